This is an optimization exercise on Yosys and OpenROAD, whose aim is small area, not a production implementation.
In this exercise RTL edits were held to simulation tests only and were not proved equivalent to the original.
Runs are listed by start time; runs that overlapped did not see each other's results, and the first one shown may already differ from the original design.
Not every run is shown, and edits may drop behaviour that the tests do not exercise.
Power figures rest on the tool's default switching activity, not on a simulated workload.

### design/flow/constraint.sdc
create_clock -name core_clock -period 8.0 [get_ports {clk}]
set_input_delay 1.6000 -clock core_clock [delete_from_list [all_inputs] [get_ports {clk}]]
set_output_delay 1.6000 -clock core_clock [all_outputs]
set_load 0.01 [all_outputs]
### design/flow/config.mk
export PLATFORM = sky130hd
export DESIGN_NAME = puf
export DESIGN_NICKNAME = puf
export VERILOG_FILES = /design/flow/design.v
export SDC_FILE = /design/flow/constraint.sdc
export NUM_CORES = 4
export LEC_CHECK = 0
export CAP_MARGIN = 20
export CORE_MARGIN = 2
export CORE_UTILIZATION = 40
export SLEW_MARGIN = 20
### design/flow/run.sh
#!/bin/bash
# synth_recipe.tcl (not shown) runs the flow's synth.tcl, then flattens the netlist and writes it again
# the make line also repeats each setting of config.mk as NAME=value (left out here)
make -C /OpenROAD-flow-scripts/flow DESIGN_CONFIG=/design/flow/config.mk WORK_HOME=/design/flow/orfs CLKGATE_MAP_FILE= SYNTH_SCRIPT=/design/flow/synth_recipe.tcl finish
### design/flow/design.v
`default_nettype none
module clock_rand (
    input  wire        clk,
    input  wire        rst_n,
    input  wire        i_en,
    input  wire [7:0]  i_seed,
    input  wire        i_load,
    input  wire        i_ser_in_valid,
    input  wire        i_ser_in,
    output wire        o_ser_out_valid,
    output wire        o_ser_out,
    output wire        o_r0,
    output wire        o_r1,
    output wire        o_r2,
    output wire        o_clk,
    output wire        o_clk_en);
    integer idx;
    reg [7:0]  state;
    reg clk_rand;
    wire fb = (
        state[6] ^
        state[5] ^
        state[1] ^
        state[0]
    ) ^ (~(|state));
    always @(posedge clk or negedge rst_n)
        if (!rst_n) begin
            state <= 0;
            clk_rand <= 0;
        end
        else begin
            if (i_load)
                state <= i_seed;
            else if (i_ser_in_valid)
                state <= {i_ser_in, state[7:1]};
            else
                state <= {fb, state[7:1]};
            if (state[0] | (~i_en))
                clk_rand <= ~clk_rand;
        end
    assign o_clk = clk_rand;
    assign o_clk_en = (~clk_rand) & (state[0] | (~i_en));
    assign o_ser_out_valid = i_ser_in_valid;
    assign o_ser_out = state[0];
    assign o_r0 = state[4];
    assign o_r1 = state[6];
    assign o_r2 = state[2];
endmodule
`default_nettype none
module casr (
    input  wire        clk,
    input  wire        rst_n,
    input  wire [10:0] i_seed,
    input  wire        i_load,
    input  wire        i_ser_in_valid,
    input  wire        i_ser_in,
    output wire        o_ser_out_valid,
    output wire        o_ser_out,
    output wire        o_r0,
    output wire        o_r1,
    output wire        o_r2);
    integer idx;
    reg [10:0] state;
    wire [10:0] nxt_state;
    always @(posedge clk or negedge rst_n)
        if (!rst_n)
            state <= 0;
        else
            if (i_load)
                state <= i_seed;
            else if (i_ser_in_valid)
                state <= {i_ser_in, state[10:1]};
            else
                for (idx = 0; idx < 11; idx = idx+1)
                    state[idx] <= (~(|state)) ? 1 : nxt_state[idx];
    genvar  i;
    generate
        for (i = 1; i <= 11; i = i+1) begin : casr_blk
            wire left  = (i > 1)  ? state[11-i+1] : 0;
            wire right = (i < 11) ? state[11-i-1] : 0;
            assign nxt_state[11-i] = (i == 1) ? left ^ right ^ state[11-1] : left ^ right;
        end
    endgenerate
    assign o_ser_out_valid = i_ser_in_valid;
    assign o_ser_out = state[0];
    assign o_r0 = state[9];
    assign o_r1 = state[3];
    assign o_r2 = state[1];
endmodule
`default_nettype none
module smp_lfsr (
    input  wire        clk,
    input  wire        rst_n,
    input  wire [55:0] i_wdata1,
    input  wire        i_load,
    input  wire        i_halt,
    output wire [55:0] o_rdata1);
    reg [55:0]  state;
    wire fb = (
        state[22] ^
        state[21] ^
        state[1] ^
        state[0]
    );
    always @(posedge clk or negedge rst_n)
        if (!rst_n) begin
            state <= 56'b0;
        end
        else begin
            if (i_load)
                state <= i_wdata1;
            else if (!i_halt)
                state <= {fb, state[55:1]};
        end
    assign o_rdata1 = state;
endmodule
`default_nettype none
module ncm_nlfsr (
    input  wire        clk,
    input  wire        i_clk_en,
    input  wire        rst_n,
    input  wire [55:0] i_wdata1,
    input  wire        i_load,
    input  wire        i_halt,
    output wire [55:0] o_rdata1);
    reg [28:0]  sh1_s29;
    reg [26:0]  sh1_s27;
    wire sh1_p27 = sh1_s27[0];
    wire sh1_p29 = sh1_s29[0];
    wire sh1_fb29 = (
        (sh1_s29[28] & sh1_s29[20]) ^
        sh1_s29[27] ^
        sh1_s29[23] ^
        sh1_s29[22] ^
        sh1_s29[19] ^
        sh1_s29[16] ^
        sh1_s29[12] ^
        sh1_s29[11] ^
        sh1_s29[6] ^
        sh1_s29[5] ^
        sh1_s29[3] ^
        sh1_s29[0]
    ) ^ sh1_p27;
    wire sh1_fb27 = (
        (sh1_s27[10] & sh1_s27[6]) ^
        sh1_s27[21] ^
        sh1_s27[19] ^
        sh1_s27[17] ^
        sh1_s27[14] ^
        sh1_s27[11] ^
        sh1_s27[10] ^
        sh1_s27[8] ^
        sh1_s27[4] ^
        sh1_s27[2] ^
        sh1_s27[1] ^
        sh1_s27[0]
    ) ^ sh1_p29;
    always @(posedge clk or negedge rst_n)
        if (!rst_n) begin
            sh1_s29 <= 0;
            sh1_s27 <= 0;
        end
        else if (i_clk_en) begin
            if (i_load)
                { sh1_s29, sh1_s27 } <= i_wdata1;
            else if (!i_halt) begin
                sh1_s29 <= {sh1_fb29, sh1_s29[28:1]};
                sh1_s27 <= {sh1_fb27, sh1_s27[26:1]};
            end
        end
    wire [55:0] sh1 = {sh1_s29, sh1_s27};
    assign o_rdata1    = sh1;
endmodule
`default_nettype none
module msk_nlfsr (
    input  wire        clk,
    input  wire        i_clk_en,
    input  wire        rst_n,
    input  wire [55:0] i_wdata1,
    input  wire [55:0] i_wdata2,
    input  wire        i_load,
    input  wire        i_halt,
    input  wire        i_ser_in_valid,
    input  wire        i_ser_in,
    input  wire        i_r1,
    input  wire        i_r2,
    input  wire        i_rxor,
    output wire [55:0] o_rdata1,
    output wire [55:0] o_rdata2,
    output wire [55:0] o_rdata_xor);
    reg [28:0]  sh1_s29;
    reg [26:0]  sh1_s27;
    reg [28:0]  sh2_s29;
    reg [26:0]  sh2_s27;
    wire sh1_p27 = sh1_s27[0];
    wire sh1_p29 = sh1_s29[0];
    wire sh2_p27 = sh2_s27[0];
    wire sh2_p29 = sh2_s29[0];
    wire sh1_fb29 = (
        (
            (sh1_s29[28] & sh1_s29[20]) ^
            (sh1_s29[28] | (~sh2_s29[20]))
        ) ^
        sh1_s29[27] ^
        sh1_s29[23] ^
        sh1_s29[22] ^
        sh1_s29[19] ^
        sh1_s29[16] ^
        sh1_s29[12] ^
        sh1_s29[11] ^
        sh1_s29[6] ^
        sh1_s29[5] ^
        sh1_s29[3] ^
        sh1_s29[0]
    ) ^ sh1_p27 ^ i_r1;
    wire sh1_fb27 = (
        (
            (sh1_s27[10] & sh1_s27[6]) ^
            (sh1_s27[10] | (~sh2_s27[6]))
        ) ^
        sh1_s27[21] ^
        sh1_s27[19] ^
        sh1_s27[17] ^
        sh1_s27[14] ^
        sh1_s27[11] ^
        sh1_s27[10] ^
        sh1_s27[8] ^
        sh1_s27[4] ^
        sh1_s27[2] ^
        sh1_s27[1] ^
        sh1_s27[0]
    ) ^ sh1_p29 ^ i_r2;
    wire sh2_fb29 = (
        (
            (sh2_s29[28] | (~sh2_s29[20])) ^
            (sh2_s29[28] & sh1_s29[20])
        ) ^
        sh2_s29[27] ^
        sh2_s29[23] ^
        sh2_s29[22] ^
        sh2_s29[19] ^
        sh2_s29[16] ^
        sh2_s29[12] ^
        sh2_s29[11] ^
        sh2_s29[6] ^
        sh2_s29[5] ^
        sh2_s29[3] ^
        sh2_s29[0]
    ) ^ sh2_p27 ^ i_r1;
    wire sh2_fb27 = (
        (
            (sh2_s27[10] | (~sh2_s27[6])) ^
            (sh2_s27[10] & sh1_s27[6])
        ) ^
        sh2_s27[21] ^
        sh2_s27[19] ^
        sh2_s27[17] ^
        sh2_s27[14] ^
        sh2_s27[11] ^
        sh2_s27[10] ^
        sh2_s27[8] ^
        sh2_s27[4] ^
        sh2_s27[2] ^
        sh2_s27[1] ^
        sh2_s27[0]
    ) ^ sh2_p29 ^ i_r2;
    always @(posedge clk or negedge rst_n)
        if (!rst_n) begin
            sh1_s29 <= 0;
            sh1_s27 <= 0;
            sh2_s29 <= 0;
            sh2_s27 <= 0;
        end
        else if (i_clk_en) begin
            if (i_load) begin
                { sh1_s29, sh1_s27 } <= i_wdata1;
                { sh2_s29, sh2_s27 } <= i_wdata2;
            end
            else if (i_ser_in_valid) begin
                { sh1_s29, sh1_s27 } <= {i_ser_in, sh1_s29, sh1_s27[26:1]};
                { sh2_s29, sh2_s27 } <= {i_ser_in, sh2_s29, sh2_s27[26:1]};
            end
            else if (!i_halt) begin
                sh1_s29 <= {sh1_fb29, sh1_s29[28:1]};
                sh1_s27 <= {sh1_fb27, sh1_s27[26:1]};
                sh2_s29 <= {sh2_fb29, sh2_s29[28:1]};
                sh2_s27 <= {sh2_fb27, sh2_s27[26:1]};
            end
        end
    wire [55:0] sh1 = {sh1_s29, sh1_s27};
    wire [55:0] sh2 = {sh2_s29, sh2_s27};
    assign o_rdata1    = sh1;
    assign o_rdata2    = sh2;
    assign o_rdata_xor = sh1 ^ (i_rxor ? sh2 : 56'b0);
endmodule
`default_nettype none
module smp_core (
    input  wire        clk,
    input  wire        rst_n,
    input  wire        i_go,
    input  wire [55:0] i_chl_seed,
    input  wire [55:0] i_key1,
    input  wire [ 7:0] i_chx,
    input  wire [ 3:0] i_rpt,
    output wire        o_apuf_a,
    output wire [55:0] o_apuf_chl,
    input  wire        i_apuf_q,
    output wire [55:0] o_state1,
    output reg         o_q,
    output reg         o_valid,
    output reg         o_done);
    reg [3:0] state;
    reg [6:0] cycl_cnter;
    reg [7:0] runs_cnter;
    reg [3:0] rpts_cnter;
    reg [2:0] apuf_cnter;
    reg [4:0] rpts_accm;
    wire [55:0] lfsr_wdata1;
    wire [55:0] lfsr_rdata1;
    reg lfsr_wpar;
    reg lfsr_halt;
    wire [55:0] chl;
    wire        q1, q0;
    reg a;
    reg apuf_done;
    reg apuf_ready;
    wire cycl_init_done  = (cycl_cnter == 'd111) ? 1'b1 : 1'b0;
    wire cycl_flush_done = (cycl_cnter ==  'd56) ? 1'b1 : 1'b0;
    wire [3:0] state_plus1 = state + 1'b1;
    wire [7:0] cycl_cnter_plus1 = cycl_cnter + 1'b1;
    wire [7:0] runs_cnter_plus1 = runs_cnter + 1'b1;
    wire [3:0] rpts_cnter_plus1 = rpts_cnter + 1'b1;
    wire load_key  = (state == 'd1) ? 1 : 0;
    always @(posedge clk or negedge rst_n)
        if (!rst_n) begin
            state <= 0;
            lfsr_wpar <= 0;
            lfsr_halt <= 0;
            runs_cnter <= 0;
            cycl_cnter <= 0;
            rpts_cnter <= 0;
            rpts_accm <= 0;
            a <= 0;
            o_q <= 0;
            o_valid <= 0;
            o_done <= 0;
        end else begin
            case (state)
                'd0: begin
                    if (i_go) begin
                        state <= state_plus1;
                        lfsr_wpar <= 1;
                        runs_cnter <= 0;
                    end
                end
                'd1: begin
                    state <= state_plus1;
                    lfsr_wpar <= 1;
                    lfsr_halt <= 0;
                    cycl_cnter <= 0;
                end
                'd2: begin
                    lfsr_wpar <= 0;
                    cycl_cnter <= cycl_cnter_plus1;
                    if (cycl_init_done) begin
                        state <= state_plus1;
                        cycl_cnter <= 0;
                    end
                end
                'd3: begin  
                    rpts_cnter <= 0;
                    rpts_accm <= 0;
                    lfsr_halt <= 0;
                    cycl_cnter <= cycl_cnter_plus1;
                    if (cycl_flush_done) begin
                        state <= state_plus1;
                        runs_cnter <= runs_cnter_plus1;
                        lfsr_halt <= 1;
                        cycl_cnter <= 0;
                    end
                end
                'd4: begin  
                    if (apuf_ready) begin
                        state <= state_plus1;
                        rpts_cnter <= rpts_cnter_plus1;
                        a <= 1;
                    end
                end
                'd5: begin
                    if (apuf_done) begin
                        a <= 0;
                        rpts_accm <= q0 ? rpts_accm + 1'b1 : rpts_accm - 1'b1;
                        if (rpts_cnter == i_rpt)
                            state <= state_plus1;
                        else
                            state <= 'd4;
                    end
                end
                'd6: begin
                    state <= state_plus1;
                    o_q <= rpts_accm[4];
                    o_valid <= 1;
                end
                'd7: begin
                    o_q <= 0;
                    o_valid <= 0;
                    if (runs_cnter == i_chx) begin
                        state <= state_plus1;
                        o_done <= 1;
                    end
                    else
                        state <= 'd3;
                end
                'd8: begin
                    if (!i_go) begin
                        state <= 0;
                        o_done <= 0;
                    end
                end
            endcase
        end
    assign lfsr_wdata1 = (load_key)  ? (i_key1) :
                          (lfsr_rdata1 ^ i_chl_seed);
    smp_lfsr U_SMP_LFSR (
        .clk            ( clk            ) ,
        .rst_n          ( rst_n          ) ,
        .i_wdata1       ( lfsr_wdata1    ) ,
        .i_load         ( lfsr_wpar      ) ,
        .i_halt         ( lfsr_halt      ) ,
        .o_rdata1       ( lfsr_rdata1    ) );
    assign chl = lfsr_rdata1;
    assign o_state1 = lfsr_rdata1;
    always @(posedge clk or negedge rst_n)
        if (!rst_n) begin
            apuf_cnter <= 0;
            apuf_done <= 0;
            apuf_ready <= 0;
        end
        else
            if (a) begin
                apuf_ready <= 0;
                if (apuf_cnter == 'd7)
                    apuf_done <= 1;
                else begin
                    apuf_done <= 0;
                    apuf_cnter <= apuf_cnter + 1'b1;
                end
            end
            else begin
                apuf_done <= 0;
                if (apuf_cnter == 0)
                    apuf_ready <= 1;
                else begin
                    apuf_ready <= 0;
                    apuf_cnter <= apuf_cnter - 1'b1;
                end
            end
    assign q0 = i_apuf_q;
    assign q1 = 1'b0;
    assign o_apuf_a = a;
    assign o_apuf_chl = chl;
endmodule
`default_nettype none
module ncm_core (
    input  wire        clk,
    input  wire        rst_n,
    input  wire        i_go,
    input  wire [55:0] i_chl_seed,
    input  wire [55:0] i_key1,
    input  wire [55:0] i_erchl,
    input  wire [ 7:0] i_seed8,
    input  wire [ 7:0] i_chx,
    input  wire [ 7:0] i_grd,
    input  wire [ 3:0] i_rpt,
    input  wire        i_use_seed,
    input  wire        i_use_clkrnd,
    output wire        o_apuf_a,
    output wire [55:0] o_apuf_chl,
    input  wire        i_apuf_q,
    output wire [55:0] o_state1,
    output reg         o_q,
    output reg         o_valid,
    output reg         o_done);
    wire clkr;
    wire clkr_en;
    reg clock_rand_load_par;
    reg clock_rand_load_ser;
    reg [3:0] state;
    reg [6:0] cycl_cnter;
    reg [7:0] runs_cnter;
    reg [3:0] rpts_cnter;
    reg [2:0] apuf_cnter;
    reg [4:0] rpts_accm;
    wire [55:0] nlfsr_wdata1;
    wire [55:0] nlfsr_rdata1;
    reg nlfsr_wpar;
    reg nlfsr_halt;
    wire [55:0] chl;
    wire        q1, q0;
    reg a;
    reg apuf_done;
    reg apuf_ready;
    wire cycl_init_done  = (cycl_cnter == 'd111) ? 1'b1 : 1'b0;
    wire cycl_flush_done = (cycl_cnter ==  'd56) ? 1'b1 : 1'b0;
    wire [3:0] state_plus1 = state + 1'b1;
    wire [7:0] cycl_cnter_plus1 = cycl_cnter + 1'b1;
    wire [7:0] runs_cnter_plus1 = runs_cnter + 1'b1;
    wire [3:0] rpts_cnter_plus1 = rpts_cnter + 1'b1;
    wire init_mode = (state <  'd5) ? 1 : 0;
    wire load_key  = (state == 'd5) ? 1 : 0;
    always @(posedge clk or negedge rst_n)
        if (!rst_n) begin
            state <= 0;
            clock_rand_load_par <= 0;
            clock_rand_load_ser <= 0;
            nlfsr_wpar <= 0;
            nlfsr_halt <= 0;
            runs_cnter <= 0;
            cycl_cnter <= 0;
            rpts_cnter <= 0;
            rpts_accm <= 0;
            a <= 0;
            o_q <= 0;
            o_valid <= 0;
            o_done <= 0;
        end else if (clkr_en) begin
            case (state)
                'd0: begin
                    if (i_go) begin
                        state <= state_plus1;
                        runs_cnter <= 0;
                        nlfsr_halt <= 1;
                        cycl_cnter <= 0;
                        if (i_use_seed) begin
                            clock_rand_load_par <= 1;
                            nlfsr_wpar <= 1;
                            state <= 'd4;  
                        end
                    end
                end
                'd1: begin  
                    if (apuf_ready) begin
                        state <= state_plus1;
                        cycl_cnter <= cycl_cnter_plus1;
                        a <= 1;
                    end
                end
                'd2: begin
                    if (apuf_done) begin
                        state <= state_plus1;
                        clock_rand_load_ser <= 1;
                    end
                end
                'd3: begin
                    a <= 0;
                    clock_rand_load_ser <= 0;
                    if (cycl_cnter == (8 + 11)) begin
                        state <= state_plus1;
                        nlfsr_wpar <= 1;
                    end
                    else
                        state <= 'd1;
                end
                'd4: begin  
                    state <= state_plus1;
                    clock_rand_load_par <= 0;
                    nlfsr_wpar <= 1;
                end
                'd5: begin
                    state <= state_plus1;
                    clock_rand_load_par <= 0;
                    nlfsr_wpar <= 0;
                    cycl_cnter <= 0;
                end
                'd6: begin
                    nlfsr_halt <= 0;
                    cycl_cnter <= cycl_cnter_plus1;
                    if (cycl_cnter == i_grd | (~i_use_clkrnd)) begin
                        state <= state_plus1;
                        cycl_cnter <= 0;
                        nlfsr_wpar <= 1;
                    end
                end
                'd7: begin
                    nlfsr_wpar <= 0;
                    cycl_cnter <= cycl_cnter_plus1;
                    if (cycl_init_done) begin
                        state <= state_plus1;
                        cycl_cnter <= 0;
                    end
                end
                'd8: begin  
                    rpts_cnter <= 0;
                    rpts_accm <= 0;
                    nlfsr_halt <= 0;
                    cycl_cnter <= cycl_cnter_plus1;
                    if (cycl_flush_done) begin
                        state <= state_plus1;
                        runs_cnter <= runs_cnter_plus1;
                        nlfsr_halt <= 1;
                        cycl_cnter <= 0;
                    end
                end
                'd9: begin  
                    if (apuf_ready) begin
                        state <= state_plus1;
                        rpts_cnter <= rpts_cnter_plus1;
                        a <= 1;
                    end
                end
                'd10: begin
                    if (apuf_done) begin
                        a <= 0;
                        rpts_accm <= q0 ? rpts_accm + 1'b1 : rpts_accm - 1'b1;
                        if (rpts_cnter == i_rpt)
                            state <= state_plus1;
                        else
                            state <= 'd9;  
                    end
                end
                'd11: begin
                    state <= state_plus1;
                    o_q <= rpts_accm[4];
                    o_valid <= 1;
                end
                'd12: begin
                    o_q <= 0;
                    o_valid <= 0;
                    if (runs_cnter == i_chx) begin
                        state <= state_plus1;
                        o_done <= 1;
                    end
                    else
                        state <= 'd8;  
                end
                'd13: begin
                    if (!i_go) begin
                        state <= 0;
                        o_done <= 0;
                    end
                end
            endcase
        end
    clock_rand U_CLOCK_RAND (
        .clk             ( clk                         ) ,
        .rst_n           ( rst_n                       ) ,
        .i_en            ( i_use_clkrnd & (~init_mode) ) ,
        .i_seed          ( i_seed8                     ) ,
        .i_load          ( clock_rand_load_par         ) ,
        .i_ser_in_valid  ( clock_rand_load_ser         ) ,
        .i_ser_in        ( q0                          ) ,
        .o_ser_out_valid (                             ) ,
        .o_ser_out       (                             ) ,
        .o_clk           ( clkr                        ) ,
        .o_clk_en        ( clkr_en                     ) ,
        .o_r0            (                             ) ,
        .o_r1            (                             ) ,
        .o_r2            (                             ) );
    assign nlfsr_wdata1 = (load_key)  ? (i_key1) :
                          (nlfsr_rdata1 ^ i_chl_seed);
    ncm_nlfsr U_NCM_NLFSR (
        .clk            ( clk                ) ,
        .i_clk_en       ( clkr_en            ) ,
        .rst_n          ( rst_n           ) ,
        .i_wdata1       ( nlfsr_wdata1    ) ,
        .i_load         ( nlfsr_wpar      ) ,
        .i_halt         ( nlfsr_halt      ) ,
        .o_rdata1       ( nlfsr_rdata1    ) );
    assign chl = init_mode ? i_erchl : nlfsr_rdata1;
    assign o_state1 = nlfsr_rdata1;
    always @(posedge clk or negedge rst_n)
        if (!rst_n) begin
            apuf_cnter <= 0;
            apuf_done <= 0;
            apuf_ready <= 0;
        end
        else
            if (a) begin
                apuf_ready <= 0;
                if (apuf_cnter == 'd7)
                    apuf_done <= 1;
                else begin
                    apuf_done <= 0;
                    apuf_cnter <= apuf_cnter + 1'b1;
                end
            end
            else begin
                apuf_done <= 0;
                if (apuf_cnter == 0)
                    apuf_ready <= 1;
                else begin
                    apuf_ready <= 0;
                    apuf_cnter <= apuf_cnter - 1'b1;
                end
            end
    assign q0 = i_apuf_q;
    assign q1 = 1'b0;
    assign o_apuf_a = a;
    assign o_apuf_chl = chl;
endmodule
`default_nettype none
module msk_core (
    input  wire        clk,
    input  wire        rst_n,
    input  wire        i_go,
    input  wire [55:0] i_chl_seed,
    input  wire [55:0] i_key1,
    input  wire [55:0] i_key2,
    input  wire [55:0] i_erchl,
    input  wire [55:0] i_seed56,
    input  wire [ 7:0] i_seed8,
    input  wire [10:0] i_seed11,
    input  wire [ 7:0] i_chx,
    input  wire [ 7:0] i_grd,
    input  wire [ 3:0] i_rpt,
    input  wire        i_use_seed,
    input  wire        i_use_clkrnd,
    output wire        o_apuf_a,
    output wire [55:0] o_apuf_chl,
    input  wire        i_apuf_q,
    output wire [55:0] o_state1,
    output wire [55:0] o_state2,
    output reg         o_q,
    output reg         o_valid,
    output reg         o_done);
    wire clkr;
    wire clkr_en;
    wire r0, r1, r2;
    wire clock_rand_ser_out_valid;
    wire clock_rand_ser_out;
    reg  clock_rand_load_par;
    reg  clock_rand_load_ser;
    wire clock_rand_r0;
    wire clock_rand_r1;
    wire clock_rand_r2;
    wire casr_load_par;
    wire casr_r0;
    wire casr_r1;
    wire casr_r2;
    reg [3:0] state;
    reg [6:0] cycl_cnter;
    reg [7:0] runs_cnter;
    reg [3:0] rpts_cnter;
    reg [2:0] apuf_cnter;
    reg [4:0] rpts_accm;
    wire [55:0] nlfsr_wdata1;
    wire [55:0] nlfsr_wdata2;
    wire [55:0] nlfsr_rdata1;
    wire [55:0] nlfsr_rdata2;
    wire [55:0] nlfsr_rdata_xor;
    reg nlfsr_wpar;
    reg nlfsr_wser;
    reg nlfsr_rxor;
    reg nlfsr_halt;
    wire [55:0] chl;
    wire        q1, q0;
    reg a;
    reg apuf_done;
    reg apuf_ready;
    wire cycl_init_done  = (cycl_cnter == 'd111) ? 1'b1 : 1'b0;
    wire cycl_flush_done = (cycl_cnter ==  'd56) ? 1'b1 : 1'b0;
    wire [3:0] state_plus1 = state + 1'b1;
    wire [7:0] cycl_cnter_plus1 = cycl_cnter + 1'b1;
    wire [7:0] runs_cnter_plus1 = runs_cnter + 1'b1;
    wire [3:0] rpts_cnter_plus1 = rpts_cnter + 1'b1;
    wire init_mode = (state <  'd6) ? 1 : 0;
    wire load_key  = (state == 'd6) ? 1 : 0;
    always @(posedge clk or negedge rst_n)
        if (!rst_n) begin
            state <= 0;
            clock_rand_load_par <= 0;
            clock_rand_load_ser <= 0;
            nlfsr_wpar <= 0;
            nlfsr_wser <= 0;
            nlfsr_rxor <= 0;
            nlfsr_halt <= 0;
            runs_cnter <= 0;
            cycl_cnter <= 0;
            rpts_cnter <= 0;
            rpts_accm <= 0;
            a <= 0;
            o_q <= 0;
            o_valid <= 0;
            o_done <= 0;
        end else if (clkr_en) begin
            case (state)
                'd0: begin
                    if (i_go) begin
                        state <= state_plus1;
                        runs_cnter <= 0;
                        nlfsr_halt <= 1;
                        cycl_cnter <= 0;
                        if (i_use_seed) begin
                            clock_rand_load_par <= 1;
                            nlfsr_wpar <= 1;
                            state <= 'd5;  
                        end
                    end
                end
                'd1: begin  
                    if (apuf_ready) begin
                        state <= state_plus1;
                        cycl_cnter <= cycl_cnter_plus1;
                        a <= 1;
                    end
                end
                'd2: begin
                    if (apuf_done) begin
                        state <= state_plus1;
                        clock_rand_load_ser <= 1;
                    end
                end
                'd3: begin
                    a <= 0;
                    clock_rand_load_ser <= 0;
                    if (cycl_cnter == (8 + 11)) begin
                        state <= state_plus1;
                        nlfsr_wser <= 1;
                        cycl_cnter <= 0;
                    end
                    else
                        state <= 'd1;
                end
                'd4: begin
                    cycl_cnter <= cycl_cnter_plus1;
                    if (cycl_cnter == 56) begin
                        state <= state_plus1;
                        nlfsr_wser <= 0;
                    end
                end
                'd5: begin  
                    state <= state_plus1;
                    clock_rand_load_par <= 0;
                    nlfsr_wpar <= 1;
                end
                'd6: begin
                    state <= state_plus1;
                    nlfsr_wpar <= 0;
                    cycl_cnter <= 0;
                end
                'd7: begin
                    nlfsr_halt <= 0;
                    cycl_cnter <= cycl_cnter_plus1;
                    if (cycl_cnter == i_grd | (~i_use_clkrnd)) begin
                        state <= state_plus1;
                        cycl_cnter <= 0;
                        nlfsr_wpar <= 1;
                    end
                end
                'd8: begin
                    nlfsr_wpar <= 0;
                    cycl_cnter <= cycl_cnter_plus1;
                    if (cycl_init_done) begin
                        state <= state_plus1;
                        cycl_cnter <= 0;
                    end
                end
                'd9: begin  
                    rpts_cnter <= 0;
                    rpts_accm <= 0;
                    nlfsr_halt <= 0;
                    nlfsr_rxor <= 0;
                    cycl_cnter <= cycl_cnter_plus1;
                    if (cycl_flush_done) begin
                        state <= state_plus1;
                        runs_cnter <= runs_cnter_plus1;
                        nlfsr_halt <= 1;
                        nlfsr_rxor <= 1;
                        cycl_cnter <= 0;
                    end
                end
                'd10: begin  
                    if (apuf_ready) begin
                        state <= state_plus1;
                        rpts_cnter <= rpts_cnter_plus1;
                        a <= 1;
                    end
                end
                'd11: begin
                    if (apuf_done) begin
                        a <= 0;
                        rpts_accm <= q0 ? rpts_accm + 1'b1 : rpts_accm - 1'b1;
                        if (rpts_cnter == i_rpt)
                            state <= state_plus1;
                        else
                            state <= 'd10;  
                    end
                end
                'd12: begin
                    state <= state_plus1;
                    o_q <= rpts_accm[4];
                    o_valid <= 1;
                end
                'd13: begin
                    o_q <= 0;
                    o_valid <= 0;
                    if (runs_cnter == i_chx) begin
                        state <= state_plus1;
                        o_done <= 1;
                    end
                    else
                        state <= 'd9;  
                end
                'd14: begin
                    if (!i_go) begin
                        state <= 0;
                        o_done <= 0;
                    end
                end
            endcase
        end
    clock_rand U_CLOCK_RAND (
        .clk             ( clk                         ) ,
        .rst_n           ( rst_n                       ) ,
        .i_en            ( i_use_clkrnd & (~init_mode) ) ,
        .i_seed          ( i_seed8                     ) ,
        .i_load          ( clock_rand_load_par         ) ,
        .i_ser_in_valid  ( clock_rand_load_ser         ) ,
        .i_ser_in        ( q0                          ) ,
        .o_ser_out_valid ( clock_rand_ser_out_valid    ) ,
        .o_ser_out       ( clock_rand_ser_out          ) ,
        .o_clk           ( clkr                        ) ,
        .o_clk_en        ( clkr_en                     ) ,
        .o_r0            ( clock_rand_r0               ) ,
        .o_r1            ( clock_rand_r1               ) ,
        .o_r2            ( clock_rand_r2               ) );
    assign casr_load_par = clock_rand_load_par;
    casr U_CASR (
        .clk             ( clk                         ) ,
        .rst_n           ( rst_n                       ) ,
        .i_seed          ( i_seed11                    ) ,
        .i_load          ( casr_load_par               ) ,
        .i_ser_in_valid  ( clock_rand_ser_out_valid    ) ,
        .i_ser_in        ( clock_rand_ser_out          ) ,
        .o_ser_out_valid (                             ) ,
        .o_ser_out       (                             ) ,
        .o_r0            ( casr_r0                     ) ,
        .o_r1            ( casr_r1                     ) ,
        .o_r2            ( casr_r2                     ) );
    assign r0 = clock_rand_r0 ^ casr_r0;
    assign r1 = clock_rand_r1 ^ casr_r1;
    assign r2 = clock_rand_r2 ^ casr_r2;
    assign nlfsr_wdata1 = (init_mode) ? i_seed56 : 
                          (load_key)  ? (nlfsr_rdata1 ^ i_key1) :
                          (nlfsr_rdata1 ^ i_chl_seed);
    assign nlfsr_wdata2 = (init_mode) ? i_seed56 :
                          (load_key)  ? (nlfsr_rdata2 ^ i_key2)  :
                          (nlfsr_rdata2);
    msk_nlfsr U_MSK_NLFSR (
        .clk            ( clk                ) ,
        .i_clk_en       ( clkr_en            ) ,
        .rst_n          ( rst_n              ) ,
        .i_wdata1       ( nlfsr_wdata1       ) ,
        .i_wdata2       ( nlfsr_wdata2       ) ,
        .i_load         ( nlfsr_wpar         ) ,
        .i_halt         ( nlfsr_halt         ) ,
        .i_ser_in_valid ( nlfsr_wser         ) ,
        .i_ser_in       ( r0                 ) ,
        .i_r1           ( r1                 ) ,
        .i_r2           ( r2                 ) ,
        .i_rxor         ( nlfsr_rxor         ) ,
        .o_rdata1       ( nlfsr_rdata1       ) ,
        .o_rdata2       ( nlfsr_rdata2       ) ,
        .o_rdata_xor    ( nlfsr_rdata_xor    ) );
    assign chl = init_mode ? i_erchl : nlfsr_rdata_xor;
    assign o_state1 = nlfsr_rdata1;
    assign o_state2 = nlfsr_rdata2;
    always @(posedge clk or negedge rst_n)
        if (!rst_n) begin
            apuf_cnter <= 0;
            apuf_done <= 0;
            apuf_ready <= 0;
        end
        else
            if (a) begin
                apuf_ready <= 0;
                if (apuf_cnter == 'd7)
                    apuf_done <= 1;
                else begin
                    apuf_done <= 0;
                    apuf_cnter <= apuf_cnter + 1'b1;
                end
            end
            else begin
                apuf_done <= 0;
                if (apuf_cnter == 0)
                    apuf_ready <= 1;
                else begin
                    apuf_ready <= 0;
                    apuf_cnter <= apuf_cnter - 1'b1;
                end
            end
    assign q0 = i_apuf_q;
    assign q1 = 1'b0;
    assign o_apuf_a = a;
    assign o_apuf_chl = chl;
endmodule
`default_nettype none
module puf(
    input  wire         clk,
    input  wire         rst_n,
    input  wire         i_go,           
    input  wire [ 55:0] i_chl_seed,     
    input  wire [ 55:0] i_key1,         
    input  wire [ 55:0] i_key2,         
    input  wire [ 55:0] i_erchl,        
    input  wire [ 55:0] i_seed56,       
    input  wire [  7:0] i_seed8,        
    input  wire [ 10:0] i_seed11,       
    input  wire [ 15:0] i_scc_end,      
    input  wire [ 15:0] i_scc_begin,    
    input  wire [ 15:0] i_evx,          
    input  wire [  7:0] i_chx,          
    input  wire [  7:0] i_grd,          
    input  wire [  3:0] i_rpt,          
    input  wire         i_use_seed,     
    input  wire         i_use_clkrnd,   
    input  wire [  1:0] i_arc,          
    output wire         o_apuf_smp_a,    
    output wire [ 55:0] o_apuf_smp_chl,  
    input  wire         i_apuf_smp_q,    
    output wire         o_apuf_ncm_a,    
    output wire [ 55:0] o_apuf_ncm_chl,  
    input  wire         i_apuf_ncm_q,    
    output wire         o_apuf_msk_a,    
    output wire [ 55:0] o_apuf_msk_chl,  
    input  wire         i_apuf_msk_q,    
    output wire [ 55:0] o_state1,       
    output wire [ 55:0] o_state2,       
    output wire [ 15:0] o_stat,         
    output wire [127:0] o_auth,         
    output reg          o_save,         
    output reg          o_done);        
    reg [3:0] state;
    reg [127:0] auth;
    reg [ 15:0] stat;
    reg [1:0] valid_trans;
    reg       q_last;
    reg [15:0] evx_cnter;
    reg [15:0] scc_cnter;
    wire [ 3:0] state_plus1 = state + 1'b1;
    wire [15:0] evx_cnter_plus1 = evx_cnter + 1'b1;
    wire [ 7:0] scc_cnter_plus1 = scc_cnter + 1'b1;
    reg  go    [0:2];
    wire q     [0:2];
    wire valid [0:2];
    wire done  [0:2];
    wire [55:0] state1 [0:2];
    wire [55:0] state2;
    reg [1:0] i_go_meta; 
    wire      i_go_sync = i_go_meta[1];
    always @(posedge clk or negedge rst_n)
        if (!rst_n) i_go_meta <= 2'b0;
        else        i_go_meta <= {i_go_meta[0], i_go};
    always @(posedge clk or negedge rst_n)
        if (!rst_n) begin
            state <= 0;
            auth <= 128'b0;
            stat <= 0;
            evx_cnter <= 0;
            scc_cnter <= 0;
            valid_trans <= 0;
            q_last <= 0;
            go[0] <= 0; 
            go[1] <= 0;
            go[2] <= 0;
            o_save <= 0;
            o_done <= 0;
        end
        else begin
            valid_trans <= {valid_trans[0], valid[i_arc]};
            q_last <= q[i_arc];
            if (valid_trans == 2'b01) begin
                stat <= stat + q_last;
                auth <= {auth[126:0], q_last};
            end
            case (state)
                'd0: begin
                    if (i_go_sync) begin
                        state <= state_plus1;
                        stat <= 0;
                        auth <= 128'b0;
                        evx_cnter <= 0;
                    end
                end
                'd1: begin
                    state <= state_plus1;
                    evx_cnter <= evx_cnter_plus1;
                    scc_cnter <= 0;
                    go[i_arc] <= 1;
                end
                'd2: begin
                    if (scc_cnter == i_scc_end)
                        o_save <= 0;
                    else begin
                        scc_cnter <= scc_cnter_plus1;
                        if (scc_cnter == i_scc_begin)
                            o_save <= 1;
                    end
                    if (done[i_arc]) begin
                        state <= state_plus1;
                        go[i_arc] <= 0;
                    end
                end
                'd3: begin
                    if (!done[i_arc]) begin
                        if (evx_cnter == i_evx)
                            state <= state_plus1;
                        else
                            state <= 'd1;
                    end
                end
                'd4: begin
                    state <= state_plus1;
                    o_done <= 1;
                    o_save <= 0;
                end
                'd5: begin
                    if (!i_go_sync) begin
                        state <= 0;
                        o_done <= 0;
                    end
                end
                default: begin
                    state <= state_plus1;
                end
            endcase
        end
    smp_core U_SMP_CORE (
        .clk          ( clk          ) ,
        .rst_n        ( rst_n        ) ,
        .i_go         ( go[0]        ) ,
        .i_chl_seed   ( i_chl_seed   ) ,
        .i_key1       ( i_key1       ) ,
        .i_chx        ( i_chx        ) ,
        .i_rpt        ( i_rpt        ) ,
        .o_apuf_a     ( o_apuf_smp_a   ) ,
        .o_apuf_chl   ( o_apuf_smp_chl ) ,
        .i_apuf_q     ( i_apuf_smp_q   ) ,
        .o_state1     ( state1[0]    ) ,
        .o_q          ( q[0]         ) ,
        .o_valid      ( valid[0]     ) ,
        .o_done       ( done[0]      ) );
    ncm_core U_NCM_CORE (
        .clk          ( clk          ) ,
        .rst_n        ( rst_n        ) ,
        .i_go         ( go[1]        ) ,
        .i_chl_seed   ( i_chl_seed   ) ,
        .i_key1       ( i_key1       ) ,
        .i_erchl      ( i_erchl      ) ,
        .i_seed8      ( i_seed8      ) ,
        .i_chx        ( i_chx        ) ,
        .i_grd        ( i_grd        ) ,
        .i_rpt        ( i_rpt        ) ,
        .i_use_seed   ( i_use_seed   ) ,
        .i_use_clkrnd ( i_use_clkrnd ) ,
        .o_apuf_a     ( o_apuf_ncm_a   ) ,
        .o_apuf_chl   ( o_apuf_ncm_chl ) ,
        .i_apuf_q     ( i_apuf_ncm_q   ) ,
        .o_state1     ( state1[1]    ) ,
        .o_q          ( q[1]         ) ,
        .o_valid      ( valid[1]     ) ,
        .o_done       ( done[1]      ) );
    msk_core U_MSK_CORE (
        .clk          ( clk          ) ,
        .rst_n        ( rst_n        ) ,
        .i_go         ( go[2]        ) ,
        .i_chl_seed   ( i_chl_seed   ) ,
        .i_key1       ( i_key1       ) ,
        .i_key2       ( i_key2       ) ,
        .i_erchl      ( i_erchl      ) ,
        .i_seed56     ( i_seed56     ) ,
        .i_seed8      ( i_seed8      ) ,
        .i_seed11     ( i_seed11     ) ,
        .i_chx        ( i_chx        ) ,
        .i_grd        ( i_grd        ) ,
        .i_rpt        ( i_rpt        ) ,
        .i_use_seed   ( i_use_seed   ) ,
        .i_use_clkrnd ( i_use_clkrnd ) ,
        .o_apuf_a     ( o_apuf_msk_a   ) ,
        .o_apuf_chl   ( o_apuf_msk_chl ) ,
        .i_apuf_q     ( i_apuf_msk_q   ) ,
        .o_state1     ( state1[2]    ) ,
        .o_state2     ( state2       ) ,
        .o_q          ( q[2]         ) ,
        .o_valid      ( valid[2]     ) ,
        .o_done       ( done[2]      ) );
    assign o_state1 = state1[i_arc];
    assign o_state2 = state2;
    assign o_auth = auth;
    assign o_stat = stat;
endmodule
==> results.sh, run 1 <==
export IMPL_status="finished clean"
export IMPL_grt_pass1_vias=33410
export IMPL_crit_slowest_cell="ha_4"
export IMPL_fin_cells=6226
export IMPL_dieHeight_um=305.7
export IMPL_cts_hold_fix_buffers=0
export IMPL_vias=35520
export IMPL_final_cell_mix="clkdlybuf4s50_1 (804), nand2_1 (661), dfrtp_1 (553)"
export IMPL_arrival_ns=4.20
export IMPL_wl_um=147400
export IMPL_cts_resized=0
export IMPL_min_period_over_period=0.7250
export IMPL_clkSinkCount=558
export IMPL_syn_to_final_growth_pct=30.33
export IMPL_crit_path_end_kind="output port"
export IMPL_powerDensity_mw_per_mm2=325.0
export IMPL_final_common_cell="clkdlybuf4s50_1"
export IMPL_cts_root_buf="clkbuf_16"
export IMPL_clock_skew_ns=0.02523
export IMPL_start_util=0.4039
export IMPL_via_per_inst=5.704
export IMPL_synthArstFlopShare=1.000
export IMPL_fp_dieArea_mm2=0.09346
export IMPL_insertion_delay_ns=0.63
export IMPL_rsz0062_at_grt="no"
export IMPL_place_area_mm2=0.04501
export IMPL_pre_cts_slack_ns=2.241
export IMPL_path_common_cell="clkdlybuf4s50_1"
export IMPL_gp_congestion=0.9368
export IMPL_pin_count=806
export IMPL_crit_fanout=79
export IMPL_dp_cells=6069
export IMPL_utilization=0.5264
export IMPL_ant_nets=0
export IMPL_grt_first_pass_wirelength_um=219000
export IMPL_required_ns=6.40
export IMPL_syn_num_nets=4816
export IMPL_synth_distinct_cells=86
export IMPL_setup_ws_ns=2.200
export IMPL_yosys_warnings=11
export IMPL_die_w_um=305.7
export IMPL_synth_flop_cell="dfrtp_1"
export IMPL_hpwl_um=107200
export IMPL_synth_top_area_frac=0.3835
export IMPL_power_mw=15.42
export IMPL_critPathKind="in2out"
export IMPL_drt_initial_drc_count=3159
export IMPL_grt_max_degree=185
export IMPL_synthTopCellsByArea="dfrtp_1 (38%), xnor2_1 (7.2%), nand2_1 (6.8%)"
export IMPL_avgSynthCellArea_um2=8.298
export IMPL_synth_seq_cells=558
export IMPL_final_net_count=5392
export IMPL_layout_drive_gt1_share=0.05502
export IMPL_setup_tns_ns=0
export IMPL_start_kind="input pin"
export IMPL_hold_slack_ns=0.3457
export IMPL_setup_viol=0
export IMPL_drv_slew=0
export IMPL_slowest_delay_ns=0.62
export IMPL_placementRows=110
export IMPL_wl_per_cell_um=23.68
export IMPL_nFillCells=8436
export IMPL_ir_drop_mv=0.3831
export IMPL_p_leak_nw=18.88
export IMPL_synth_edf_count=0
export IMPL_first_pass_iters=9
export IMPL_synth_cells=4388
export IMPL_crit_chain="clkdlybuf4s50_1, inv_1, ha_4, buf_12, nor2_1, a21oi_1, clkdlybuf4s50_1"
export IMPL_finalCriticalPeriod_ns=5.800
export IMPL_antenna_found_initial=52
export IMPL_cts_htree_levels=3
export IMPL_yosys_area_top_type="dfrtp_1"
export IMPL_stdcell_area_mm2=0.04746
export IMPL_drv_cap=0
export IMPL_port_buffers=805
export IMPL_hold_violations=0
export IMPL_grt_usage=0.3051
export IMPL_post_cts_setup_buffers=0
export IMPL_max_slew_margin_rel=0.2375
export IMPL_clk_pin_slew_ns=0.05
export IMPL_overflow=0
export IMPL_syn_area_mm2=0.03641
export IMPL_worst_pin_slew_ns=1.144
export IMPL_tritoncts="built"
export IMPL_worstHoldPathType="reg2reg"
export IMPL_yosysSeqAreaShare=0.3835
export IMPL_drc=0
export IMPL_cts_made_buffers=69
export IMPL_core_region_area_mm2=0.09015
export IMPL_clk_path_buf_depth=3
export IMPL_fmax_mhz=172.4
-- cell usage after synthesis, types with 5 or more instances --
cell type and count:
a31oi_1 19, buf_4 7, a311oi_1 57, clkbuf_1 230, o21ai_0 400, or2_2 8, nand2b_1 25, mux2i_1 177
nand2_1 662, xor2_1 88, a21oi_1 487, nor4_1 34, mux2_2 79, and2_1 8, o31ai_1 15, or3_1 13
buf_2 56, a22o_1 61, o22ai_1 69, a21o_1 13, ha_1 45, inv_1 124, a22oi_1 59, nand3_1 52
nand4_1 30, dfrtp_1 558, a211oi_1 7, o21ai_1 5, xnor2_1 298, fa_1 6, nand3b_1 7, nor3b_1 61
nor2b_1 51, buf_1 36, and3_1 29, buf_6 5, nor2_1 320, o211ai_1 7, a211o_1 5, nor3_1 84
-- final timing paths --
check	start	end	slack (ns)	cells after the start
worst min-delay path	i_go_meta[0]	i_go_meta[1]	0.35	0
worst max-delay path	i_arc[0]	o_state1[5]	2.20	7
worst min register to register	i_go_meta[0]	i_go_meta[1]	0.35	0
max in group asynchronous	rst_n	U_NCM_CORE.nlfsr_wpar	5.50	2
min in group asynchronous	rst_n	U_MSK_CORE.U_MSK_NLFSR.sh1_s27[16]	0.95	1
worst max register to register	U_MSK_CORE.state[0]	U_MSK_CORE.U_MSK_NLFSR.sh2_s27[6]	4.39	8
-- routing by layer --
metal	wire length, µm	vias to the layer above	track usage
met3	11420	275	0.06191
met4	4648	36	0.1124
met2	69900	1498	0.4940
li1	-	16500	-
met5	238	-	0
met1	61240	17210	0.4026
-- critical path: cells and delay by family --
kind | cells | cell delay [ns]
buf+inv | 4 | 1.61
fa+ha+maj | 1 | 0.62
compound gates | 1 | 0.13
simple gates | 1 | 0.09
-- report_power, final --
group          internal, mW  leakage [nW]  switching (mW)
registers              3.44          7.21            1.19
clock network          1.91          1.15            1.36
logic                  3.29          10.5            4.23
total                  8.64          18.9            6.78
-- final cells by class --
class / count / area [µm²] / share of cell area
diodes: 34 / 85.08 / 0.001793
inverters: 124 / 465.4 / 0.009808
clock inverters: 31 / 432.9 / 0.009122
flip-flops and latches: 558 / 13980 / 0.2946
clock buffers: 92 / 1923 / 0.04052
repair buffers: 839 / 8381 / 0.1766
well taps: 1176 / 1471 / 0.03100
multi-input cells: 3372 / 20720 / 0.4366
-- kinds of logic after synthesis --
kind of cell / after synthesis / synth area share
adders and majority gates: 51 / 0.01876
AOI/OAI and AO/OA: 1261 / 0.2031
DFF: 558 / 0.3835
xor gates and xnor gates: 389 / 0.09470
and+or+nand+nor: 1415 / 0.1760
buffers and inverters: 458 / 0.05089
muxes: 256 / 0.07309
-- sequential cells by signal, summed over array words and instances, names as in the netlist, 27 cells and up --
name / flops
U_MSK_CORE.U_MSK_NLFSR.sh1_s29: 29
auth: 128
U_SMP_CORE.U_SMP_LFSR.state: 56
U_MSK_CORE.U_MSK_NLFSR.sh2_s29: 29
U_MSK_CORE.U_MSK_NLFSR.sh2_s27: 27
U_NCM_CORE.U_NCM_NLFSR.sh1_s29: 29
U_NCM_CORE.U_NCM_NLFSR.sh1_s27: 27
U_MSK_CORE.U_MSK_NLFSR.sh1_s27: 27
==> inputs of run 2 (changes only) <==
==> design/flow/design.v (replaced) <==
`default_nettype none
module puf(
    input  wire         clk,
    input  wire         rst_n,
    input  wire         i_go,           
    input  wire [ 55:0] i_chl_seed,     
    input  wire [ 55:0] i_key1,         
    input  wire [ 55:0] i_key2,         
    input  wire [ 55:0] i_erchl,        
    input  wire [ 55:0] i_seed56,       
    input  wire [  7:0] i_seed8,        
    input  wire [ 10:0] i_seed11,       
    input  wire [ 15:0] i_scc_end,      
    input  wire [ 15:0] i_scc_begin,    
    input  wire [ 15:0] i_evx,          
    input  wire [  7:0] i_chx,          
    input  wire [  7:0] i_grd,          
    input  wire [  3:0] i_rpt,          
    input  wire         i_use_seed,     
    input  wire         i_use_clkrnd,   
    input  wire [  1:0] i_arc,          
    output wire         o_apuf_smp_a,    
    output wire [ 55:0] o_apuf_smp_chl,  
    input  wire         i_apuf_smp_q,    
    output wire         o_apuf_ncm_a,    
    output wire [ 55:0] o_apuf_ncm_chl,  
    input  wire         i_apuf_ncm_q,    
    output wire         o_apuf_msk_a,    
    output wire [ 55:0] o_apuf_msk_chl,  
    input  wire         i_apuf_msk_q,    
    output wire [ 55:0] o_state1,       
    output wire [ 55:0] o_state2,       
    output wire [ 15:0] o_stat,         
    output wire [127:0] o_auth,         
    output reg          o_save,         
    output wire         o_done);        
    wire act0 = (i_arc == 2'd0);
    wire act1 = (i_arc == 2'd1);
    wire act2 = i_arc[1];
    genvar gi;
    localparam T_IDLE = 3'd0, T_START = 3'd1, T_RUN = 3'd2, T_WAIT = 3'd3,
               T_FIN = 3'd4, T_DONE = 3'd5;
    reg [2:0] tst;
    reg [1:0] go_meta;
    wire      go_sync = go_meta[1];
    wire t_idle  = (tst == T_IDLE);
    wire t_start = (tst == T_START);
    wire t_run   = (tst == T_RUN);
    wire t_fin   = (tst == T_FIN);
    wire go = t_run;                 
    assign o_done = (tst == T_DONE);
    wire run_go = t_idle & go_sync;  
    localparam C_IDLE = 4'd0,  C_RNG1 = 4'd1,  C_RNG2 = 4'd2,  C_RNG3 = 4'd3,
               C_SER  = 4'd4,  C_SEED = 4'd5,  C_KEY  = 4'd6,  C_GRD  = 4'd7,
               C_INIT = 4'd8,  C_FLS1 = 4'd9,  C_FLSH = 4'd10, C_RDY  = 4'd11,
               C_EVAL = 4'd12, C_OUT  = 4'd13, C_NEXT = 4'd14, C_WGO  = 4'd15;
    reg [3:0] cst;
    reg [6:0] cycl;      
    reg [7:0] runs;      
    reg [3:0] rpts;      
    reg [4:0] accm;      
    reg [3:0] acnt;      
    wire ready = (acnt == 4'd0);
    wire adone = acnt[3];
    wire st_idle = (cst == C_IDLE);
    wire st_rng1 = (cst == C_RNG1);
    wire st_rng2 = (cst == C_RNG2);
    wire st_rng3 = (cst == C_RNG3);
    wire st_ser  = (cst == C_SER);
    wire st_seed = (cst == C_SEED);
    wire st_key  = (cst == C_KEY);
    wire st_grd  = (cst == C_GRD);
    wire st_init = (cst == C_INIT);
    wire st_fls1 = (cst == C_FLS1);
    wire st_flsh = (cst == C_FLSH);
    wire st_fls  = st_fls1 | st_flsh;
    wire st_rdy  = (cst == C_RDY);
    wire st_eval = (cst == C_EVAL);
    wire st_next = (cst == C_NEXT);
    wire st_wgo  = (cst == C_WGO);
    wire a       = st_rng2 | st_rng3 | st_eval;
    wire c_valid = st_next;
    wire c_q     = accm[4];
    wire c_done  = st_wgo;
    wire init_md = (cst < C_KEY);
    wire cyc0    = (cycl == 7'd0);
    wire c19     = (cycl == 7'd19);
    wire c56     = (cycl == 7'd56);
    wire c111    = (cycl == 7'd111);
    wire gdone   = ({1'b0, cycl} == i_grd) | ~i_use_clkrnd;
    wire rlast   = &rpts;
    wire nlast   = &runs;
    wire en1, en2;
    wire en = act0 ? 1'b1 : act1 ? en1 : en2;
    wire q_sel = act0 ? i_apuf_smp_q : act1 ? i_apuf_ncm_q : i_apuf_msk_q;
    wire ld = (st_seed & (act1 | i_use_seed)) | st_key | (st_init & cyc0);
    wire sh = ((st_grd | st_init | st_flsh) & ~cyc0) | st_fls1;
    reg [3:0] cst_nx;
    always @(*) begin
        cst_nx = cst;
        case (cst)
            C_IDLE: if (go) cst_nx = act0 ? C_KEY : i_use_seed ? C_SEED : C_RNG1;
            C_RNG1: if (ready) cst_nx = C_RNG2;
            C_RNG2: if (adone) cst_nx = C_RNG3;
            C_RNG3: cst_nx = c19 ? (act1 ? C_SEED : C_SER) : C_RNG1;
            C_SER:  if (c56) cst_nx = C_SEED;
            C_SEED: cst_nx = C_KEY;
            C_KEY:  cst_nx = act0 ? C_INIT : C_GRD;
            C_GRD:  if (gdone) cst_nx = C_INIT;
            C_INIT: if (c111) cst_nx = C_FLS1;
            C_FLS1: if (c56) cst_nx = C_RDY;
            C_FLSH: if (c56) cst_nx = C_RDY;
            C_RDY:  if (ready) cst_nx = C_EVAL;
            C_EVAL: if (adone) cst_nx = rlast ? C_OUT : C_RDY;
            C_OUT:  cst_nx = C_NEXT;
            C_NEXT: cst_nx = nlast ? C_WGO : C_FLSH;
            C_WGO:  if (!go) cst_nx = C_IDLE;
        endcase
    end
    always @(posedge clk or negedge rst_n)
        if (!rst_n)
            cst <= C_IDLE;
        else if (en)
            cst <= cst_nx;
    wire cyc_clr = en & ((st_idle & go) | (st_rng3 & c19) | st_key |
                         (st_grd & gdone) | (st_init & c111) | (st_fls & c56));
    wire cyc_inc = en & ((st_rng1 & ready) | st_ser | (st_grd & ~gdone) |
                         (st_init & ~c111) | (st_fls & ~c56));
    wire [6:0] cycl_nx;
    wire [7:0] cycl_k;
    assign cycl_k[0] = cyc_inc;
    generate
        for (gi = 0; gi < 7; gi = gi + 1) begin : g_cycl
            cel_cntc U_C (.c(cycl[gi]), .k(cycl_k[gi]), .clr(cyc_clr),
                          .n(cycl_nx[gi]), .ko(cycl_k[gi+1]));
        end
    endgenerate
    wire runs_ld  = en & st_idle & go;
    wire runs_inc = en & st_fls & c56;
    wire [7:0] runs_nx;
    wire [8:0] runs_k;
    assign runs_k[0] = runs_inc;
    generate
        for (gi = 0; gi < 8; gi = gi + 1) begin : g_runs
            cel_cnt U_C (.c(runs[gi]), .k(runs_k[gi]), .ld(runs_ld), .e(i_chx[gi]),
                         .n(runs_nx[gi]), .ko(runs_k[gi+1]));
        end
    endgenerate
    wire rpts_ld  = en & st_fls;
    wire rpts_inc = en & st_rdy & ready;
    wire [3:0] rpts_nx;
    wire [4:0] rpts_k;
    assign rpts_k[0] = rpts_inc;
    generate
        for (gi = 0; gi < 4; gi = gi + 1) begin : g_rpts
            cel_cnt U_C (.c(rpts[gi]), .k(rpts_k[gi]), .ld(rpts_ld), .e(i_rpt[gi]),
                         .n(rpts_nx[gi]), .ko(rpts_k[gi+1]));
        end
    endgenerate
    always @(posedge clk or negedge rst_n)
        if (!rst_n) begin
            cycl <= 0;
            runs <= 0;
            rpts <= 0;
            accm <= 0;
        end else begin
            cycl <= cycl_nx;
            runs <= runs_nx;
            rpts <= rpts_nx;
            if (en & st_fls)
                accm <= 0;
            else if (en & st_eval & adone)
                accm <= q_sel ? accm + 1'b1 : accm - 1'b1;
        end
    always @(posedge clk or negedge rst_n)
        if (!rst_n)
            acnt <= 0;
        else if (a) begin
            if (!adone) acnt <= acnt + 1'b1;
        end else if (!ready)
            acnt <= acnt - 1'b1;
    wire ien1 = i_use_clkrnd & act1 & ~init_md;
    wire ien2 = i_use_clkrnd & act2 & ~init_md;
    wire lpar = st_seed & i_use_seed;
    wire lser = st_rng3;
    reg  [7:0] cr1, cr2;
    reg        ck1, ck2;
    reg [10:0] casr;
    wire cr1_fb = cr1[6] ^ cr1[5] ^ cr1[1] ^ cr1[0] ^ ~(|cr1);
    wire cr2_fb = cr2[6] ^ cr2[5] ^ cr2[1] ^ cr2[0] ^ ~(|cr2);
    wire tg1 = cr1[0] | ~ien1;
    wire tg2 = cr2[0] | ~ien2;
    assign en1 = ~ck1 & tg1;
    assign en2 = ~ck2 & tg2;
    wire l1  = lpar & act1;
    wire l2  = lpar & act2;
    wire nl1 = ~l1;
    wire nl2 = ~l2;
    wire [7:0] cr1_up = {((lser & act1) ? i_apuf_ncm_q : cr1_fb), cr1[7:1]};
    wire [7:0] cr2_up = {((lser & act2) ? i_apuf_msk_q : cr2_fb), cr2[7:1]};
    wire [7:0] cr1_nx, cr2_nx;
    generate
        for (gi = 0; gi < 8; gi = gi + 1) begin : g_cr
            c_ao22 U_1 (.a1(l1), .a2(i_seed8[gi]), .b1(nl1), .b2(cr1_up[gi]), .y(cr1_nx[gi]));
            c_ao22 U_2 (.a1(l2), .a2(i_seed8[gi]), .b1(nl2), .b2(cr2_up[gi]), .y(cr2_nx[gi]));
        end
    endgenerate
    wire cs_l  = l2;
    wire cs_s  = lser & act2;
    wire cs_z  = ~(|casr);
    wire cs_LS = ~cs_l & cs_s;
    wire cs_NZ = cs_l | cs_s | ~cs_z;
    wire cs_LN = ~cs_l & ~cs_s & ~cs_z;
    wire [10:0] casr_up = {cr2[0], casr[10:1]};
    wire [10:0] casr_x  = {casr[9] ^ casr[10], casr[10:2] ^ casr[8:0], casr[1]};
    wire [10:0] casr_nx;
    generate
        for (gi = 0; gi < 11; gi = gi + 1) begin : g_casr
            cel_casr U_C (.l(cs_l), .d(i_seed11[gi]), .s(cs_LS), .u(casr_up[gi]),
                          .nz(cs_NZ), .x(cs_LN), .v(casr_x[gi]), .n(casr_nx[gi]));
        end
    endgenerate
    always @(posedge clk or negedge rst_n)
        if (!rst_n) begin
            cr1  <= 0;
            cr2  <= 0;
            ck1  <= 0;
            ck2  <= 0;
            casr <= 0;
        end else begin
            cr1  <= cr1_nx;
            cr2  <= cr2_nx;
            casr <= casr_nx;
            if (tg1) ck1 <= ~ck1;
            if (tg2) ck2 <= ~ck2;
        end
    wire r0 = cr2[4] ^ casr[9];
    wire r1 = cr2[6] ^ casr[3];
    wire r2 = cr2[2] ^ casr[1];
    reg [55:0] smp;
    reg [55:0] ncm;      
    reg [55:0] msk1;     
    reg [55:0] msk2;     
    reg        rxor;
    wire smp_fb = smp[22] ^ smp[21] ^ smp[1] ^ smp[0];
    wire s_L  = act0 & st_key;
    wire s_X  = act0 & st_init & cyc0;
    wire s_S  = act0 & sh;
    wire s_HX = ~(s_L | s_S);
    wire [55:0] smp_up = {smp_fb, smp[55:1]};
    wire [55:0] smp_nx;
    wire [28:0] n29 = ncm[55:27];
    wire [26:0] n27 = ncm[26:0];
    wire n_fb29 = (n29[28] & n29[20]) ^ n29[27] ^ n29[23] ^ n29[22] ^ n29[19] ^
                  n29[16] ^ n29[12] ^ n29[11] ^ n29[6] ^ n29[5] ^ n29[3] ^
                  n29[0] ^ n27[0];
    wire n_fb27 = (n27[10] & n27[6]) ^ n27[21] ^ n27[19] ^ n27[17] ^ n27[14] ^
                  n27[11] ^ n27[10] ^ n27[8] ^ n27[4] ^ n27[2] ^ n27[1] ^
                  n27[0] ^ n29[0];
    wire n_en = act1 & en1;
    wire n_L  = n_en & st_key;
    wire n_X  = n_en & (st_seed | (st_init & cyc0));
    wire n_S  = n_en & sh;
    wire n_HX = ~(n_L | n_S);
    wire [55:0] ncm_up = {n_fb29, ncm[55:28], n_fb27, ncm[26:1]};
    wire [55:0] ncm_nx;
    wire [28:0] a29 = msk1[55:27];
    wire [26:0] a27 = msk1[26:0];
    wire [28:0] b29 = msk2[55:27];
    wire [26:0] b27 = msk2[26:0];
    wire a_fb29 = ((a29[28] & a29[20]) ^ (a29[28] | ~b29[20])) ^
                  a29[27] ^ a29[23] ^ a29[22] ^ a29[19] ^ a29[16] ^ a29[12] ^
                  a29[11] ^ a29[6] ^ a29[5] ^ a29[3] ^ a29[0] ^ a27[0] ^ r1;
    wire a_fb27 = ((a27[10] & a27[6]) ^ (a27[10] | ~b27[6])) ^
                  a27[21] ^ a27[19] ^ a27[17] ^ a27[14] ^ a27[11] ^ a27[10] ^
                  a27[8] ^ a27[4] ^ a27[2] ^ a27[1] ^ a27[0] ^ a29[0] ^ r2;
    wire b_fb29 = ((b29[28] | ~b29[20]) ^ (b29[28] & a29[20])) ^
                  b29[27] ^ b29[23] ^ b29[22] ^ b29[19] ^ b29[16] ^ b29[12] ^
                  b29[11] ^ b29[6] ^ b29[5] ^ b29[3] ^ b29[0] ^ b27[0] ^ r1;
    wire b_fb27 = ((b27[10] | ~b27[6]) ^ (b27[10] & a27[6])) ^
                  b27[21] ^ b27[19] ^ b27[17] ^ b27[14] ^ b27[11] ^ b27[10] ^
                  b27[8] ^ b27[4] ^ b27[2] ^ b27[1] ^ b27[0] ^ b29[0] ^ r2;
    wire m_run = act2 & ~st_idle;
    wire m_ser = m_run & st_ser;
    wire m_L   = en2 & m_run & st_seed & i_use_seed;
    wire m_XK  = en2 & m_run & st_key;
    wire m_XC  = en2 & m_run & st_init & cyc0;
    wire m_S   = en2 & (m_run ? (st_ser | sh) : ~rxor);
    wire m_HX  = ~(m_L | m_S);
    wire [55:0] msk1_up = {(m_ser ? r0 : a_fb29), msk1[55:28],
                           (m_ser ? msk1[27] : a_fb27), msk1[26:1]};
    wire [55:0] msk2_up = {(m_ser ? r0 : b_fb29), msk2[55:28],
                           (m_ser ? msk2[27] : b_fb27), msk2[26:1]};
    wire [55:0] msk1_nx, msk2_nx;
    generate
        for (gi = 0; gi < 56; gi = gi + 1) begin : g_bit
            cel_lsx U_SMP (.l(s_L), .d(i_key1[gi]), .s(s_S), .u(smp_up[gi]),
                           .hx(s_HX), .x(s_X), .c(i_chl_seed[gi]), .q(smp[gi]),
                           .n(smp_nx[gi]));
            cel_lsx U_NCM (.l(n_L), .d(i_key1[gi]), .s(n_S), .u(ncm_up[gi]),
                           .hx(n_HX), .x(n_X), .c(i_chl_seed[gi]), .q(ncm[gi]),
                           .n(ncm_nx[gi]));
            cel_lsxx U_M1 (.l(m_L), .d(i_seed56[gi]), .s(m_S), .u(msk1_up[gi]),
                           .hx(m_HX), .x1(m_XK), .c1(i_key1[gi]), .x2(m_XC),
                           .c2(i_chl_seed[gi]), .q(msk1[gi]), .n(msk1_nx[gi]));
            cel_lsx U_M2 (.l(m_L), .d(i_seed56[gi]), .s(m_S), .u(msk2_up[gi]),
                          .hx(m_HX), .x(m_XK), .c(i_key2[gi]), .q(msk2[gi]),
                          .n(msk2_nx[gi]));
        end
    endgenerate
    always @(posedge clk or negedge rst_n)
        if (!rst_n) begin
            smp  <= 0;
            ncm  <= 0;
            msk1 <= 0;
            msk2 <= 0;
        end else begin
            smp  <= smp_nx;
            ncm  <= ncm_nx;
            msk1 <= msk1_nx;
            msk2 <= msk2_nx;
        end
    always @(posedge clk or negedge rst_n)
        if (!rst_n)
            rxor <= 1'b0;
        else if (en2 & m_run & st_fls)
            rxor <= c56;
    reg [127:0] auth;
    reg [ 15:0] stat;
    reg [  1:0] vt;
    reg [ 15:0] evx;     
    reg [  7:0] scc;     
    wire vt01 = (vt == 2'b01);
    wire a_sh = vt01 & ~run_go;
    wire a_hd = ~vt01 & ~run_go;
    wire [127:0] auth_up = {auth[126:0], c_q};
    wire [127:0] auth_nx;
    generate
        for (gi = 0; gi < 128; gi = gi + 1) begin : g_auth
            c_ao22 U_A (.a1(a_sh), .a2(auth_up[gi]), .b1(a_hd), .b2(auth[gi]),
                        .y(auth_nx[gi]));
        end
    endgenerate
    wire [15:0] stat_nx;
    wire [16:0] stat_k;
    assign stat_k[0] = vt01 & c_q;
    generate
        for (gi = 0; gi < 16; gi = gi + 1) begin : g_stat
            cel_cntc U_C (.c(stat[gi]), .k(stat_k[gi]), .clr(run_go),
                          .n(stat_nx[gi]), .ko(stat_k[gi+1]));
        end
    endgenerate
    wire [15:0] evx_nx;
    wire [16:0] evx_k;
    assign evx_k[0] = t_start;
    generate
        for (gi = 0; gi < 16; gi = gi + 1) begin : g_evx
            cel_cnt U_C (.c(evx[gi]), .k(evx_k[gi]), .ld(run_go), .e(i_evx[gi]),
                         .n(evx_nx[gi]), .ko(evx_k[gi+1]));
        end
    endgenerate
    wire evx_last = &evx;
    wire eq_end = (scc == i_scc_end[7:0]) & ~(|i_scc_end[15:8]);
    wire eq_beg = (scc == i_scc_begin[7:0]) & ~(|i_scc_begin[15:8]);
    wire [7:0] scc_nx;
    wire [8:0] scc_k;
    assign scc_k[0] = t_run & ~eq_end;
    generate
        for (gi = 0; gi < 8; gi = gi + 1) begin : g_scc
            cel_cntc U_C (.c(scc[gi]), .k(scc_k[gi]), .clr(t_start),
                          .n(scc_nx[gi]), .ko(scc_k[gi+1]));
        end
    endgenerate
    always @(posedge clk or negedge rst_n)
        if (!rst_n) go_meta <= 2'b0;
        else        go_meta <= {go_meta[0], i_go};
    reg [2:0] tst_nx;
    always @(*) begin
        tst_nx = tst;
        case (tst)
            T_IDLE:  if (go_sync) tst_nx = T_START;
            T_START: tst_nx = T_RUN;
            T_RUN:   if (c_done) tst_nx = T_WAIT;
            T_WAIT:  if (!c_done) tst_nx = evx_last ? T_FIN : T_START;
            T_FIN:   tst_nx = T_DONE;
            T_DONE:  if (!go_sync) tst_nx = T_IDLE;
            default: tst_nx = T_IDLE;
        endcase
    end
    always @(posedge clk or negedge rst_n)
        if (!rst_n) begin
            tst    <= T_IDLE;
            auth   <= 128'b0;
            stat   <= 0;
            evx    <= 0;
            scc    <= 0;
            vt     <= 0;
            o_save <= 0;
        end else begin
            tst  <= tst_nx;
            vt   <= {vt[0], c_valid};
            auth <= auth_nx;
            stat <= stat_nx;
            evx  <= evx_nx;
            scc  <= scc_nx;
            if ((t_run & eq_end) | t_fin)
                o_save <= 1'b0;
            else if (t_run & eq_beg)
                o_save <= 1'b1;
        end
    assign o_apuf_smp_a   = a & act0;
    assign o_apuf_ncm_a   = a & act1;
    assign o_apuf_msk_a   = a & act2;
    assign o_apuf_smp_chl = smp;
    assign o_state2       = msk2;
    assign o_stat         = stat;
    assign o_auth         = auth;
    wire g1  = act1 & ~init_md;
    wire g2  = act2 & ~init_md;
    wire ng1 = ~g1;
    wire ng2 = ~g2;
    wire sel1 = act0;
    wire sel2 = act1;
    wire sel3 = ~act0 & ~act1;
    wire [55:0] mx, s1n;
    generate
        for (gi = 0; gi < 56; gi = gi + 1) begin : g_out
            c_ao22   U_NC (.a1(g1), .a2(ncm[gi]), .b1(ng1), .b2(i_erchl[gi]),
                           .y(o_apuf_ncm_chl[gi]));
            c_xq     U_MX (.q(msk1[gi]), .x(rxor), .c(msk2[gi]), .y(mx[gi]));
            c_ao22   U_MC (.a1(g2), .a2(mx[gi]), .b1(ng2), .b2(i_erchl[gi]),
                           .y(o_apuf_msk_chl[gi]));
            c_aoi222 U_S1 (.a1(sel1), .a2(smp[gi]), .b1(sel2), .b2(ncm[gi]),
                           .c1(sel3), .c2(msk1[gi]), .y(s1n[gi]));
            c_inv    U_S1N (.a(s1n[gi]), .y(o_state1[gi]));
        end
    endgenerate
endmodule
module cel_cnt (input wire c, input wire k, input wire ld, input wire e,
                output wire n, output wire ko);
    assign n  = ld ? ~e : (c ^ k);
    assign ko = c & k;
endmodule
module cel_cntc (input wire c, input wire k, input wire clr,
                 output wire n, output wire ko);
    wire xn;
    c_xnor U_X (.a(c), .b(k), .y(xn));
    c_nor2 U_N (.a(clr), .b(xn), .y(n));
    c_and2 U_K (.a(c), .b(k), .y(ko));
endmodule
module c_xnor (input wire a, input wire b, output wire y);
    assign y = ~(a ^ b);
endmodule
module c_nor2 (input wire a, input wire b, output wire y);
    assign y = ~(a | b);
endmodule
module c_and2 (input wire a, input wire b, output wire y);
    assign y = a & b;
endmodule
module cel_casr (input wire l, input wire d, input wire s, input wire u,
                 input wire nz, input wire x, input wire v, output wire n);
    assign n = (l & d) | (s & u) | (x & v) | ~nz;
endmodule
module cel_lsx (
    input  wire l, input wire d, input wire s, input wire u,
    input  wire hx, input wire x, input wire c, input wire q,
    output wire n);
    wire t, y;
    c_xq     U_T (.q(q), .x(x), .c(c), .y(t));
    c_aoi222 U_Y (.a1(l), .a2(d), .b1(s), .b2(u), .c1(hx), .c2(t), .y(y));
    c_inv    U_N (.a(y), .y(n));
endmodule
module cel_lsxx (
    input  wire l, input wire d, input wire s, input wire u,
    input  wire hx, input wire x1, input wire c1, input wire x2, input wire c2,
    input  wire q,
    output wire n);
    wire t, y;
    c_xq2    U_T (.q(q), .x1(x1), .c1(c1), .x2(x2), .c2(c2), .y(t));
    c_aoi222 U_Y (.a1(l), .a2(d), .b1(s), .b2(u), .c1(hx), .c2(t), .y(y));
    c_inv    U_N (.a(y), .y(n));
endmodule
module c_aoi222 (input wire a1, input wire a2, input wire b1, input wire b2,
                 input wire c1, input wire c2, output wire y);
    assign y = ~((a1 & a2) | (b1 & b2) | (c1 & c2));
endmodule
module c_ao22 (input wire a1, input wire a2, input wire b1, input wire b2,
               output wire y);
    assign y = (a1 & a2) | (b1 & b2);
endmodule
module c_xq (input wire q, input wire x, input wire c, output wire y);
    assign y = q ^ (x & c);
endmodule
module c_xq2 (input wire q, input wire x1, input wire c1, input wire x2,
              input wire c2, output wire y);
    wire v;
    c_ao22 U_V (.a1(x1), .a2(c1), .b1(x2), .b2(c2), .y(v));
    c_xor  U_Y (.a(q), .b(v), .y(y));
endmodule
module c_xor (input wire a, input wire b, output wire y);
    assign y = a ^ b;
endmodule
module c_inv (input wire a, output wire y);
    assign y = ~a;
endmodule
--- a/design/flow/config.mk
+++ b/design/flow/config.mk
@@ -8,4 +8,6 @@
 export CAP_MARGIN = 20
 export CORE_MARGIN = 2
-export CORE_UTILIZATION = 40
+export CORE_UTILIZATION = 50
 export SLEW_MARGIN = 20
+export SYNTH_HIERARCHICAL = 1
+export SYNTH_MINIMUM_KEEP_SIZE = 0
==> run 2 against run 1 <==
Against the previous run:
- flip-flop and latch count fell by 96
- clock skew fell by 0.011 ns
- global-route usage rose by 13 points
- largest cell class unchanged
- cell count fell by 34%
- synthesized area fell by 29%
- still clean
- routed wire length fell by 17%
- critical path depth did not move
==> results.sh, run 2 <==
export IMPL_overflow=0
export IMPL_startpoint="i_arc[0]"
export IMPL_die_w_um=231.9
export IMPL_use_met3=0.1338
export IMPL_power_mw=11.39
export IMPL_syn_to_final_growth_pct=41.31
export IMPL_gp_congestion=1.011
export IMPL_cts_htree_levels=2
export IMPL_crit_fanout=33
export IMPL_grt_first_pass_wirelength_um=173900
export IMPL_setup_viol=0
export IMPL_clkSinkCount=462
export IMPL_fin_cells=4080
export IMPL_power_switching_mw=4.575
export IMPL_via_per_inst=6.552
export IMPL_grt_usage=0.4366
export IMPL_rsz0062_at_grt="no"
export IMPL_pwr_share_comb=0.418
export IMPL_sequentialPowerShare=0.362
export IMPL_clock_power_share=0.219
export IMPL_drv_slew=0
export IMPL_finalCriticalPeriod_ns=6.364
export IMPL_max_slew_margin_rel=0.2424
export IMPL_ant_nets=0
export IMPL_grt_max_degree=177
export IMPL_grt_most_used_layer="met2"
export IMPL_drc=0
export IMPL_crit_path_end_kind="output port"
export IMPL_pin_count=806
export IMPL_setup_tns_ns=0
export IMPL_min_period_over_period=0.7955
export IMPL_worstHoldPathType="reg2reg"
export IMPL_placementRows=83
export IMPL_pre_cts_slack_ns=1.747
export IMPL_fmax_mhz=157.1
export IMPL_avgSynthCellArea_um2=10.40
export IMPL_drt_initial_drc_count=5400
export IMPL_netSwitchingFraction=0.4017
export IMPL_cts_root_buf="clkbuf_16"
export IMPL_required_ns=6.40
export IMPL_dieHeight_um=231.9
export IMPL_synth_cells=2497
export IMPL_clk_path_buf_depth=3
export IMPL_hold_violations=0
export IMPL_met1_usage=0.5532
export IMPL_start_kind="input pin"
export IMPL_cts_hold_fix_buffers=0
export IMPL_core_region_area_mm2=0.05130
export IMPL_min_delay_start="go_meta[0]"
export IMPL_ir_drop_mv=0.2294
export IMPL_tritoncts="built"
export IMPL_nFillCells=3913
export IMPL_final_net_count=3730
export IMPL_setup_ws_ns=1.636
export IMPL_wl_um=122000
export IMPL_cts_made_buffers=51
export IMPL_p_int_mw=6.814
export IMPL_vias=26730
export IMPL_start_util=0.5060
export IMPL_drv_cap=0
export IMPL_top_register="auth"
export IMPL_syn_area_mm2=0.02596
export IMPL_hpwl_um=87360
export IMPL_layout_drive_gt1_share=0.04586
export IMPL_antenna_found_initial=45
export IMPL_arrival_ns=4.76
export IMPL_insertion_delay_ns=0.61
export IMPL_syn_num_nets=2908
export IMPL_port_buffers=805
export IMPL_final_common_cell="clkdlybuf4s50_1"
export IMPL_p_leak_nw=16.99
export IMPL_first_pass_iters=13
export IMPL_cts_resized=0
export IMPL_clk_pin_slew_ns=0.06
export IMPL_largest_reg_flops=128
export IMPL_fp_dieArea_mm2=0.05376
export IMPL_status="finished clean"
export IMPL_final_cell_mix="clkdlybuf4s50_1 (803), dfrtp_1 (461), xnor2_1 (341)"
export IMPL_grt_use_met2=0.6743
export IMPL_powerDensity_mw_per_mm2=310.4
export IMPL_dp_cells=3946
export IMPL_post_cts_setup_buffers=0
export IMPL_grt_pass1_vias=25480
export IMPL_wl_per_cell_um=29.91
export IMPL_worst_pin_slew_ns=1.134
export IMPL_yosys_warnings=7
export IMPL_r2r_start="cycl[2]"
export IMPL_critPathKind="in2out"
export IMPL_clock_skew_ns=0.01382
==> run 2: cell types whose count changed in the layout (fill, tap and decap cells not counted), sizes merged, moves of 96 or more <==
cell	before	now
a21oi	490	47
o21ai	407	17
nand2	665	261
mux2i	177	5
inv	126	294
a22o	61	315
a222oi	0	280
nor2	324	96
dfrtp	558	462
==> run 2: per-layer routing <==
metal | vias to the layer above | share of wire
met4 | 8 | 0.054
met3 | 357 | 0.12
met2 | 1997 | 0.46
met5 | - | 0.00047
li1 | 11050 | -
met1 | 13330 | 0.36
==> run 2: cell type report <==
class | instances | area (µm²) | area share
tap | 680 | 850.8 | 0.02319
antenna | 42 | 105.1 | 0.002865
clock inverter | 17 | 257.7 | 0.007026
timing repair buffer | 838 | 8349 | 0.2276
sequential | 462 | 11560 | 0.3152
inverter | 293 | 1100 | 0.02998
clock buffer | 75 | 1498 | 0.04082
multi-input combinational | 1673 | 12960 | 0.3534
==> run 2: per-stage QoR <==
stage                     cell area (µm²)    util  hold slack [ns]
after detailed placement            34820  0.6787           0.3563
final                               36690  0.7151           0.3754
after floorplan                     26000       -           0.3312
after CTS                           36570  0.7129           0.3755
after global routing                36680  0.7149           0.3857
after global placement              34820  0.6787           0.3366
==> run 2: power groups by stage <==
stage	Combinational (mW)	Clock, mW	Sequential (mW)
2_1_floorplan	2.89	0	3.62
3_3_place_gp	4.55	0	4.09
3_5_place_dp	4.65	0	4.09
4_1_cts	4.69	2.51	4.06
5_1_grt	5.10	2.61	4.15
6_report	4.77	2.50	4.13
==> run 2: path summary, 6_finish.rpt <==
path / endpoint / slack [ns] / depth (start not counted)
setup reg to reg: msk2[8] / 3.80 / 9
max in group asynchronous: smp[9] / 5.43 / 2
min in group asynchronous: auth[37] / 1.03 / 1
setup / recovery: o_state1[4] / 1.64 / 7
hold reg to reg: go_meta[1] / 0.38 / 0
hold / removal: go_meta[1] / 0.38 / 0
==> run 2: worst max-delay path, stage by stage <==
cell and delay [ns]:
clkdlybuf4s50_1 0.56, or2_2 0.48, inv_2 0.67, buf_4 0.53, a222oi_1 0.21, inv_1 0.09, clkdlybuf4s50_1 0.60
==> inputs of run 3 (changes only) <==
--- a/design/flow/design.v
+++ b/design/flow/design.v
@@ -60,7 +60,6 @@
     reg [3:0] rpts;      
     reg [4:0] accm;      
-    reg [3:0] acnt;      
-    wire ready = (acnt == 4'd0);
-    wire adone = acnt[3];
+    wire ready = (cycl[3:0] == 4'd0);
+    wire adone = cycl[3];
     wire st_idle = (cst == C_IDLE);
     wire st_rng1 = (cst == C_RNG1);
@@ -79,4 +78,5 @@
     wire st_next = (cst == C_NEXT);
     wire st_wgo  = (cst == C_WGO);
+    wire st_out  = (cst == C_OUT);
     wire a       = st_rng2 | st_rng3 | st_eval;
     wire c_valid = st_next;
@@ -85,5 +85,4 @@
     wire init_md = (cst < C_KEY);
     wire cyc0    = (cycl == 7'd0);
-    wire c19     = (cycl == 7'd19);
     wire c56     = (cycl == 7'd56);
     wire c111    = (cycl == 7'd111);
@@ -103,5 +102,5 @@
             C_RNG1: if (ready) cst_nx = C_RNG2;
             C_RNG2: if (adone) cst_nx = C_RNG3;
-            C_RNG3: cst_nx = c19 ? (act1 ? C_SEED : C_SER) : C_RNG1;
+            C_RNG3: cst_nx = nlast ? (act1 ? C_SEED : C_SER) : C_RNG1;
             C_SER:  if (c56) cst_nx = C_SEED;
             C_SEED: cst_nx = C_KEY;
@@ -123,19 +122,23 @@
         else if (en)
             cst <= cst_nx;
-    wire cyc_clr = en & ((st_idle & go) | (st_rng3 & c19) | st_key |
-                         (st_grd & gdone) | (st_init & c111) | (st_fls & c56));
-    wire cyc_inc = en & ((st_rng1 & ready) | st_ser | (st_grd & ~gdone) |
-                         (st_init & ~c111) | (st_fls & ~c56));
-    wire [6:0] cycl_nx;
-    wire [7:0] cycl_k;
-    assign cycl_k[0] = cyc_inc;
-    generate
-        for (gi = 0; gi < 7; gi = gi + 1) begin : g_cycl
-            cel_cntc U_C (.c(cycl[gi]), .k(cycl_k[gi]), .clr(cyc_clr),
-                          .n(cycl_nx[gi]), .ko(cycl_k[gi+1]));
-        end
-    endgenerate
-    wire runs_ld  = en & st_idle & go;
-    wire runs_inc = en & st_fls & c56;
+    wire st_acm  = st_rng1 | st_rng2 | st_rng3 | st_rdy | st_eval;
+    wire cyc_clr = (en & ((st_idle & go) | (st_rng3 & nlast) | st_key |
+                          (st_grd & gdone) | (st_init & c111) | (st_fls & c56))) |
+                   st_out | st_next;
+    wire cyc_inc = en & (st_ser | (st_grd & ~gdone) | (st_init & ~c111) |
+                         (st_fls & ~c56));
+    always @(posedge clk)
+        if (cyc_clr)
+            cycl <= 7'd0;
+        else if (st_acm) begin
+            if (a) begin
+                if (!adone) cycl <= cycl + 1'b1;
+            end else if (!ready)
+                cycl <= cycl - 1'b1;
+        end else if (cyc_inc)
+            cycl <= cycl + 1'b1;
+    wire runs_ld  = en & ((st_idle & go) | st_key);
+    wire runs_inc = en & ((st_fls & c56) | (st_rng1 & ready));
+    wire [7:0] runs_e = st_idle ? 8'd19 : i_chx;
     wire [7:0] runs_nx;
     wire [8:0] runs_k;
@@ -143,5 +146,5 @@
     generate
         for (gi = 0; gi < 8; gi = gi + 1) begin : g_runs
-            cel_cnt U_C (.c(runs[gi]), .k(runs_k[gi]), .ld(runs_ld), .e(i_chx[gi]),
+            cel_cnt U_C (.c(runs[gi]), .k(runs_k[gi]), .ld(runs_ld), .e(runs_e[gi]),
                          .n(runs_nx[gi]), .ko(runs_k[gi+1]));
         end
@@ -158,26 +161,12 @@
         end
     endgenerate
-    always @(posedge clk or negedge rst_n)
-        if (!rst_n) begin
-            cycl <= 0;
-            runs <= 0;
-            rpts <= 0;
+    always @(posedge clk) begin
+        runs <= runs_nx;
+        rpts <= rpts_nx;
+        if (en & st_fls)
             accm <= 0;
-        end else begin
-            cycl <= cycl_nx;
-            runs <= runs_nx;
-            rpts <= rpts_nx;
-            if (en & st_fls)
-                accm <= 0;
-            else if (en & st_eval & adone)
-                accm <= q_sel ? accm + 1'b1 : accm - 1'b1;
-        end
-    always @(posedge clk or negedge rst_n)
-        if (!rst_n)
-            acnt <= 0;
-        else if (a) begin
-            if (!adone) acnt <= acnt + 1'b1;
-        end else if (!ready)
-            acnt <= acnt - 1'b1;
+        else if (en & st_eval & adone)
+            accm <= q_sel ? accm + 1'b1 : accm - 1'b1;
+    end
     wire ien1 = i_use_clkrnd & act1 & ~init_md;
     wire ien2 = i_use_clkrnd & act2 & ~init_md;
@@ -238,9 +227,13 @@
     wire r1 = cr2[6] ^ casr[3];
     wire r2 = cr2[2] ^ casr[1];
-    reg [55:0] smp;
-    reg [55:0] ncm;      
-    reg [55:0] msk1;     
-    reg [55:0] msk2;     
+    localparam [55:0] PM = {28{2'b01}};     
+    reg [55:0] smp_q, ncm_q, m1_q, m2_q;    
     reg        rxor;
+    wire [55:0] smp  = smp_q ^ PM;
+    wire [55:0] ncm  = ncm_q ^ PM;           
+    wire [55:0] msk1 = m1_q ^ PM;            
+    wire [55:0] msk2 = m2_q ^ PM;            
+    wire [55:0] key1_p = i_key1   ^ ~PM;
+    wire [55:0] sd56_p = i_seed56 ^ ~PM;
     wire smp_fb = smp[22] ^ smp[21] ^ smp[1] ^ smp[0];
     wire s_L  = act0 & st_key;
@@ -248,5 +241,5 @@
     wire s_S  = act0 & sh;
     wire s_HX = ~(s_L | s_S);
-    wire [55:0] smp_up = {smp_fb, smp[55:1]};
+    wire [55:0] smp_up = {~smp_fb, smp_q[55:1]};
     wire [55:0] smp_nx;
     wire [28:0] n29 = ncm[55:27];
@@ -263,5 +256,5 @@
     wire n_S  = n_en & sh;
     wire n_HX = ~(n_L | n_S);
-    wire [55:0] ncm_up = {n_fb29, ncm[55:28], n_fb27, ncm[26:1]};
+    wire [55:0] ncm_up = {~n_fb29, ncm_q[55:28], n_fb27, ncm_q[26:1]};
     wire [55:0] ncm_nx;
     wire [28:0] a29 = msk1[55:27];
@@ -288,22 +281,22 @@
     wire m_S   = en2 & (m_run ? (st_ser | sh) : ~rxor);
     wire m_HX  = ~(m_L | m_S);
-    wire [55:0] msk1_up = {(m_ser ? r0 : a_fb29), msk1[55:28],
-                           (m_ser ? msk1[27] : a_fb27), msk1[26:1]};
-    wire [55:0] msk2_up = {(m_ser ? r0 : b_fb29), msk2[55:28],
-                           (m_ser ? msk2[27] : b_fb27), msk2[26:1]};
+    wire [55:0] msk1_up = {~(m_ser ? r0 : a_fb29), m1_q[55:28],
+                           (m_ser ? m1_q[27] : a_fb27), m1_q[26:1]};
+    wire [55:0] msk2_up = {~(m_ser ? r0 : b_fb29), m2_q[55:28],
+                           (m_ser ? m2_q[27] : b_fb27), m2_q[26:1]};
     wire [55:0] msk1_nx, msk2_nx;
     generate
         for (gi = 0; gi < 56; gi = gi + 1) begin : g_bit
-            cel_lsx U_SMP (.l(s_L), .d(i_key1[gi]), .s(s_S), .u(smp_up[gi]),
-                           .hx(s_HX), .x(s_X), .c(i_chl_seed[gi]), .q(smp[gi]),
+            cel_lsx U_SMP (.l(s_L), .d(key1_p[gi]), .s(s_S), .u(smp_up[gi]),
+                           .hx(s_HX), .x(s_X), .c(i_chl_seed[gi]), .q(smp_q[gi]),
                            .n(smp_nx[gi]));
-            cel_lsx U_NCM (.l(n_L), .d(i_key1[gi]), .s(n_S), .u(ncm_up[gi]),
-                           .hx(n_HX), .x(n_X), .c(i_chl_seed[gi]), .q(ncm[gi]),
+            cel_lsx U_NCM (.l(n_L), .d(key1_p[gi]), .s(n_S), .u(ncm_up[gi]),
+                           .hx(n_HX), .x(n_X), .c(i_chl_seed[gi]), .q(ncm_q[gi]),
                            .n(ncm_nx[gi]));
-            cel_lsxx U_M1 (.l(m_L), .d(i_seed56[gi]), .s(m_S), .u(msk1_up[gi]),
+            cel_lsxx U_M1 (.l(m_L), .d(sd56_p[gi]), .s(m_S), .u(msk1_up[gi]),
                            .hx(m_HX), .x1(m_XK), .c1(i_key1[gi]), .x2(m_XC),
-                           .c2(i_chl_seed[gi]), .q(msk1[gi]), .n(msk1_nx[gi]));
-            cel_lsx U_M2 (.l(m_L), .d(i_seed56[gi]), .s(m_S), .u(msk2_up[gi]),
-                          .hx(m_HX), .x(m_XK), .c(i_key2[gi]), .q(msk2[gi]),
+                           .c2(i_chl_seed[gi]), .q(m1_q[gi]), .n(msk1_nx[gi]));
+            cel_lsx U_M2 (.l(m_L), .d(sd56_p[gi]), .s(m_S), .u(msk2_up[gi]),
+                          .hx(m_HX), .x(m_XK), .c(i_key2[gi]), .q(m2_q[gi]),
                           .n(msk2_nx[gi]));
         end
@@ -311,13 +304,13 @@
     always @(posedge clk or negedge rst_n)
         if (!rst_n) begin
-            smp  <= 0;
-            ncm  <= 0;
-            msk1 <= 0;
-            msk2 <= 0;
+            smp_q <= PM;
+            ncm_q <= PM;
+            m1_q  <= PM;
+            m2_q  <= PM;
         end else begin
-            smp  <= smp_nx;
-            ncm  <= ncm_nx;
-            msk1 <= msk1_nx;
-            msk2 <= msk2_nx;
+            smp_q <= smp_nx;
+            ncm_q <= ncm_nx;
+            m1_q  <= msk1_nx;
+            m2_q  <= msk2_nx;
         end
     always @(posedge clk or negedge rst_n)
@@ -372,4 +365,8 @@
         end
     endgenerate
+    always @(posedge clk) begin
+        evx <= evx_nx;
+        scc <= scc_nx;
+    end
     always @(posedge clk or negedge rst_n)
         if (!rst_n) go_meta <= 2'b0;
@@ -393,6 +390,4 @@
             auth   <= 128'b0;
             stat   <= 0;
-            evx    <= 0;
-            scc    <= 0;
             vt     <= 0;
             o_save <= 0;
@@ -402,6 +397,4 @@
             auth <= auth_nx;
             stat <= stat_nx;
-            evx  <= evx_nx;
-            scc  <= scc_nx;
             if ((t_run & eq_end) | t_fin)
                 o_save <= 1'b0;
@@ -412,12 +405,11 @@
     assign o_apuf_ncm_a   = a & act1;
     assign o_apuf_msk_a   = a & act2;
-    assign o_apuf_smp_chl = smp;
-    assign o_state2       = msk2;
     assign o_stat         = stat;
     assign o_auth         = auth;
-    wire g1  = act1 & ~init_md;
-    wire g2  = act2 & ~init_md;
-    wire ng1 = ~g1;
-    wire ng2 = ~g2;
+    wire g1   = act1 & ~init_md;
+    wire g2   = act2 & ~init_md;
+    wire ng1  = ~g1;
+    wire ng2  = ~g2;
+    wire nrx  = ~rxor;
     wire sel1 = act0;
     wire sel2 = act1;
@@ -426,12 +418,25 @@
     generate
         for (gi = 0; gi < 56; gi = gi + 1) begin : g_out
-            c_ao22   U_NC (.a1(g1), .a2(ncm[gi]), .b1(ng1), .b2(i_erchl[gi]),
-                           .y(o_apuf_ncm_chl[gi]));
-            c_xq     U_MX (.q(msk1[gi]), .x(rxor), .c(msk2[gi]), .y(mx[gi]));
-            c_ao22   U_MC (.a1(g2), .a2(mx[gi]), .b1(ng2), .b2(i_erchl[gi]),
-                           .y(o_apuf_msk_chl[gi]));
-            c_aoi222 U_S1 (.a1(sel1), .a2(smp[gi]), .b1(sel2), .b2(ncm[gi]),
-                           .c1(sel3), .c2(msk1[gi]), .y(s1n[gi]));
-            c_inv    U_S1N (.a(s1n[gi]), .y(o_state1[gi]));
+            if (gi % 2 == 1) begin : g_t
+                assign o_apuf_smp_chl[gi] = smp_q[gi];
+                assign o_state2[gi]       = m2_q[gi];
+                c_ao22   U_NC (.a1(g1), .a2(ncm_q[gi]), .b1(ng1), .b2(i_erchl[gi]),
+                               .y(o_apuf_ncm_chl[gi]));
+                c_xq     U_MX (.q(m1_q[gi]), .x(rxor), .c(m2_q[gi]), .y(mx[gi]));
+                c_aoi222 U_S1 (.a1(sel1), .a2(smp_q[gi]), .b1(sel2), .b2(ncm_q[gi]),
+                               .c1(sel3), .c2(m1_q[gi]), .y(s1n[gi]));
+                c_inv    U_S1N (.a(s1n[gi]), .y(o_state1[gi]));
+            end else begin : g_c
+                c_inv    U_SC (.a(smp_q[gi]), .y(o_apuf_smp_chl[gi]));
+                c_inv    U_S2 (.a(m2_q[gi]), .y(o_state2[gi]));
+                c_mxn    U_NC (.s(g1), .ns(ng1), .qn(ncm_q[gi]), .b(i_erchl[gi]),
+                               .y(o_apuf_ncm_chl[gi]));
+                c_xqn    U_MX (.qn(m1_q[gi]), .nx(nrx), .cn(m2_q[gi]), .y(mx[gi]));
+                c_aoi222 U_S1 (.a1(sel1), .a2(smp_q[gi]), .b1(sel2), .b2(ncm_q[gi]),
+                               .c1(sel3), .c2(m1_q[gi]), .y(o_state1[gi]));
+                assign s1n[gi] = 1'b0;
+            end
+            c_ao22 U_MC (.a1(g2), .a2(mx[gi]), .b1(ng2), .b2(i_erchl[gi]),
+                         .y(o_apuf_msk_chl[gi]));
         end
     endgenerate
@@ -466,8 +471,7 @@
     input  wire hx, input wire x, input wire c, input wire q,
     output wire n);
-    wire t, y;
-    c_xq     U_T (.q(q), .x(x), .c(c), .y(t));
-    c_aoi222 U_Y (.a1(l), .a2(d), .b1(s), .b2(u), .c1(hx), .c2(t), .y(y));
-    c_inv    U_N (.a(y), .y(n));
+    wire t;
+    c_xqi    U_T (.q(q), .x(x), .c(c), .y(t));
+    c_aoi222 U_Y (.a1(l), .a2(d), .b1(s), .b2(u), .c1(hx), .c2(t), .y(n));
 endmodule
 module cel_lsxx (
@@ -476,8 +480,7 @@
     input  wire q,
     output wire n);
-    wire t, y;
+    wire t;
     c_xq2    U_T (.q(q), .x1(x1), .c1(c1), .x2(x2), .c2(c2), .y(t));
-    c_aoi222 U_Y (.a1(l), .a2(d), .b1(s), .b2(u), .c1(hx), .c2(t), .y(y));
-    c_inv    U_N (.a(y), .y(n));
+    c_aoi222 U_Y (.a1(l), .a2(d), .b1(s), .b2(u), .c1(hx), .c2(t), .y(n));
 endmodule
 module c_aoi222 (input wire a1, input wire a2, input wire b1, input wire b2,
@@ -492,9 +495,21 @@
     assign y = q ^ (x & c);
 endmodule
+module c_xqi (input wire q, input wire x, input wire c, output wire y);
+    assign y = ~(q ^ (x & c));
+endmodule
+module c_xqn (input wire qn, input wire nx, input wire cn, output wire y);
+    wire w;
+    c_nor2 U_W (.a(nx), .b(cn), .y(w));
+    c_xnor U_Y (.a(qn), .b(w), .y(y));
+endmodule
+module c_mxn (input wire s, input wire ns, input wire qn, input wire b,
+              output wire y);
+    assign y = (~ns & ~qn) | (ns & b);
+endmodule
 module c_xq2 (input wire q, input wire x1, input wire c1, input wire x2,
               input wire c2, output wire y);
     wire v;
     c_ao22 U_V (.a1(x1), .a2(c1), .b1(x2), .b2(c2), .y(v));
-    c_xor  U_Y (.a(q), .b(v), .y(y));
+    c_xnor U_Y (.a(q), .b(v), .y(y));
 endmodule
 module c_xor (input wire a, input wire b, output wire y);
==> design/flow/flow/run.sh (new file) <==
#!/bin/bash
# Layout flow: the standard ORFS flow (standard.sh), with two changes to
# how the layout is made:
#  - ports are buffered with the smallest buffer (buf_1) instead of the
#    default pick (clkdlybuf4s50_1); every port still gets its buffer;
#  - clock tree: clkbuf_8 buffers, sink clusters of at most 12 flops within
#    50 um, no dummy loads.
# standard.sh's full output goes to standard.log here (ORFS also keeps each
# step's log under orfs/logs).
set -euo pipefail
export BUFFER_PORTS_ARGS="-buffer_cell sky130_fd_sc_hd__buf_1"
export CTS_ARGS="-sink_clustering_enable -repair_clock_nets -dont_use_dummy_load -buf_list sky130_fd_sc_hd__clkbuf_8 -sink_clustering_size 12 -sink_clustering_max_diameter 50"
bash standard.sh > standard.log 2>&1
==> design/flow/standard.sh (new file) <==
#!/bin/bash
# synth_recipe.tcl (not shown) runs the flow's synth.tcl, then flattens the netlist and writes it again
# the make line also repeats each setting of config.mk as NAME=value (left out here)
make -C /OpenROAD-flow-scripts/flow DESIGN_CONFIG=/design/flow/config.mk WORK_HOME=/design/flow/orfs CLKGATE_MAP_FILE= SYNTH_SCRIPT=/design/flow/synth_recipe.tcl "${@:-finish}"
removed: design/flow/run.sh
==> run 3 against run 2 <==
Against the previous run:
- cell count shrank 3.3%
- clock skew grew 0.064 ns
- combinational power grew about 30%
- cell area shrank 18%
- synthesized cell count shrank 2.9%
- die area shrank 2.1%
- hold slack lost 0.015 ns
- first-iteration DRC count shrank 14%
- routed wire length shrank 2.7%
- non-clock buffer count shrank 2
- synthesized area shrank 2.1%
- highest routed layer unchanged
==> results.sh, run 3 <==
export IMPL_start_util=0.5065
export IMPL_finalCriticalPeriod_ns=6.483
export IMPL_hold_slack_ns=0.3607
export IMPL_power_switching_mw=5.985
export IMPL_layout_drive_gt1_share=0.07531
export IMPL_crit_path_end_kind="output port"
export IMPL_sequentialPowerShare=0.392
export IMPL_arrival_ns=4.88
export IMPL_path_buf_inv=4
export IMPL_start_kind="input pin"
export IMPL_antenna_found_initial=35
export IMPL_cts_made_buffers=54
export IMPL_p_int_mw=6.522
export IMPL_avgSynthCellArea_um2=10.48
export IMPL_grt_usage=0.4322
export IMPL_min_path_cells=0
export IMPL_powerDensity_mw_per_mm2=416.1
export IMPL_syn_to_final_growth_pct=18.28
export IMPL_worstHoldPathType="reg2reg"
export IMPL_post_cts_setup_buffers=0
export IMPL_wl_um=118700
export IMPL_grt_first_pass_wirelength_um=169200
export IMPL_clkSinkCount=458
export IMPL_netSwitchingFraction=0.4785
export IMPL_grt_max_degree=152
export IMPL_worstReg2RegEnd="m2_q[43]"
export IMPL_crit_fanout=41
export IMPL_wl_per_cell_um=30.08
export IMPL_final_cell_mix="buf_1 (803), dfrtp_1 (297), a22o_1 (286)"
export IMPL_ir_drop_mv=0.2115
export IMPL_fmax_mhz=154.3
export IMPL_status="finished clean"
export IMPL_place_area_mm2=0.02919
export IMPL_cp_top_family="buffers and inverters"
export IMPL_fp_dieArea_mm2=0.05265
export IMPL_die_w_um=229.4
export IMPL_reg2reg_setup_slack_ns=3.01
export IMPL_cts_root_buf="clkbuf_8"
export IMPL_path_common_cell="inv_2"
export IMPL_max_slew_margin_rel=0.2257
export IMPL_final_common_cell="buf_1"
export IMPL_top_register="auth"
export IMPL_rsz0062_at_grt="no"
export IMPL_hold_end="go_meta[1]"
export IMPL_multiInputGateArea_mm2=0.01314
export IMPL_first_pass_iters=11
export IMPL_clk_pin_slew_ns=0.08
export IMPL_min_delay_start="go_meta[0]"
export IMPL_dieHeight_um=229.4
export IMPL_required_ns=6.40
export IMPL_placementRows=82
export IMPL_crit_chain="clkbuf_4, or2b_4, inv_2, nand2b_4, inv_2, a22o_1, buf_1"
export IMPL_drv_slew=0
export IMPL_setup_viol=0
export IMPL_drc=0
export IMPL_insertion_delay_ns=0.70
export IMPL_via_per_inst=6.599
export IMPL_yosys_warnings=7
export IMPL_pin_count=806
export IMPL_cts_hold_fix_buffers=0
export IMPL_min_period_over_period=0.8104
export IMPL_gp_congestion=1.009
export IMPL_cts_htree_levels=2
export IMPL_r2r_start="cycl[0]"
export IMPL_pwr_share_comb=0.494
export IMPL_overflow=0
export IMPL_worst_pin_slew_ns=1.143
export IMPL_worstRegToRegCells=12
export IMPL_core_region_area_mm2=0.05017
export IMPL_setup_tns_ns=0
export IMPL_syn_area_mm2=0.02541
export IMPL_nFillCells=4570
export IMPL_syn_num_nets=2838
export IMPL_drv_cap=0
export IMPL_slowest_delay_ns=0.82
export IMPL_crit_slowest_cell="inv_2"
export IMPL_final_net_count=3655
export IMPL_cts_resized=0
export IMPL_stdcell_area_mm2=0.03006
export IMPL_largest_reg_flops=128
export IMPL_clock_power_share=0.114
export IMPL_port_buffers=805
export IMPL_p_leak_nw=11.86
export IMPL_drt_initial_drc_count=4640
export IMPL_tritoncts="built"
export IMPL_synth_cells=2425
export IMPL_hpwl_um=86310
export IMPL_cp_num_cells=7
export IMPL_clk_path_buf_depth=3
export IMPL_grt_pass1_vias=24810
export IMPL_vias=26040
export IMPL_clock_skew_ns=0.07819
export IMPL_ant_nets=0
export IMPL_hold_violations=0
export IMPL_seqCellArea_mm2=0.01136
export IMPL_critPathKind="in2out"
run 3: cell types whose count changed in the layout (fill, tap and decap cells not counted), moves of 28 or more:
| cell | before | now |
|---|---|---|
| buf_1 | 0 | 803 |
| clkdlybuf4s50_1 | 803 | 0 |
| dfrtp_1 | 461 | 297 |
| inv_1 | 289 | 150 |
| dfstp_2 | 0 | 112 |
| xnor2_1 | 341 | 231 |
| xor2_1 | 91 | 198 |
| clkbuf_16 | 52 | 0 |
| dfxtp_1 | 0 | 48 |
| clkbuf_8 | 11 | 54 |
| a22o_1 | 315 | 286 |
| nor2_1 | 87 | 115 |
run 3: per-layer routing:
metal,share of wire,wire length (µm),GRT usage
met3,0.13,15460,0.1375
met1,0.36,42560,0.5376
met4,0.056,6680,0.2204
met2,0.45,53940,0.6753
met5,0.00058,69,0
run 3: cell type report:
| class | count | area share |
|---|---|---|
| Sequential cell | 458 | 0.3780 |
| Inverter | 156 | 0.01948 |
| Timing Repair Buffer | 836 | 0.1100 |
| Clock buffer | 54 | 0.02473 |
| Multi-Input combinational cell | 1736 | 0.4370 |
| Antenna cell | 34 | 0.002831 |
| Tap cell | 672 | 0.02797 |
run 3: worst max-delay path by stage:
stage | startpoint | end
finish | i_arc[1] | o_apuf_ncm_chl[53]
global route | i_arc[1] | o_apuf_ncm_chl[53]
CTS | i_arc[1] | o_apuf_ncm_chl[53]
detailed placement | i_arc[1] | o_apuf_ncm_chl[53]
global placement | i_arc[1] | o_apuf_ncm_chl[53]
floorplan | i_use_clkrnd | m1_q[0]
run 3: power groups by stage:
stage / combinational [mW] / sequential (mW) / clock [mW]
6_report: 6.18 / 4.90 / 1.43
5_1_grt: 6.60 / 4.96 / 1.53
4_1_cts: 6.02 / 4.83 / 1.44
3_5_place_dp: 5.99 / 4.86 / 0
3_3_place_gp: 5.88 / 4.86 / 0
2_1_floorplan: 4.36 / 4.19 / 0
run 3: metrics by stage:
| step | std cells | total power, mW | utilization | setup WS, ns |
|---|---|---|---|---|
| after floorplan | 2425 | 8.547 | - | 0.4469 |
| after global placement | 3857 | 10.74 | 0.5818 | 1.722 |
| after detailed placement | 3857 | 10.85 | 0.5818 | 1.610 |
| after CTS | 3911 | 12.30 | 0.5966 | 1.622 |
| after global routing | 3939 | 13.09 | 0.5988 | 1.529 |
| final | 3946 | 12.51 | 0.5991 | 1.517 |
==> inputs of run 4 (changes only) <==
==> design/flow/flow/run.sh (replaced) <==
#!/bin/bash
# Layout flow: the standard ORFS flow (standard.sh), with two changes to
# how the layout is made:
#  - ports are buffered with the smallest buffer (buf_1) instead of the
#    default pick (clkdlybuf4s50_1); every port still gets its buffer;
#  - clock tree: clkbuf_4 buffers, sink clusters of at most 8 flops within
#    40 um, no dummy loads.
# standard.sh's full output goes to standard.log here (ORFS also keeps each
# step's log under orfs/logs).
set -euo pipefail
export BUFFER_PORTS_ARGS="-buffer_cell sky130_fd_sc_hd__buf_1"
export CTS_ARGS="-sink_clustering_enable -repair_clock_nets -dont_use_dummy_load -buf_list sky130_fd_sc_hd__clkbuf_4 -sink_clustering_size 8 -sink_clustering_max_diameter 40"
bash standard.sh > standard.log 2>&1
==> run 4 against run 3 <==
Against the previous run:
- sequential power is essentially flat
- core utilization down 0.31 points
- synthesized area unchanged
- flip-flop and latch count stayed put
- non-clock buffer count unchanged
- power decreased by 1.1%
==> results.sh, run 4 <==
export IMPL_max_slew_margin_rel=0.2164
export IMPL_final_net_count=3682
export IMPL_antenna_found_initial=33
export IMPL_vias=26220
export IMPL_arrival_ns=4.87
export IMPL_syn_area_mm2=0.02541
export IMPL_seqCellArea_mm2=0.01136
export IMPL_critPathKind="in2out"
export IMPL_syn_to_final_growth_pct=17.66
export IMPL_largest_reg_flops=128
export IMPL_fp_dieArea_mm2=0.05265
export IMPL_top_register="auth"
export IMPL_die_w_um=229.4
export IMPL_cts_htree_levels=3
export IMPL_wl_met3_um=15130
export IMPL_yosys_warnings=7
export IMPL_final_common_cell="buf_1"
export IMPL_routed_top_layer="met5"
export IMPL_cts_hold_fix_buffers=0
export IMPL_ir_drop_mv=0.2459
export IMPL_setup_tns_ns=0
export IMPL_setup_viol=0
export IMPL_clk_path_buf_depth=3
export IMPL_worst_pin_slew_ns=1.175
export IMPL_wl_met1_um=42720
export IMPL_nFillCells=4583
export IMPL_cp_top_family="buffers and inverters"
export IMPL_crit_path_end_kind="output port"
export IMPL_grt_first_pass_wirelength_um=170300
export IMPL_hpwl_um=86310
export IMPL_drv_slew=0
export IMPL_start_kind="input pin"
export IMPL_synth_cells=2425
export IMPL_crit_fanout=41
export IMPL_cts_made_buffers=81
export IMPL_cts_resized=0
export IMPL_powerDensity_mw_per_mm2=413.8
export IMPL_setup_ws_ns=1.528
export IMPL_slowest_delay_ns=0.83
export IMPL_ant_nets=0
export IMPL_min_delay_start="go_meta[0]"
export IMPL_post_cts_setup_buffers=0
export IMPL_rsz0062_at_grt="no"
export IMPL_grt_max_degree=152
export IMPL_p_leak_nw=11.85
export IMPL_crit_slowest_cell="inv_2"
export IMPL_placementRows=82
export IMPL_avgSynthCellArea_um2=10.48
export IMPL_required_ns=6.40
export IMPL_r2r_start="cycl[0]"
export IMPL_wl_met2_um=54570
export IMPL_status="finished clean"
export IMPL_drt_initial_drc_count=4820
export IMPL_path_buf_inv=4
export IMPL_wl_um=118700
export IMPL_start_util=0.5065
export IMPL_drv_cap=0
export IMPL_first_pass_iters=13
export IMPL_min_period_over_period=0.8090
export IMPL_grt_usage=0.4347
export IMPL_clock_skew_ns=0.1184
export IMPL_final_cell_mix="buf_1 (803), dfrtp_1 (297), a22o_1 (286)"
export IMPL_crit_chain="clkbuf_4, or2b_4, inv_2, nand2b_4, inv_2, a22o_1, buf_1"
export IMPL_syn_num_nets=2838
export IMPL_hold_violations=0
export IMPL_gp_congestion=1.009
export IMPL_finalCriticalPeriod_ns=6.472
export IMPL_insertion_delay_ns=0.86
export IMPL_tritoncts="built"
export IMPL_dieHeight_um=229.4
export IMPL_fmax_mhz=154.5
export IMPL_clk_pin_slew_ns=0.08
export IMPL_port_buffers=805
export IMPL_pre_cts_slack_ns=1.610
export IMPL_path_common_cell="inv_2"
export IMPL_startpoint="i_arc[1]"
export IMPL_layout_drive_gt1_share=0.08295
export IMPL_overflow=0
export IMPL_grt_pass1_vias=24960
export IMPL_worstHoldPathType="reg2reg"
export IMPL_cts_root_buf="clkbuf_4"
export IMPL_multiInputGateArea_mm2=0.01314
export IMPL_clkSinkCount=458
export IMPL_core_region_area_mm2=0.05017
export IMPL_via_per_inst=6.609
export IMPL_pin_count=806
export IMPL_drc=0
export IMPL_wl_per_cell_um=29.92
export IMPL_utilization=0.5960
## run 4: power breakdown
part           internal [mW]  switching [mW]
clock                  0.462           0.844
combinational           2.55            3.62
sequential              3.37            1.53
total                   6.38            5.99
## run 4: final cells by class
class	count	share of cell area
diodes	28	0.002343
clock buffers	81	0.02034
inverters	156	0.01958
multi-input cells	1736	0.4393
flip-flops and latches	458	0.3800
well taps	672	0.02812
repair buffers	836	0.1103
## run 4: through the flow
step                total power, mW  instances  hold WS, ns  instance area, µm²
floorplan                     8.547       2425       0.3312               25450
global placement              10.74       3857       0.3442               29190
detailed placement            10.85       3857       0.3425               29190
CTS                           12.17       3938       0.3720               29800
global route                  12.96       3961       0.3856               29890
finish                        12.37       3967       0.3715               29900
## run 4: per-layer routing
layer,up-vias,track usage
li1,10960,-
met1,13000,0.5444
met2,1935,0.6770
met3,306,0.1406
met4,22,0.2135
met5,-,0
## run 4: path summary, 6_finish.rpt
check	endpoint	slack, ns	cells after the start
worst max-delay path	o_apuf_ncm_chl[53]	1.53	7
worst min-delay path	go_meta[1]	0.37	0
worst max register to register	m2_q[11]	2.87	12
worst min register to register	go_meta[1]	0.37	0
max in group asynchronous	ck2	5.16	3
min in group asynchronous	cr1[6]	0.78	1

-- static timing again, ports no longer ideal --
Ports are ideal in the flow. The routed layouts listed here were re-timed in OpenROAD. Step 1: set_driving_cell puts a clkbuf_16 on clk and a buf_2 on each other input, an assumption about the parent block. Step 2 also shifts input and output timing later by t, the mid clock arrival at the registers, as if the neighbouring blocks saw the same clock. a / b / c = ideal ports / drivers / drivers and shift; a / b = the first two.
run	t, ns	slack for setup (ns)	worst register clock-pin slew, ns	worst slew at a driven data input, ns	cell pins on the clock port's net
run 1	0.694	2.200 / 2.177 / 2.177	0.07 / 0.07	0.17	1
run 2	0.663	1.636 / 1.613 / 1.613	0.06 / 0.06	0.15	1
run 3	0.719	1.517 / 1.490 / 1.490	0.09 / 0.09	0.21	1
run 4	0.867	1.528 / 1.501 / 1.501	0.10 / 0.10	0.21	1
After both steps every run listed still meets setup and hold.
